This design comes from an exercise in tuning for small area on the open sky130 flow, not from production work. RTL that was checked went through simulation tests only; none was proved equivalent to the original. The runs stand in the order in which they began. Some may have run side by side, so a run need not build on the results above it, and the first need not be the original design. The series may have gaps, and a smaller design here may also do less where the tests do not look. No functional check of the RTL was part of run 6.

**config.mk**
```make
export PLATFORM = sky130hd
export DESIGN_NAME = z_1_rtc_top
export DESIGN_NICKNAME = z_1_rtc_top
export VERILOG_FILES = /design/flow/design.v
export SDC_FILE = /design/flow/constraint.sdc
export NUM_CORES = 4
export LEC_CHECK = 0
export CAP_MARGIN = 20
export CORE_MARGIN = 2
export CORE_UTILIZATION = 40
export SLEW_MARGIN = 20
```
**constraint.sdc**
```tcl
create_clock -name core_clock -period 10.0 [get_ports {clk}]
set_input_delay 2.0000 -clock core_clock [delete_from_list [all_inputs] [get_ports {clk}]]
set_output_delay 2.0000 -clock core_clock [all_outputs]
set_load 0.01 [all_outputs]
```
**design.v**
```verilog
module divider #(
	parameter INTERNAL_COUNT = 78125,
	parameter ROLLOVER_WIDTH = 7
)(
	input clk,
	input rst,
	input trig,
	output reg one_hz,
	output reg half_hz_50
);
reg s_trig;
reg last_s_trig;
wire trig_edge_pulse;
reg [(ROLLOVER_WIDTH-1):0] rollover;
integer counter;
reg last_rollover;
assign trig_edge_pulse = s_trig && (~last_s_trig);
always @(posedge clk) begin
	last_s_trig <= s_trig;
	s_trig <= trig;
	if (rst) begin
		s_trig <= 0;
		last_s_trig <= 0;
	end
end
always @(posedge clk) begin
	counter <= counter;
	rollover <= rollover;
	one_hz <= 0;
	half_hz_50 <= half_hz_50;
	last_rollover <= rollover[ROLLOVER_WIDTH-1];
	if (rst) begin
		one_hz <= 0;
		half_hz_50 <= 0;
		counter <= 0;
		rollover <= 0;
		last_rollover <= 0;
	end
	if (rollover[ROLLOVER_WIDTH-1] && ~(last_rollover)) begin
		counter <= counter + 1;
	end
	if (counter == INTERNAL_COUNT) begin
		one_hz <= 1;
		half_hz_50 <= ~half_hz_50;
		counter <= 0;
	end
	if (trig_edge_pulse) begin
		rollover <= rollover + 1;
	end
end
endmodule
module register #(
	parameter WIDTH = 8
)(
	input clk,
	input rst,
	input we,
	input [WIDTH-1:0] d,
	output reg [WIDTH-1:0] q
);
always @(posedge clk) begin
	if (rst) begin
		q <= 0;
	end else if (we) begin
		q <= d;
	end else begin
		q <= q;
	end
end
endmodule
module spi_slave #(
	parameter TXWIDTH = 8,
	parameter RXWIDTH = 8
)(
	input clk,
	input rst,
	input sclk,
	input mosi,
	output reg miso,
	input [TXWIDTH-1:0] tx_buffer,
	input wr,
	output reg tx_halt,
	output reg [RXWIDTH-1:0] rx_buffer,
	output reg rx_dv
);
reg [TXWIDTH-1:0] txb;
integer bits_in, bits_out;
reg s_sclk, ds_sclk;  
wire ppulse_s_sclk, npulse_s_sclk;  
always @(posedge clk) begin
	s_sclk <= sclk;
	ds_sclk <= s_sclk;
end
assign ppulse_s_sclk = s_sclk & (~ds_sclk);
assign npulse_s_sclk = (~s_sclk) & ds_sclk;
always @(posedge clk) begin
	if(rst) begin
		miso <= 0;
		rx_buffer <= 0;
		rx_dv <= 0;
		bits_in <= 0;
		bits_out <= 0;
	end else if (ppulse_s_sclk) begin
		rx_buffer <= {rx_buffer[RXWIDTH-2:0], mosi};
		bits_in <= bits_in + 1;
	end else if (npulse_s_sclk) begin
		if (bits_out != 0) begin
			miso <= txb[TXWIDTH-1];
			txb <= {txb[TXWIDTH-2:0], 1'b0};
			bits_out <= bits_out - 1;
			tx_halt <= 1;
		end
	end
	if (bits_in == RXWIDTH) begin
		rx_dv <= 1;
		bits_in <= 0;
	end else begin
		rx_dv <= 0;
	end
	if (bits_out == 0) begin
		tx_halt <= 0;
	end
	if (wr & ~tx_halt) begin
		txb <= tx_buffer;
		bits_out <= TXWIDTH;
		tx_halt <= 1;
	end
end
endmodule
module spi_fsm #(
	parameter DEPTH = 8,  
	parameter WIDTH = 8,  
	parameter WRCMD = 8'h01,
	parameter RDCMD = 8'h02
)(
	input clk,
	input rst,
	output reg spi_we,  
	input spi_dv,  
	input spi_halt,
	input [WIDTH-1:0] i_data,  
	output reg [WIDTH-1:0] o_data,  
	output reg buf_dv,  
	input [(DEPTH*WIDTH)-1:0] i_buffer,
	output reg [(DEPTH*WIDTH)-1:0] o_buffer
);
parameter [2:0] S0 = 3'b000,
		S1 = 3'b001,
		S2 = 3'b010,
		S3 = 3'b011,
		S4 = 3'b100,
		S5 = 3'b101;
integer count;
reg [2:0] current_state, next_state;
always @(posedge clk) begin
	if (rst) begin
		current_state <= S0;
	end else begin
		current_state <= next_state;
	end
end
always @(*) begin
	case(current_state)
		S0: begin
			if (spi_dv && (i_data == WRCMD)) begin
				next_state =  S1;
			end else if (spi_dv && (i_data == RDCMD)) begin
				next_state = S3;
			end else begin
				next_state = S0;
			end
		end
		S1: begin
			if(count != 0) begin
				next_state = S1;
			end else begin
				next_state = S2;
			end
		end
		S2: begin
			next_state = S0;
		end
		S3: begin
			next_state = S4;
		end
		S4: begin
			if(count != 0) begin
				next_state = S5;
			end else begin
				next_state = S0;
			end
		end
		S5: begin
			next_state = S4;
		end
		default: begin
			next_state = S0;
		end
	endcase
end
always @(posedge clk) begin
	spi_we <= spi_we;
	o_data <= o_data;
	buf_dv <= buf_dv;
	o_buffer <= o_buffer;
	count <= count;
	if(rst) begin
		spi_we <= 0;
		o_data <= 0;
		buf_dv <= 0;
		o_buffer <= 0;
		count <= DEPTH;
	end else begin
		case(current_state)
			S0: begin
				spi_we <= 0;
				buf_dv <= 0;
				count <= DEPTH;
			end
			S1: begin
				if(spi_dv) begin
					o_buffer <= {o_buffer[(WIDTH*(DEPTH-1))-1:0], i_data};
					count <= count - 1;
				end
			end
			S2: begin
				buf_dv <= 1;
			end
			S3: begin
				o_buffer <= i_buffer;
			end
			S4: begin
				if(~spi_halt) begin 
					spi_we <= 1;
					o_data <= o_buffer[(WIDTH*DEPTH)-1:(WIDTH*(DEPTH-1))];
					o_buffer <= {o_buffer[(WIDTH*(DEPTH-1))-1:0], {WIDTH{1'b0}}};
					count <= count - 1;
				end else begin
					spi_we <= 0;
				end
			end
			S5: begin
				count <= count;  
			end
		endcase
	end
end
endmodule
module timer #(
	parameter WIDTH = 64
)(
	input clk,
	input rst,
	input count_enable,
	input load_enable,
	input one_hz,
	input [WIDTH-1:0] i_time,
	output [WIDTH-1:0] o_time
);
reg [WIDTH-1:0] d;
reg we;
always @(posedge clk) begin
	we <= 0;
	d <= d;
	if (load_enable) begin
		d <= i_time;
		we <= 1;
	end else if(count_enable && one_hz) begin
		d <= o_time + 1;
		we <= 1;
	end
end
register #(
	.WIDTH(WIDTH)
) r (
	.clk(clk),
	.rst(rst),
	.we(we),
	.d(d),
	.q(o_time)
);
endmodule
module z_1_rtc_top (
	input  clk,       
	input  rst,       
	output spi_miso,  
	input  spi_sck,   
	input  spi_ss_n,  
	input  spi_mosi,  
	output half_hz,   
	input  freq_in    
);
wire sclk, mosi, miso, ss;
assign ss = ~spi_ss_n;
assign mosi = spi_mosi & ss;
assign spi_miso = miso;  
assign sclk = spi_sck & ss;
wire frequency_source;
assign frequency_source = freq_in;
wire [7:0] o_spi_data, i_spi_data;
wire spi_we, spi_halt, spi_dv;
wire [63:0] i_epoch_data, o_epoch_data;
wire epoch_le, epoch_ce;
assign epoch_ce = 1'b1;
wire one_hz;
wire half_hz_50;
assign half_hz = half_hz_50;
divider #(
	.INTERNAL_COUNT(78125),
	.ROLLOVER_WIDTH(1)
) main_divider (
	.clk(clk),
	.rst(rst),
	.trig(frequency_source),
	.one_hz(one_hz),
	.half_hz_50(half_hz_50)
);
spi_slave spi (
	.clk(clk),
	.rst(rst),
	.sclk(sclk),
	.mosi(mosi),
	.miso(miso),
	.tx_buffer(i_spi_data),
	.wr(spi_we),
	.tx_halt(spi_halt),
	.rx_buffer(o_spi_data),
	.rx_dv(spi_dv)
);
spi_fsm #(
	.WRCMD(8'h01),
	.RDCMD(8'h02)
) epoch_controller (
	.clk(clk),
	.rst(rst),
	.spi_we(spi_we),
	.spi_dv(spi_dv),
	.spi_halt(spi_halt),
	.i_data(o_spi_data),
	.o_data(i_spi_data),
	.buf_dv(epoch_le),
	.i_buffer(o_epoch_data),
	.o_buffer(i_epoch_data)
);
timer epoch (
	.clk(clk),
	.rst(rst),
	.count_enable(epoch_ce),
	.load_enable(epoch_le),
	.one_hz(one_hz),
	.i_time(i_epoch_data),
	.o_time(o_epoch_data)
);
endmodule
```
**run.sh**
```bash
#!/bin/bash
# synth_recipe.tcl (not shown) runs the flow's synth.tcl, then flattens the netlist and writes it again
# the make line also repeats each setting of config.mk as NAME=value (left out here)
make -C /OpenROAD-flow-scripts/flow DESIGN_CONFIG=/design/flow/config.mk WORK_HOME=/design/flow/orfs CLKGATE_MAP_FILE= SYNTH_SCRIPT=/design/flow/synth_recipe.tcl finish
```
==> results of run 1 <==
## how the worst min path moves through the flow
stage	startpoint	to	slack, ps
after global routing	spi.s_sclk$_DFF_P_	spi.ds_sclk$_DFF_P_	460
after floorplan	spi.s_sclk$_DFF_P_	spi.ds_sclk$_DFF_P_	380
final	main_divider.one_hz$_DFF_P_	epoch.we$_SDFF_PP1_	440
after detailed placement	main_divider.one_hz$_DFF_P_	epoch.we$_SDFF_PP1_	430
after global placement	main_divider.one_hz$_DFF_P_	epoch.we$_SDFF_PP1_	440
after CTS	main_divider.one_hz$_DFF_P_	epoch.we$_SDFF_PP1_	450
## layer usage
| metal | share of wire [%] | wire, um | vias up |
|---|---|---|---|
| met1 | 50 | 18700 | 6128 |
| met2 | 45 | 16600 | 184 |
| li1 | - | - | 6596 |
| met3 | 3.4 | 1270 | 50 |
| met4 | 1.9 | 726 | 0 |
| met5 | 0 | 0 | - |
## kinds of logic after synthesis
group	count (synthesis)	share of synthesized area [%]
AND/OR/NAND/NOR	798	23.6
adder cells (fa/ha/maj)	9	0.672
buffers and inverters	150	3.39
AO/OA/AOI/OAI	306	11.5
XOR/XNOR	100	5.23
flip-flops	361	47.5
multiplexers	135	8.14
## critical path, stage by stage
cell and delay, ps:
buf_6 580, inv_1 250, nand2_1 730, or4_1 200
o21ai_0 60
## synthesized netlist by cell type, types with 24 or more instances
cell | count | share of area, %
dfxtp_1 | 288 | 34
nor2_1 | 271 | 6.1
nand2_1 | 154 | 3.4
mux2i_1 | 124 | 7.4
clkbuf_1 | 110 | 2.5
o21ai_0 | 82 | 2.4
xnor2_1 | 75 | 3.9
edfxtp_1 | 73 | 13
a21oi_1 | 72 | 2.1
nor4_1 | 64 | 2.4
nand3_1 | 58 | 1.7
a211oi_1 | 52 | 2.3
nand4_1 | 44 | 1.6
or3_1 | 42 | 1.6
nor3_1 | 34 | 1.0
a31oi_1 | 26 | 0.97
or4_1 | 25 | 1.1
xor2_1 | 25 | 1.3
inv_1 | 24 | 0.54
o31ai_1 | 24 | 1.1
## layout make-up
| type | instances | area [sq um] | share of cell area [%] |
|---|---|---|---|
| inverter | 25 | 93.8 | 0.507 |
| multi-input combinational | 1348 | 8270 | 44.7 |
| timing repair buffer | 17 | 150 | 0.810 |
| sequential | 361 | 7960 | 43.0 |
| clock buffer | 59 | 1210 | 6.56 |
| clock inverter | 15 | 165 | 0.892 |
| tap | 532 | 666 | 3.59 |
## metrics by stage
step | instance area [sq um] | worst slack [ps] | std cells
5_1_grt | 18500 | 6350 | 2357
2_1_floorplan | 16800 | 6410 | 1859
4_1_cts | 18500 | 6470 | 2357
3_3_place_gp | 17100 | 5940 | 2283
3_5_place_dp | 17100 | 5920 | 2283
6_report | 18500 | 6510 | 2357
## state kept, by name, indices dropped and copies added (netlist names), 3 cells and up
name	flops
epoch.d	64
epoch.r.q	64
epoch_controller.count	32
epoch_controller.current_state	3
epoch_controller.o_buffer	64
epoch_controller.o_data	8
main_divider.counter	32
spi.bits_in	32
spi.bits_out	32
spi.rx_buffer	8
spi.txb	8
==> results by group, run 1 <==
Status
  • Outcome: finished clean

Worst setup path
  • Startpoint class of the critical path: input pin
  • Crit Path Category: input pin to flop
  • Reg2reg end: epoch.d[61]$_DFFE_PP_
  • Critical Path Fanout Max: between 100 and 150
  • Type of destination of the critical path: flop
  • Required arrival time at the worst endpoint: 10,400 ps
  • CP Data Arrival Time: 3890 ps
  • Setup slack of the worst register-to-register path: 6530 ps
  • Critical path capture point: spi.bits_out[2]$_SDFFE_PP0P_
  • Startpoint of the most critical register-to-register path: epoch.r.q[19]$_SDFFE_PP0P_
  • Critical path startpoint: rst
  • Depth of the worst register-to-register path: 5

GRT
  • Largest net degree at the start of global routing: roughly 110
  • Met3 GRT Util: 2.36%
  • Vias in the first global route: 12,112
  • Peak-usage layer in the global routing report: met2
  • Global-route track usage on met1: 23.9%
  • GR Util All Layers: 16.9%
  • Grt total ovfl: 0
  • Wire length of the first global-routing pass: 62,100 um
  • Initial antenna violation count: 0
  • GR Layer Usage met2: 27.0%

Final layout
  • Growth of design area from synthesis to finish: 10.5%
  • Diode count: 0
  • Proportion of layout cells with a drive suffix above 1: 7.12%
  • Fill cell instance count of the final layout: 3,978
  • Most common cell after layout, fill and taps aside: dfxtp_1
  • Final design utilization: 45.1%
  • Commonest cells after routing, fill and taps aside: 286 x dfxtp_1, 271 x nor2_1, 152 x nand2_1
  • Post-layout net count: between 1,500 and 2,000

Timing
  • Max-slew violations: 0
  • Sum of negative setup slack: 0 ps
  • Unrepaired setup endpoints after global routing: false
  • Final cycle utilization of the critical path: around a third
  • Final number of setup-violating endpoints: 0
  • Clock period minus worst slack: 3490 ps
  • Fmax: 286 MHz
  • Headroom to the max-slew limit: 27.0%
  • Final hold slack: 443 ps
  • Slew @ Worst Pin: 1090 ps
  • Hold violation count in the final report: 0
  • Clock skew: 28.8 ps

Placement
  • Port Buffers: 7
  • Total half-perimeter wirelength after legalization and detailed placement: 22,700 um
  • GPL Wtd Cong: slightly below 0.8

Routing
  • Remaining routing DRC violations: 0
  • Total vias in the final route: 12,958
  • First-pass iteration count of the detailed router: 5
  • Average routed wire per standard cell: ~16 um
  • Detailed Route Iter0 Violations: 810
  • Final Routed Wirelength: 37,300 um
  • Via density per instance: 5.50
  • Final antenna-violating net count: 0

Clocking
  • Number of buffers added for setup after CTS: 0
  • Maximum buffer depth of the clock tree: 3
  • Clock root buffer master: clkbuf_16
  • Insertion delay of the later-clocked pin in the worst-skew pair: 550 ps
  • Post-cts hold buffer count: 0
  • CTS tree: yes
  • Clock slew at reported path FFs: roughly 60 ps
  • Number of cells upsized or downsized after cts: 0
  • Inserted Clock Buffers: 40
  • CTS Sinks: 361
  • CTS H-tree lvls: 2

Run
  • # Max-Cap Violations: 0

Synth
  • Synth unique cells: 60
  • Share of synthesized area occupied by flip-flops and latches: between 40% and 50%
  • Net count after synthesis: between 1,500 and 2,000
  • Ys Warns: 5
  • Synth Area per Inst: between 9 and 10 sq um
  • Post-synth EDFFs: 73
  • Number of register bits inferred by synthesis: 361
  • Cells after Synth: 1,859
  • Prevailing post-synth register cell: dfxtp_1
  • Post-synthesis instance area: 0.0168 sq mm
  • Ys async rst share: 0%

Floorplanning
  • Row Count: 74
  • Initial core utilization: 40.8%
  • Number of top-level design ports: 8
  • Horiz. Die Dim: 209 um
  • Height of the die: 209 um
  • Core Footprint: slightly above 0.04 sq mm
  • Die Area: 0.0436 sq mm

Worst hold path
  • Depth of the worst hold-timing path: 1
  • Worst min-delay path category: flop to flop
Power of run 1 is not shown: the default activity estimate is doubtful for this run.
==> run 2, diff against run 1 <==
==> design.v (replaced) <==
module z_1_rtc_top #(
	parameter [16:0] INTERNAL_COUNT = 17'd78125
)(
	input  clk,
	input  rst,
	output spi_miso,
	input  spi_sck,
	input  spi_ss_n,
	input  spi_mosi,
	output half_hz,
	input  freq_in
);
reg s_trig, l_trig, roll, l_roll, one_hz, half;
reg [16:0] dcnt;
wire trig_pulse = s_trig & ~l_trig;
wire dinc = roll & ~l_roll;
wire hit = (dcnt == INTERNAL_COUNT);
always @(posedge clk) begin
	s_trig <= freq_in & ~rst;
	l_trig <= s_trig;
	l_roll <= roll;
	if (rst) begin
		roll <= 1'b0;
		dcnt <= 17'd0;
		one_hz <= 1'b0;
		half <= 1'b0;
	end else begin
		roll <= roll ^ trig_pulse;
		one_hz <= hit;
		half <= half ^ hit;
		dcnt <= hit ? 17'd0 : dcnt + {16'd0, dinc};
	end
end
assign half_hz = half;
wire sclk_in = spi_sck & ~spi_ss_n;
wire mosi_in = spi_mosi & ~spi_ss_n;
reg s_sclk, ds_sclk;
always @(posedge clk) begin
	s_sclk <= sclk_in;
	ds_sclk <= s_sclk;
end
wire pp = s_sclk & ~ds_sclk;
wire np = ~s_sclk & ds_sclk;
reg [7:0] rxb;
reg [3:0] bi;
wire rx_dv = (bi == 4'd9);
always @(posedge clk) begin
	if (pp) rxb <= {rxb[6:0], mosi_in};
	if (rst)
		bi <= 4'd0;
	else if (bi == 4'd8)
		bi <= 4'd9;
	else if (rx_dv)
		bi <= {3'd0, pp};
	else if (pp)
		bi <= bi + 4'd1;
end
localparam [1:0] M_IDLE = 2'd0, M_WR = 2'd1, M_RD = 2'd2;
reg [1:0] mode;
reg [3:0] cnt;
reg ph;
reg sendd;
reg [63:0] ob;
reg [63:0] q;
reg inc1;
reg [7:0] txb;
reg [3:0] bo;
reg miso_r;
wire halt = (bo != 4'd0);
wire busy = (bo[3] | bo[2] | bo[1]);
wire is_w = (mode == M_WR);
wire is_r = (mode == M_RD);
wire s3 = is_r & ph & (cnt == 4'd15);
wire s4 = is_r & ~ph;
wire ld = is_w & (cnt == 4'd11);
wire send = s4 & ~halt;
always @(posedge clk) begin
	ph <= ~ph;
	sendd <= send;
	if (rst) begin
		mode <= M_IDLE;
	end else begin
		case (mode)
			M_IDLE: begin
				if (rx_dv && rxb == 8'h01) begin
					mode <= M_WR;
					cnt <= 4'd0;
				end else if (rx_dv && rxb == 8'h02) begin
					mode <= M_RD;
					cnt <= 4'd15;
					ph <= 1'b1;
				end
			end
			M_WR: begin
				if (rx_dv | cnt[3]) cnt <= cnt + 4'd1;
				if (ld) mode <= M_IDLE;
			end
			default: begin
				if (s3 | send) cnt <= cnt + 4'd1;
				if (s4 && cnt == 4'd8) mode <= M_IDLE;
			end
		endcase
	end
end
always @(posedge clk) begin
	if (s3)
		ob <= q;
	else if ((is_w & rx_dv) | sendd)
		ob <= {ob[55:0], rxb};
end
always @(posedge clk) begin
	inc1 <= one_hz;
	if (rst)
		q <= 64'd0;
	else if (ld & ~one_hz)
		q <= ob;
	else if (inc1)
		q <= q + 64'd1;
end
always @(posedge clk) begin
	if (rst) begin
		bo <= 4'd0;
		miso_r <= 1'b0;
	end else if (sendd) begin
		txb <= ob[63:56];
		bo <= 4'd9;
	end else if (np & busy) begin
		miso_r <= txb[7];
		txb <= {txb[6:0], 1'b0};
		bo <= bo - 4'd1;
	end else if (bo == 4'd1) begin
		bo <= 4'd0;
	end
end
assign spi_miso = miso_r;
endmodule
==> run 2 against run 1 <==
Non-clock buffer count down 2. Sequential share of layout area up 2.4 points. Maximum frequency down 14%. Synthesized area down 45%. Register-to-register slack better by 480 ps. Largest cell class is now registers.
==> results by group, run 2 <==
Status
  • Outcome: finished clean (unchanged)

Timing
  • Final number of setup-violating endpoints: 0 (unchanged)
  • Max-slew violations: 0 (unchanged)
  • Headroom to the max-slew limit: 30.4% (was 27.0%)
  • Clock period minus worst slack: 4050 ps (was 3490 ps)
  • Unrepaired setup endpoints after global routing: false (unchanged)
  • Clock skew: 9.64 ps (was 28.8 ps)
  • Slew @ Worst Pin: 1040 ps (was 1090 ps)
  • Sum of negative setup slack: 0 ps (unchanged)
  • Fmax: 247 MHz (was 286 MHz)
  • Hold violation count in the final report: 0 (unchanged)
  • Final cycle utilization of the critical path: 40.5% (was 34.9%)

Final layout
  • Post-layout net count: 894 (was 1,808)
  • Regs by FF count: ob: 64 flops, q: 64 flops, dcnt: 17 flops (was epoch.d: 64 flops, epoch.r.q: 64 flops, epoch_controller.o_buffer: 64 flops)
  • Sequential cell area: 0.00458 sq mm (was 0.00796 sq mm)
  • Proportion of layout cells with a drive suffix above 1: 14.0% (was 7.12%)
  • Footprint of the multi-input gates: 0.00438 sq mm (was 0.00827 sq mm)
  • Fill cell instance count of the final layout: 2,151 (was 3,978)
  • Finished Layout Cells: 1,176 (was 2,357)
  • Most common cell after layout, fill and taps aside: dfxtp_1 (unchanged)
  • Diode count: 0 (unchanged)
  • Commonest cells after routing, fill and taps aside: 103 x dfxtp_1, 87 x nor2_1, 84 x edfxtp_1 (was 286 x dfxtp_1, 271 x nor2_1, 152 x nand2_1)
  • Growth of design area from synthesis to finish: 9.47% (was 10.5%)

Run
  • # Max-Cap Violations: 0 (unchanged)

Synth
  • Ranking of synthesized cells by area: edfxtp_1 27%, dfxtp_1 22%, mux2_2 8.8%, nor2_1 3.5%, nand3_1 3.5% (was dfxtp_1 34%, edfxtp_1 13%, mux2i_1 7.4%, nor2_1 6.1%, xnor2_1 3.9%)
  • Synth Area per Inst: 10.3 sq um (was 9.02 sq um)
  • Most frequent cell after synthesis: dfxtp_1 (unchanged)
  • Cell type with the largest total area after synthesis: edfxtp_1 (was dfxtp_1)
  • Post-synth EDFFs: 84 (was 73)
  • Ys Warns: 1 (was 5)
  • Synth Area in Adders: 1.36% (was 0.672%)
  • Post-synthesis instance area: 0.00922 sq mm (was 0.0168 sq mm)
  • Area share of and/or/nand/nor cells after synthesis: 22.0% (was 23.6%)
  • Share of synthesized area occupied by flip-flops and latches: 49.7% (was 47.5%)
  • Synth unique cells: 60 (unchanged)
  • Top cells by instance count after synthesis: 103 x dfxtp_1, 87 x nor2_1, 84 x edfxtp_1 (was 288 x dfxtp_1, 271 x nor2_1, 154 x nand2_1)
  • Combinational family with the most area after synthesis: simple AND/OR/NAND/NOR gates (unchanged)
  • Ys async rst share: 0% (unchanged)
  • Net count after synthesis: 912 (was 1,874)
  • Compound-gate portion of the synthesized area: 9.55% (was 11.5%)
  • Mux cell area share after synthesis: 8.90% (was 8.14%)
  • Synthesized-area fraction occupied by xor and xnor cells: 5.41% (was 5.23%)
  • Number of register bits inferred by synthesis: 187 (was 361)
  • Cells after Synth: 896 (was 1,859)
  • Prevailing post-synth register cell: dfxtp_1 (unchanged)
  • Share of the synthesized area in the top cell type: 27.4% (was 34.4%)

GRT
  • Wire length of the first global-routing pass: 35,600 um (was 62,100 um)
  • Largest net degree at the start of global routing: 72 (was 113)
  • Grt total ovfl: 0 (unchanged)
  • GR Util All Layers: 18.5% (was 16.9%)
  • Initial antenna violation count: 0 (unchanged)
  • Vias in the first global route: 6,553 (was 12,112)

Worst setup path
  • Critical path startpoint: rst (unchanged)
  • Startpoint class of the critical path: input pin (unchanged)
  • Crit Path Category: input pin to flop (unchanged)
  • Critical Path Fanout Max: 53 (was 103)
  • Required arrival time at the worst endpoint: 10,310 ps (was 10,400 ps)
  • Startpoint of the most critical register-to-register path: cnt[0]$_DFFE_PP_ (was epoch.r.q[19]$_SDFFE_PP0P_)
  • Type of destination of the critical path: flop (unchanged)
  • CP Data Arrival Time: 4360 ps (was 3890 ps)

Floorplanning
  • Core Footprint: 0.0226 sq mm (was 0.0411 sq mm)
  • Number of top-level design ports: 8 (unchanged)
  • Row Count: 55 (was 74)
  • Horiz. Die Dim: 156 um (was 209 um)
  • Die Area: 0.0243 sq mm (was 0.0436 sq mm)
  • Height of the die: 156 um (was 209 um)
  • Initial core utilization: 40.7% (was 40.8%)

Routing
  • Via density per instance: 5.84 (was 5.50)
  • Remaining routing DRC violations: 0 (unchanged)
  • First-pass iteration count of the detailed router: 5 (unchanged)
  • Final Routed Wirelength: 21,700 um (was 37,300 um)
  • Final antenna-violating net count: 0 (unchanged)
  • Average routed wire per standard cell: 18.4 um (was 15.8 um)
  • Detailed Route Iter0 Violations: 621 (was 810)
  • Total vias in the final route: 6,866 (was 12,958)

Clocking
  • Maximum buffer depth of the clock tree: 2 (was 3)
  • Insertion delay of the later-clocked pin in the worst-skew pair: 440 ps (was 550 ps)
  • Number of cells upsized or downsized after cts: 0 (unchanged)
  • Number of buffers added for setup after CTS: 0 (unchanged)
  • CTS tree: yes (unchanged)
  • Clock slew at reported path FFs: 70 ps (was 60 ps)
  • Post-cts hold buffer count: 0 (unchanged)
  • CTS Sinks: 187 (was 361)
  • Clock root buffer master: clkbuf_16 (unchanged)
  • Inserted Clock Buffers: 17 (was 40)
  • CTS H-tree lvls: 4 (was 2)

Placement
  • Total half-perimeter wirelength after legalization and detailed placement: 14,200 um (was 22,700 um)
  • Number of placed instances, taps included: 1,144 (was 2,283)
  • GPL Wtd Cong: 0.889 (was 0.783)
  • Port Buffers: 7 (unchanged)

Worst hold path
  • Hold_sp: s_trig$_DFF_P_ (was main_divider.one_hz$_DFF_P_)
  • Worst min-delay path category: flop to flop (unchanged)
run 2: cell type report:
class / count / share of cell area (%)
clock buffers: 22 / 4.92
clock inverters: 10 / 0.744
inverters: 21 / 0.781
multi-input cells: 636 / 43.4
flip-flops and latches: 187 / 45.4
well taps: 285 / 3.53
repair buffers: 15 / 1.24
run 2: final timing paths:
kind | end | slack, ps | depth (start not counted)
setup reg to reg | ob[29]$_DFFE_PP_ | 7010 | 5
hold reg to reg | l_trig$_DFF_P_ | 350 | 0
hold / removal | l_trig$_DFF_P_ | 350 | 0
setup / recovery | q[57]$_SDFFE_PP0P_ | 5950 | 8
run 2: critical path, cell delays in order:
cell and delay [ps]:
buf_2 450, buf_4 630, nor2b_1 120, a21boi_0 150
buf_4 240, nand2_1 110, o221a_2 180, or3b_2 430
run 2: kinds of logic after synthesis:
logic type | count (synthesis)
AOI/OAI and AO/OA | 120
xor gates and xnor gates | 57
and+or+nand+nor | 376
adders and majority gates | 10
buffers and inverters | 73
muxes | 73
DFF | 187
run 2: per-layer routing:
layer  vias to the layer above  part of all wire, %  track usage, %
met1                      3348                   49            26.4
met2                       143                   46            29.4
met3                        22                  3.9            2.64
met5                         -                    0               0
met4                         0                  1.2            5.37
li1                       3353                    -               -
run 2: through the flow:
stage	hold WS [ps]	setup slack, ps	utilization (%)	instance area, sq um
floorplan	324	6430	-	9220
global placement	329	5430	42.0	9520
detailed placement	331	5380	42.0	9520
CTS	348	5850	44.6	10100
global route	359	5780	44.6	10100
finish	345	5950	44.6	10100
Power of run 2 is not shown: the default activity estimate is doubtful for this run.
==> run 3, diff against run 2 <==
--- a/design.v
+++ b/design.v
@@ -104,16 +104,17 @@
 end
+wire ob_sh = (is_w & rx_dv) | sendd;
+wire ob_hold = ~s3 & ~ob_sh;
 always @(posedge clk) begin
-	if (s3)
-		ob <= q;
-	else if ((is_w & rx_dv) | sendd)
-		ob <= {ob[55:0], rxb};
+	ob <= ({64{s3}} & q) | ({64{ob_sh}} & {ob[55:0], rxb}) | ({64{ob_hold}} & ob);
 end
+wire ldx = ld & ~one_hz;
+wire [64:0] qc;
+assign qc[0] = inc1;
+genvar gi;
+generate for (gi = 0; gi < 64; gi = gi + 1) begin : g_qc
+	assign qc[gi+1] = qc[gi] & q[gi];
+end endgenerate
 always @(posedge clk) begin
 	inc1 <= one_hz;
-	if (rst)
-		q <= 64'd0;
-	else if (ld & ~one_hz)
-		q <= ob;
-	else if (inc1)
-		q <= q + 64'd1;
+	q <= {64{~rst}} & (({64{ldx}} & ob) | ({64{~ldx}} & (q ^ qc[63:0])));
 end
@@ -124,3 +125,2 @@
 	end else if (sendd) begin
-		txb <= ob[63:56];
 		bo <= 4'd9;
@@ -128,3 +128,2 @@
 		miso_r <= txb[7];
-		txb <= {txb[6:0], 1'b0};
 		bo <= bo - 4'd1;
@@ -134,2 +133,6 @@
 end
+wire tx_sh = np & busy;
+wire tx_hold = ~sendd & ~tx_sh;
+always @(posedge clk)
+	txb <= ({8{sendd}} & ob[63:56]) | ({8{tx_sh}} & {txb[6:0], 1'b0}) | ({8{tx_hold}} & txb);
 assign spi_miso = miso_r;
==> run 3 against run 2 <==
The layout now fails its checks (setup timing). Clock skew rose by 7.3 ps. Global-route usage shrank 2.0 points. Critical path type is now flop to flop. Highest routed layer unchanged. Utilization rose by 4.6 points. Largest cell class is now multi-input combinational cells. Synthesized cell count decreased by 9.7%. Non-clock buffer count is 1 lower. Count of clock-buffer cells in the layout is 3 lower.
==> results by group, run 3 <==
Final layout
  • Footprint of the multi-input gates: 0.00470 sq mm (was 0.00438 sq mm)
  • Commonest cells after routing, fill and taps aside: 173 x dfxtp_1, 135 x nand2_1, 70 x a21oi_1 (was 103 x dfxtp_1, 87 x nor2_1, 84 x edfxtp_1)
  • Final design utilization: 49.1% (was 44.6%)
  • Fin area: 0.00963 sq mm (was 0.0101 sq mm)
  • Most common cell after layout, fill and taps aside: dfxtp_1 (unchanged)
  • Diode count: 0 (unchanged)
  • Regs by FF count: ob: 64 flops, q: 64 flops, dcnt: 17 flops (unchanged)
  • Sequential cell area: 0.00387 sq mm (was 0.00458 sq mm)
  • Growth of design area from synthesis to finish: 19.5% (was 9.47%)
  • Post-layout net count: 872 (was 894)
  • Fill cell instance count of the final layout: 1,777 (was 2,151)
  • Proportion of layout cells with a drive suffix above 1: 14.6% (was 14.0%)

Synth
  • Share of synthesized area occupied by flip-flops and latches: 48.0% (was 49.7%)
  • Post-synthesis instance area: 0.00806 sq mm (was 0.00922 sq mm)
  • Post-synth EDFFs: 12 (was 84)
  • Synth Area per Inst: 9.96 sq um (was 10.3 sq um)
  • Top cells by instance count after synthesis: 175 x dfxtp_1, 136 x nand2_1, 73 x ha_1 (was 103 x dfxtp_1, 87 x nor2_1, 84 x edfxtp_1)
  • Synth unique cells: 51 (was 60)
  • Ys async rst share: 0% (unchanged)
  • Net count after synthesis: 888 (was 912)
  • Ranking of synthesized cells by area: dfxtp_1 43%, ha_1 11%, a221o_1 8.0%, nand2_1 6.3%, nor2b_1 5.4% (was edfxtp_1 27%, dfxtp_1 22%, mux2_2 8.8%, nor2_1 3.5%, nand3_1 3.5%)
  • Ys Warns: 1 (unchanged)
  • Prevailing post-synth register cell: dfxtp_1 (unchanged)
  • Cells after Synth: 809 (was 896)
  • Cell type with the largest total area after synthesis: dfxtp_1 (was edfxtp_1)
  • Number of register bits inferred by synthesis: 187 (unchanged)
  • Share of the synthesized area in the top cell type: 43.5% (was 27.4%)
  • Most frequent cell after synthesis: dfxtp_1 (unchanged)

Routing
  • Average routed wire per standard cell: 15.9 um (was 18.4 um)
  • First-pass iteration count of the detailed router: 5 (unchanged)
  • Via density per instance: 5.34 (was 5.84)
  • Final Routed Wirelength: 17,000 um (was 21,700 um)
  • Remaining routing DRC violations: 0 (unchanged)
  • Total vias in the final route: 5,717 (was 6,866)
  • Final antenna-violating net count: 0 (unchanged)
  • Detailed Route Iter0 Violations: 295 (was 621)

Clocking
  • CTS H-tree lvls: 4 (unchanged)
  • CTS tree: yes (unchanged)
  • Clock root buffer master: clkbuf_16 (unchanged)
  • Maximum buffer depth of the clock tree: 2 (unchanged)
  • Number of buffers added for setup after CTS: 0 (unchanged)
  • Inserted Clock Buffers: 17 (unchanged)
  • Insertion delay of the later-clocked pin in the worst-skew pair: 430 ps (was 440 ps)
  • Clock slew at reported path FFs: 70 ps (about the same)
  • CTS Sinks: 187 (unchanged)

Worst setup path
  • Required arrival time at the worst endpoint: 10,340 ps (was 10,310 ps)
  • Startpoint class of the critical path: flop (was input pin)
  • Setup slack of the worst register-to-register path: -420 ps (was 7010 ps)
  • Crit Path Category: flop to flop (was input pin to flop)
  • Type of destination of the critical path: flop (unchanged)
  • CP Data Arrival Time: 10,760 ps (was 4360 ps)
  • Critical Path Fanout Max: 2 (was 53)
  • Slowest stage cell on the critical path: dfxtp_2 (was buf_4)
  • CP peak stage delay: 340 ps (was 630 ps)
  • Cell seen most often among critical-path stages: ha_4 (was buf_4)

GRT
  • Vias in the first global route: 5,717 (was 6,553)
  • GR Util All Layers: 16.5% (was 18.5%)
  • Grt total ovfl: 0 (unchanged)
  • Initial antenna violation count: 0 (unchanged)
  • Largest net degree at the start of global routing: 81 (was 72)
  • Wire length of the first global-routing pass: 28,800 um (was 35,600 um)

Timing
  • Final cycle utilization of the critical path: 104% (was 40.5%)
  • Final number of setup-violating endpoints: 4 (was 0)
  • Fmax: 96.0 MHz (was 247 MHz)
  • Headroom to the max-slew limit: 38.3% (was 30.4%)
  • Clock period minus worst slack: 10,420 ps (was 4050 ps)
  • Clock skew: 16.9 ps (was 9.64 ps)
  • Slew @ Worst Pin: 925 ps (was 1040 ps)
  • Final setup slack of the worst path: -417 ps (was 5950 ps)
  • Final hold slack: 357 ps (was 345 ps)
  • Max-slew violations: 0 (unchanged)
  • Hold violation count in the final report: 0 (unchanged)
  • Unrepaired setup endpoints after global routing: true (was false)

Floorplanning
  • Row Count: 51 (was 55)
  • Die Area: 0.0213 sq mm (was 0.0243 sq mm)
  • Core Footprint: 0.0196 sq mm (was 0.0226 sq mm)
  • Initial core utilization: 41.1% (was 40.7%)
  • Number of top-level design ports: 8 (unchanged)
  • Height of the die: 146 um (was 156 um)
  • Horiz. Die Dim: 146 um (was 156 um)

Run
  • # Max-Cap Violations: 0 (unchanged)

Placement
  • Port Buffers: 7 (unchanged)
  • DP Area: 0.00903 sq mm (was 0.00952 sq mm)
  • GPL Wtd Cong: 0.781 (was 0.889)
  • Total half-perimeter wirelength after legalization and detailed placement: 10,900 um (was 14,200 um)

Status
  • Outcome: complete, but fails checks (was finished clean)
  • Failed Checks: setup timing

Worst hold path
  • Worst min-delay path category: flop to flop (unchanged)
==> run 3: cell types whose count changed in the layout (fill, tap and decap cells not counted), moves of 63 or more <==
cell,before,now
ha_4,0,63
dfxtp_1,103,173
mux2_2,72,0
a221o_1,0,64
nand2_1,42,135
edfxtp_1,84,12
==> run 3: through the flow <==
stage	setup WS [ps]	cells	setup TNS [ps]
3_5_place_dp	-436	1039	-1200
6_report	-417	1071	-1060
2_1_floorplan	-166	809	-285
3_3_place_gp	-324	1039	-738
5_1_grt	-624	1071	-2140
4_1_cts	-446	1071	-1230
==> run 3: path summary, 6_finish.rpt <==
check                       from             end  cells after the start
hold / removal    s_trig$_DFF_P_  l_trig$_DFF_P_                      0
setup / recovery    q[0]$_DFF_P_   q[63]$_DFF_P_                     65
hold reg to reg   s_trig$_DFF_P_  l_trig$_DFF_P_                      0
setup reg to reg    q[0]$_DFF_P_   q[63]$_DFF_P_                     65
==> run 3: layout make-up <==
class	instances	share of cell area [%]
multi-input cells	562	48.8
clock buffers	19	4.50
inverters	11	0.429
flip-flops and latches	187	40.2
well taps	265	3.44
repair buffers	14	1.22
clock inverters	13	1.47
==> run 3: per-layer routing <==
layer  wire (um)  GRT usage, %
met5           0             0
met1        8160          21.7
met3         455          3.51
met2        8220          27.6
met4         164          4.31
==> run 3: cells by family after synthesis <==
kind of cell / count (synthesis) / share of synthesized area [%]
simple gates: 298 / 18.7
xor+xnor: 24 / 2.61
buf+inv: 60 / 3.96
flops: 187 / 48.0
compound gates: 167 / 15.4
fa+ha+maj: 73 / 11.3
==> run 3: critical path: cells and delay by family, from the launching register on <==
family | cells | cell delay [ps]
AO/OA/AOI/OAI | 1 | 180
flip-flops | 1 | 340
adder cells (fa/ha/maj) | 63 | 9540
XOR/XNOR | 1 | 120
==> run 3: repair_timing <==
item / in CTS / in global routing
endpoints found under the hold margin: 0 / 0
setup endpoints to repair: 4 / 5
pin swaps: 3 / 1
gates resized for setup: 4 / 1
hold buffers: 0 / 0
Power of run 3 is not shown: the default activity estimate is doubtful for this run.
==> run 4, diff against run 3 <==
--- a/design.v
+++ b/design.v
@@ -111,6 +111,11 @@
 wire [64:0] qc;
-assign qc[0] = inc1;
-genvar gi;
-generate for (gi = 0; gi < 64; gi = gi + 1) begin : g_qc
-	assign qc[gi+1] = qc[gi] & q[gi];
+wire [8:0] bc;
+assign bc[0] = inc1;
+genvar gi, gb;
+generate for (gb = 0; gb < 8; gb = gb + 1) begin : g_blk
+	assign bc[gb+1] = bc[gb] & (&q[gb*8 +: 8]);
+	assign qc[gb*8] = bc[gb];
+	for (gi = gb*8; gi < gb*8 + 7; gi = gi + 1) begin : g_qc
+		assign qc[gi+1] = qc[gi] & q[gi];
+	end
 end endgenerate
==> run 4 against run 3 <==
Now clean on timing, DRC and antenna. Synthesized area is 1.3% higher. Cell count is 2.6% higher. Highest routed layer unchanged. Synthesized cell count increased by 3.0%. Worst setup slack improved by 7100 ps.
==> results by group, run 4 <==
Floorplanning
  • Row Count: 52 (was 51)
  • Core Footprint: 0.0201 sq mm (was 0.0196 sq mm)
  • Die Area: 0.0216 sq mm (was 0.0213 sq mm)
  • Initial core utilization: 40.6% (was 41.1%)
  • Height of the die: 147 um (was 146 um)
  • Number of top-level design ports: 8 (unchanged)
  • Horiz. Die Dim: 147 um (was 146 um)

Timing
  • Clock skew: 8.67 ps (was 16.9 ps)
  • Final number of setup-violating endpoints: 0 (was 4)
  • Hold violation count in the final report: 0 (unchanged)
  • Headroom to the max-slew limit: 36.9% (was 38.3%)
  • Slew @ Worst Pin: 947 ps (was 925 ps)
  • Clock period minus worst slack: 3350 ps (was 10,420 ps)
  • Fmax: 298 MHz (was 96.0 MHz)
  • Unrepaired setup endpoints after global routing: false (was true)
  • Final cycle utilization of the critical path: 33.5% (was 104%)
  • Max-slew violations: 0 (unchanged)
  • Sum of negative setup slack: 0 ps (was -1060 ps)

Final layout
  • Proportion of layout cells with a drive suffix above 1: 6.27% (was 14.6%)
  • Final design utilization: 44.8% (was 49.1%)
  • Fill cell instance count of the final layout: 1,950 (was 1,777)
  • Footprint of the multi-input gates: 0.00401 sq mm (was 0.00470 sq mm)
  • Finished Layout Cells: 1,099 (was 1,071)
  • Sequential cell area: 0.00386 sq mm (was 0.00387 sq mm)
  • Commonest cells after routing, fill and taps aside: 175 x dfxtp_1, 124 x nand2_1, 73 x nor2b_1 (was 173 x dfxtp_1, 135 x nand2_1, 70 x a21oi_1)
  • Fin area: 0.00901 sq mm (was 0.00963 sq mm)
  • Growth of design area from synthesis to finish: 10.5% (was 19.5%)
  • Post-layout net count: 888 (was 872)
  • Regs by FF count: ob: 64 flops, q: 64 flops, dcnt: 17 flops (unchanged)
  • Diode count: 0 (unchanged)
  • Most common cell after layout, fill and taps aside: dfxtp_1 (unchanged)

Synth
  • Ys async rst share: 0% (unchanged)
  • Number of register bits inferred by synthesis: 187 (unchanged)
  • Top cells by instance count after synthesis: 175 x dfxtp_1, 124 x nand2_1, 75 x nor2b_1 (was 175 x dfxtp_1, 136 x nand2_1, 73 x ha_1)
  • Net count after synthesis: 905 (was 888)
  • Ys Warns: 1 (unchanged)
  • Prevailing post-synth register cell: dfxtp_1 (unchanged)
  • Most frequent cell after synthesis: dfxtp_1 (unchanged)
  • Synth unique cells: 50 (was 51)
  • Ranking of synthesized cells by area: dfxtp_1 43%, ha_1 10%, a221o_1 7.9%, nor2b_1 5.8%, nand2_1 5.7% (was dfxtp_1 43%, ha_1 11%, a221o_1 8.0%, nand2_1 6.3%, nor2b_1 5.4%)
  • Post-synth EDFFs: 12 (unchanged)
  • Share of the synthesized area in the top cell type: 42.9% (was 43.5%)
  • Share of synthesized area occupied by flip-flops and latches: 47.4% (was 48.0%)
  • Cell type with the largest total area after synthesis: dfxtp_1 (unchanged)
  • Post-synthesis instance area: 0.00816 sq mm (was 0.00806 sq mm)
  • Cells after Synth: 833 (was 809)
  • Synth Area per Inst: 9.79 sq um (was 9.96 sq um)

Clocking
  • Maximum buffer depth of the clock tree: 2 (unchanged)
  • CTS Sinks: 187 (unchanged)
  • Insertion delay of the later-clocked pin in the worst-skew pair: 440 ps (was 430 ps)
  • CTS tree: yes (unchanged)
  • Inserted Clock Buffers: 17 (unchanged)
  • Clock root buffer master: clkbuf_16 (unchanged)
  • Number of buffers added for setup after CTS: 0 (unchanged)
  • Clock slew at reported path FFs: 70 ps (about the same)
  • Number of cells upsized or downsized after cts: 0 (was 4)
  • Post-cts hold buffer count: 0 (unchanged)
  • CTS H-tree lvls: 4 (unchanged)

Worst setup path
  • Critical Path Fanout Max: 80 (was 2)
  • Required arrival time at the worst endpoint: 10,070 ps (was 10,340 ps)
  • Startpoint class of the critical path: input pin (was flop)
  • Worst Path Buf+Inv: 3 (was 0)
  • Crit Path Category: input pin to flop (was flop to flop)
  • Cell Chain, Critical Path: buf_2 > buf_4 > inv_1 > o31ai_1 > a221oi_1
  • CP peak stage delay: 560 ps (was 340 ps)
  • Slowest stage cell on the critical path: a221oi_1 (was dfxtp_2)
  • CP Data Arrival Time: 3420 ps (was 10,760 ps)
  • Setup slack of the worst register-to-register path: 7030 ps (was -420 ps)
  • Crit-path leading delay family: buffers and inverters (was adder cells)
  • Type of destination of the critical path: flop (unchanged)

Status
  • Outcome: finished clean (was complete, but fails checks)

GRT
  • Grt total ovfl: 0 (unchanged)
  • GR Util All Layers: 15.9% (was 16.5%)
  • Largest net degree at the start of global routing: 81 (unchanged)
  • Initial antenna violation count: 0 (unchanged)
  • Vias in the first global route: 5,783 (was 5,717)
  • Wire length of the first global-routing pass: 28,400 um (was 28,800 um)

Routing
  • Via density per instance: 5.31 (was 5.34)
  • First-pass iteration count of the detailed router: 4 (was 5)
  • Detailed Route Iter0 Violations: 376 (was 295)
  • Remaining routing DRC violations: 0 (unchanged)
  • Average routed wire per standard cell: 15.1 um (was 15.9 um)
  • Final Routed Wirelength: 16,500 um (was 17,000 um)
  • Final antenna-violating net count: 0 (unchanged)
  • Total vias in the final route: 5,834 (was 5,717)

Placement
  • GPL Wtd Cong: 0.780 (was 0.781)
  • DP Area: 0.00837 sq mm (was 0.00903 sq mm)
  • Total half-perimeter wirelength after legalization and detailed placement: 9790 um (was 10,900 um)
  • Number of placed instances, taps included: 1,067 (was 1,039)
  • Port Buffers: 7 (unchanged)

Run
  • # Max-Cap Violations: 0 (unchanged)

Worst hold path
  • Worst min-delay path category: flop to flop (unchanged)
==> run 4: routing by layer <==
layer	part of all wire, %	global-route usage (%)	vias up
met5	0	0	-
met4	1.6	4.95	0
met3	3.0	3.51	16
met2	45	25.4	85
met1	50	21.6	2786
li1	-	-	2947
==> run 4: kinds of logic (layout without fill, tap and decap cells) <==
| family | Yosys count | after routing | synth area share (%) |
|---|---|---|---|
| adder cells (fa/ha/maj) | 66 | 66 | 10.1 |
| multiplexers | 1 | 1 | 0.123 |
| flip-flops | 187 | 187 | 47.4 |
| XOR/XNOR | 29 | 29 | 3.11 |
| AO/OA/AOI/OAI | 169 | 169 | 15.5 |
| buffers and inverters | 62 | 58 | 3.76 |
| AND/OR/NAND/NOR | 319 | 319 | 20.1 |
==> run 4: worst paths after layout <==
| kind | from | end | depth (start not counted) |
|---|---|---|---|
| min | s_trig$_DFF_P_ | l_trig$_DFF_P_ | 0 |
| min reg2reg | s_trig$_DFF_P_ | l_trig$_DFF_P_ | 0 |
| max reg2reg | q[7]$_DFF_P_ | q[39]$_DFF_P_ | 13 |
| max | rst | cnt[2]$_DFFE_PP_ | 5 |
==> run 4: through the flow <==
stage	hold slack (ps)	worst slack, ps
after floorplan	324	6840
after global placement	327	6240
after detailed placement	329	6210
after CTS	345	6620
after global routing	355	6500
final	345	6650
==> run 4: area by class of cell <==
| class | count | area share [%] |
|---|---|---|
| clock buffers | 21 | 5.47 |
| clock inverters | 11 | 1.68 |
| inverters | 13 | 0.541 |
| multi-input cells | 584 | 44.5 |
| flip-flops and latches | 187 | 42.9 |
| well taps | 270 | 3.75 |
| repair buffers | 13 | 1.22 |
==> run 4: worst register-to-register path, cell delays in order, from the launching register on <==
cell	delay, ps
dfxtp_1	390
nand4_1	120
nor3_1	420
nand3_1	320
nor3_1	270
ha_1	190
ha_1	150
ha_1	140
ha_1	140
ha_1	140
ha_1	130
ha_1	150
xnor2_1	70
a211oi_1	250
Power of run 4 is not shown: the default activity estimate is doubtful for this run.
==> run 5, diff against run 4 <==
--- a/config.mk
+++ b/config.mk
@@ -9,3 +9,5 @@
 export CORE_MARGIN = 2
-export CORE_UTILIZATION = 40
+export CORE_UTILIZATION = 60
+export CTS_BUF_LIST = sky130_fd_sc_hd__clkbuf_8
+export PLACE_DENSITY = 0.7
 export SLEW_MARGIN = 20
==> run 5 against run 4 <==
Worst hold slack better by 7.5 ps. Cell count shrank 8.4%. Sequential share of layout area up 1.6 points. Critical endpoint is now half_hz.
==> results by group, run 5 <==
Synth
  • Synth Area per Inst: 9.79 sq um (unchanged)
  • Cell type with the largest total area after synthesis: dfxtp_1 (unchanged)
  • Area share of and/or/nand/nor cells after synthesis: 20.1% (unchanged)
  • Ranking of synthesized cells by area: dfxtp_1 43%, ha_1 10%, a221o_1 7.9%, nor2b_1 5.8%, nand2_1 5.7% (unchanged)
  • Synth Area in Adders: 10.1% (unchanged)
  • Share of the synthesized area in the top cell type: 42.9% (unchanged)
  • Cells after Synth: 833 (unchanged)
  • Combinational family with the most area after synthesis: simple AND/OR/NAND/NOR gates (unchanged)
  • Number of register bits inferred by synthesis: 187 (unchanged)
  • Synth unique cells: 50 (unchanged)
  • Share of synthesized area occupied by flip-flops and latches: 47.4% (unchanged)
  • Compound-gate portion of the synthesized area: 15.5% (unchanged)
  • Synthesized-area fraction occupied by xor and xnor cells: 3.11% (unchanged)
  • Prevailing post-synth register cell: dfxtp_1 (unchanged)
  • Post-synthesis instance area: 0.00816 sq mm (unchanged)
  • Net count after synthesis: 905 (unchanged)
  • Top cells by instance count after synthesis: 175 x dfxtp_1, 124 x nand2_1, 75 x nor2b_1 (unchanged)
  • Post-synth EDFFs: 12 (unchanged)
  • Ys async rst share: 0% (unchanged)
  • Mux cell area share after synthesis: 0.123% (unchanged)
  • Most frequent cell after synthesis: dfxtp_1 (unchanged)
  • Ys Warns: 1 (unchanged)

Floorplanning
  • Row Count: 42 (was 52)
  • Number of top-level design ports: 8 (unchanged)
  • Horiz. Die Dim: 121 um (was 147 um)
  • Core Footprint: 0.0132 sq mm (was 0.0201 sq mm)
  • Height of the die: 121 um (was 147 um)
  • Initial core utilization: 61.6% (was 40.6%)
  • Die Area: 0.0145 sq mm (was 0.0216 sq mm)

Placement
  • Total half-perimeter wirelength after legalization and detailed placement: 10,500 um (was 9790 um)
  • GPL Wtd Cong: 0.792 (was 0.780)
  • Port Buffers: 7 (unchanged)

Clocking
  • Maximum buffer depth of the clock tree: 2 (unchanged)
  • Insertion delay of the later-clocked pin in the worst-skew pair: 460 ps (was 440 ps)
  • CTS tree: yes (unchanged)
  • Clock root buffer master: clkbuf_8 (was clkbuf_16)
  • Post-cts hold buffer count: 0 (unchanged)
  • CTS H-tree lvls: 4 (unchanged)
  • Number of cells upsized or downsized after cts: 0 (unchanged)
  • Number of buffers added for setup after CTS: 0 (unchanged)
  • Inserted Clock Buffers: 17 (unchanged)
  • Clock slew at reported path FFs: 90 ps (was 70 ps)
  • CTS Sinks: 187 (unchanged)

Worst setup path
  • CP Data Arrival Time: 1370 ps (was 3420 ps)
  • Crit Path Category: flop to output port (was input pin to flop)
  • Cell Chain, Critical Path: clkdlybuf4s50_1 (was buf_2 > buf_4 > inv_1 > o31ai_1 > a221oi_1)
  • Startpoint class of the critical path: flop (was input pin)
  • CP peak stage delay: 540 ps (was 560 ps)
  • Critical Path Fanout Max: 3 (was 80)
  • Crit-path leading delay family: buffers and inverters (unchanged)
  • Worst Path Buf+Inv: 1 (was 3)
  • Type of destination of the critical path: output port (was flop)
  • Slowest stage cell on the critical path: clkdlybuf4s50_1 (was a221oi_1)
  • Required arrival time at the worst endpoint: 8000 ps (was 10,070 ps)

Timing
  • Headroom to the max-slew limit: 38.9% (was 36.9%)
  • Final hold slack: 352 ps (was 345 ps)
  • Hold violation count in the final report: 0 (unchanged)
  • Final number of setup-violating endpoints: 0 (unchanged)
  • Final cycle utilization of the critical path: 33.7% (was 33.5%)
  • Max-slew violations: 0 (unchanged)
  • Clock skew: 10.2 ps (was 8.67 ps)
  • Sum of negative setup slack: 0 ps (unchanged)
  • Unrepaired setup endpoints after global routing: false (unchanged)
  • Fmax: 297 MHz (was 298 MHz)
  • Clock period minus worst slack: 3370 ps (was 3350 ps)
  • Slew @ Worst Pin: 916 ps (was 947 ps)

Final layout
  • Commonest cells after routing, fill and taps aside: 175 x dfxtp_1, 124 x nand2_1, 73 x nor2b_1 (unchanged)
  • Regs by FF count: ob: 64 flops, q: 64 flops, dcnt: 17 flops (unchanged)
  • Growth of design area from synthesis to finish: 6.41% (was 10.5%)
  • Proportion of layout cells with a drive suffix above 1: 6.26% (was 6.27%)
  • Most common cell after layout, fill and taps aside: dfxtp_1 (unchanged)
  • Diode count: 0 (unchanged)
  • Post-layout net count: 890 (was 888)
  • Fill cell instance count of the final layout: 1,110 (was 1,950)

Routing
  • Via density per instance: 5.91 (was 5.31)
  • Detailed Route Iter0 Violations: 417 (was 376)
  • Total vias in the final route: 5,954 (was 5,834)
  • Final antenna-violating net count: 0 (unchanged)
  • Average routed wire per standard cell: 16.5 um (was 15.1 um)
  • Final Routed Wirelength: 16,700 um (was 16,500 um)
  • First-pass iteration count of the detailed router: 6 (was 4)
  • Remaining routing DRC violations: 0 (unchanged)

Worst hold path
  • Worst min-delay path category: flop to flop (unchanged)

Run
  • # Max-Cap Violations: 0 (unchanged)

GRT
  • Grt total ovfl: 0 (unchanged)
  • GR Util All Layers: 24.0% (was 15.9%)
  • Vias in the first global route: 5,969 (was 5,783)
  • Initial antenna violation count: 0 (unchanged)
  • Wire length of the first global-routing pass: 28,300 um (was 28,400 um)
  • Largest net degree at the start of global routing: 81 (unchanged)

Status
  • Outcome: finished clean (unchanged)
## run 5: area by class of cell
type,instances,area (sq um),area share (%)
Clock inverter,15,180,2.08
Sequential cell,187,3860,44.5
Timing Repair Buffer,15,125,1.44
Multi-Input combinational cell,584,4010,46.2
Inverter,13,48.8,0.562
Clock buffer,17,234,2.70
Tap cell,176,220,2.54
## run 5: through the flow
stage	instance area, sq um	util (%)	setup WS (ps)	instances
after floorplan	8160	-	6840	833
after global placement	8260	62.4	6290	975
after detailed placement	8260	62.4	6250	975
after CTS	8680	65.5	6600	1007
after global routing	8680	65.6	6580	1007
final	8680	65.6	6630	1007
## run 5: path summary, 6_finish.rpt
path / endpoint / cells after the start / startpoint / slack [ps]
min: l_trig$_DFF_P_ / 0 / s_trig$_DFF_P_ / 350
max reg2reg: q[39]$_DFF_P_ / 13 / q[7]$_DFF_P_ / 7120
max: half_hz / 1 / half$_SDFF_PP0_ / 6630
min reg2reg: l_trig$_DFF_P_ / 0 / s_trig$_DFF_P_ / 350
## run 5: kinds of logic (layout without fill, tap and decap cells)
kind of cell | count (synthesis) | in the layout
DFF | 187 | 187
buffers and inverters | 62 | 60
xor gates and xnor gates | 29 | 29
AOI/OAI and AO/OA | 169 | 169
adders and majority gates | 66 | 66
and+or+nand+nor | 319 | 319
muxes | 1 | 1
## run 5: metal layers
layer | GRT usage, % | routed length, um | up-vias
met5 | 0 | 0 | -
met4 | 6.32 | 182 | 0
met3 | 5.05 | 539 | 15
met2 | 40.9 | 8250 | 98
met1 | 30.9 | 7690 | 2901
li1 | - | - | 2940
Power of run 5 is not shown: the default activity estimate is doubtful for this run.
==> run 6, diff against run 5 <==
--- a/design.v
+++ b/design.v
@@ -43,15 +43,12 @@
 wire np = ~s_sclk & ds_sclk;
-reg [7:0] rxb;
-reg [3:0] bi;
-wire rx_dv = (bi == 4'd9);
+reg [8:0] R;
+reg rx_dv;
+wire [7:0] rxb = R[7:0];
+wire rx_restart = rst | rx_dv;
 always @(posedge clk) begin
-	if (pp) rxb <= {rxb[6:0], mosi_in};
-	if (rst)
-		bi <= 4'd0;
-	else if (bi == 4'd8)
-		bi <= 4'd9;
-	else if (rx_dv)
-		bi <= {3'd0, pp};
+	rx_dv <= ~rst & R[8] & ~rx_dv;
+	if (rx_restart)
+		R <= {7'd0, pp & ~rst, (pp & ~rst) ? mosi_in : 1'b1};
 	else if (pp)
-		bi <= bi + 4'd1;
+		R <= {R[7:0], mosi_in};
 end
@@ -65,7 +62,6 @@
 reg inc1;
-reg [7:0] txb;
-reg [3:0] bo;
+reg [8:0] T;
+reg halt;
 reg miso_r;
-wire halt = (bo != 4'd0);
-wire busy = (bo[3] | bo[2] | bo[1]);
+wire busy = |T[7:0];
 wire is_w = (mode == M_WR);
@@ -125,19 +121,13 @@
 end
+wire tx_ld = ~rst & sendd;
+wire tx_sh = ~rst & np & busy;
+wire tx_hold = ~rst & ~sendd & ~(np & busy);
 always @(posedge clk) begin
-	if (rst) begin
-		bo <= 4'd0;
+	halt <= ~rst & (sendd | busy);
+	T <= ({9{tx_ld}} & {ob[63:56], 1'b1}) | ({9{tx_sh}} & {T[7:0], 1'b0}) | ({9{tx_hold}} & T);
+	if (rst)
 		miso_r <= 1'b0;
-	end else if (sendd) begin
-		bo <= 4'd9;
-	end else if (np & busy) begin
-		miso_r <= txb[7];
-		bo <= bo - 4'd1;
-	end else if (bo == 4'd1) begin
-		bo <= 4'd0;
-	end
+	else if (np & busy)
+		miso_r <= T[8];
 end
-wire tx_sh = np & busy;
-wire tx_hold = ~sendd & ~tx_sh;
-always @(posedge clk)
-	txb <= ({8{sendd}} & ob[63:56]) | ({8{tx_sh}} & {txb[6:0], 1'b0}) | ({8{tx_hold}} & txb);
 assign spi_miso = miso_r;
--- a/config.mk
+++ b/config.mk
@@ -7,3 +7,3 @@
 export LEC_CHECK = 0
-export CAP_MARGIN = 20
+export CAP_MARGIN = 0
 export CORE_MARGIN = 2
@@ -12,2 +12,2 @@
 export PLACE_DENSITY = 0.7
-export SLEW_MARGIN = 20
+export SLEW_MARGIN = 0
==> run 6 against run 5 <==
Utilization grew 0.74 points. Non-clock buffer count shrank 3. Worst hold slack gained 4.0 ps. Die area shrank 3.9%. Critical endpoint unchanged. First-iteration DRC count grew 23%. Worst setup slack gained 12 ps. Sequential share of layout area shrank 0.18 points. Flip-flop and latch count shrank 4. Clock skew grew 0.52 ps.
==> results by group, run 6 <==
GRT
  • Vias in the first global route: 5,762 (was 5,969)
  • Largest net degree at the start of global routing: 88 (was 81)
  • Initial antenna violation count: 0 (unchanged)
  • Grt total ovfl: 0 (unchanged)
  • GR Util All Layers: 24.0% (about the same)
  • Wire length of the first global-routing pass: 27,300 um (was 28,300 um)

Routing
  • First-pass iteration count of the detailed router: 5 (was 6)
  • Detailed Route Iter0 Violations: 511 (was 417)
  • Via density per instance: 5.88 (was 5.91)
  • Final antenna-violating net count: 0 (unchanged)
  • Average routed wire per standard cell: 16.2 um (was 16.5 um)
  • Remaining routing DRC violations: 0 (unchanged)
  • Total vias in the final route: 5,854 (was 5,954)
  • Final Routed Wirelength: 16,200 um (was 16,700 um)

Final layout
  • Proportion of layout cells with a drive suffix above 1: 5.10% (was 6.26%)
  • Fin area: 0.00840 sq mm (was 0.00868 sq mm)
  • Fill cell instance count of the final layout: 1,050 (was 1,110)
  • Footprint of the multi-input gates: 0.00386 sq mm (was 0.00401 sq mm)
  • Growth of design area from synthesis to finish: 7.29% (was 6.41%)
  • Sequential cell area: 0.00372 sq mm (was 0.00386 sq mm)
  • Regs by FF count: ob: 64 flops, q: 64 flops, dcnt: 17 flops (unchanged)
  • Commonest cells after routing, fill and taps aside: 177 x dfxtp_1, 132 x nand2_1, 71 x a21oi_1 (was 175 x dfxtp_1, 124 x nand2_1, 73 x nor2b_1)
  • Diode count: 0 (unchanged)
  • Post-layout net count: 877 (was 890)
  • Most common cell after layout, fill and taps aside: dfxtp_1 (unchanged)

Floorplanning
  • Initial core utilization: 61.8% (was 61.6%)
  • Horiz. Die Dim: 118 um (was 121 um)
  • Row Count: 41 (was 42)
  • Core Footprint: 0.0127 sq mm (was 0.0132 sq mm)
  • Number of top-level design ports: 8 (unchanged)
  • Height of the die: 118 um (was 121 um)
  • Die Area: 0.0140 sq mm (was 0.0145 sq mm)

Worst setup path
  • CP peak stage delay: 530 ps (was 540 ps)
  • Crit-path leading delay family: buffers and inverters (unchanged)
  • Startpoint class of the critical path: flop (unchanged)
  • Worst Path Buf+Inv: 1 (unchanged)
  • Critical Path Fanout Max: 3 (unchanged)
  • Slowest stage cell on the critical path: clkdlybuf4s50_1 (unchanged)
  • Depth of the worst register-to-register path: 13 (unchanged)
  • Startpoint of the most critical register-to-register path: q[7]$_DFF_P_ (unchanged)
  • Cell Chain, Critical Path: clkdlybuf4s50_1 (unchanged)
  • Critical path startpoint: half$_SDFF_PP0_ (unchanged)
  • Reg2reg end: q[63]$_DFF_P_ (was q[39]$_DFF_P_)
  • Crit Path Category: flop to output port (unchanged)
  • Required arrival time at the worst endpoint: 8000 ps (about the same)
  • Type of destination of the critical path: output port (unchanged)
  • CP Data Arrival Time: 1350 ps (was 1370 ps)
  • Setup slack of the worst register-to-register path: 7040 ps (was 7120 ps)

Synth
  • Mux cell area share after synthesis: 0.256% (was 0.123%)
  • Cells after Synth: 833 (unchanged)
  • Prevailing post-synth register cell: dfxtp_1 (unchanged)
  • Number of register bits inferred by synthesis: 183 (was 187)
  • Net count after synthesis: 899 (was 905)
  • Compound-gate portion of the synthesized area: 20.4% (was 15.5%)
  • Area share of and/or/nand/nor cells after synthesis: 16.0% (was 20.1%)
  • Synth Area in Adders: 9.59% (was 10.1%)
  • Ys Warns: 1 (unchanged)
  • Share of synthesized area occupied by flip-flops and latches: 47.6% (was 47.4%)
  • Post-synthesis instance area: 0.00783 sq mm (was 0.00816 sq mm)
  • Share of the synthesized area in the top cell type: 45.3% (was 42.9%)
  • Combinational family with the most area after synthesis: compound AO/OA/AOI/OAI gates (was simple AND/OR/NAND/NOR gates)
  • Post-synth EDFFs: 6 (was 12)
  • Most frequent cell after synthesis: dfxtp_1 (unchanged)
  • Synthesized-area fraction occupied by xor and xnor cells: 2.91% (was 3.11%)
  • Synth Area per Inst: 9.40 sq um (was 9.79 sq um)
  • Top cells by instance count after synthesis: 177 x dfxtp_1, 132 x nand2_1, 71 x a21oi_1 (was 175 x dfxtp_1, 124 x nand2_1, 75 x nor2b_1)
  • Ranking of synthesized cells by area: dfxtp_1 45%, ha_1 9.6%, a22o_1 7.2%, nand2_1 6.3%, a21o_1 6.1% (was dfxtp_1 43%, ha_1 10%, a221o_1 7.9%, nor2b_1 5.8%, nand2_1 5.7%)
  • Ys async rst share: 0% (unchanged)
  • Cell type with the largest total area after synthesis: dfxtp_1 (unchanged)
  • Synth unique cells: 41 (was 50)

Timing
  • Unrepaired setup endpoints after global routing: false (unchanged)
  • Final cycle utilization of the critical path: 33.5% (was 33.7%)
  • Hold violation count in the final report: 0 (unchanged)
  • Clock period minus worst slack: 3350 ps (was 3370 ps)
  • Max-slew violations: 0 (unchanged)
  • Sum of negative setup slack: 0 ps (unchanged)
  • Final number of setup-violating endpoints: 0 (unchanged)
  • Final hold slack: 356 ps (was 352 ps)
  • Slew @ Worst Pin: 1190 ps (was 916 ps)
  • Clock skew: 10.7 ps (was 10.2 ps)
  • Fmax: 298 MHz (was 297 MHz)
  • Headroom to the max-slew limit: 20.6% (was 38.9%)

Clocking
  • CTS Sinks: 183 (was 187)
  • Insertion delay of the later-clocked pin in the worst-skew pair: 480 ps (was 460 ps)
  • Number of buffers added for setup after CTS: 0 (unchanged)
  • Post-cts hold buffer count: 0 (unchanged)
  • Number of cells upsized or downsized after cts: 0 (unchanged)
  • Inserted Clock Buffers: 17 (unchanged)
  • CTS tree: yes (unchanged)
  • Clock root buffer master: clkbuf_8 (unchanged)
  • CTS H-tree lvls: 4 (unchanged)
  • Clock slew at reported path FFs: 80 ps (was 90 ps)
  • Maximum buffer depth of the clock tree: 2 (unchanged)

Worst hold path
  • Worst min-delay path category: flop to flop (unchanged)
  • Depth of the worst hold-timing path: 0 (unchanged)
  • Hold Path Sink: l_trig$_DFF_P_ (unchanged)
  • Hold_sp: s_trig$_DFF_P_ (unchanged)

Run
  • # Max-Cap Violations: 0 (unchanged)

Placement
  • DP Area: 0.00795 sq mm (was 0.00826 sq mm)
  • Total half-perimeter wirelength after legalization and detailed placement: 9920 um (was 10,500 um)
  • GPL Wtd Cong: 0.840 (was 0.792)
  • Port Buffers: 7 (unchanged)

Status
  • Outcome: finished clean (unchanged)
==> run 6: changes by cell type after synthesis, moves of 9 or more <==
cell | before | now
a221o_1 | 64 | 1
nor2_1 | 43 | 53
nor2b_1 | 75 | 8
a21o_1 | 7 | 64
buf_1 | 0 | 10
buf_2 | 14 | 5
clkbuf_1 | 26 | 37
a22o_1 | 8 | 64
==> run 6: layout make-up <==
type | instances | share of cell area, %
Clock buffer | 19 | 3.11
Clock inverter | 12 | 2.19
Inverter | 13 | 0.581
Multi-Input combinational cell | 584 | 46.0
Sequential cell | 183 | 44.3
Tap cell | 172 | 2.56
Timing Repair Buffer | 12 | 1.22
==> run 6: worst max-delay path by stage <==
| stage | end | slack [ps] | cells after the start |
|---|---|---|---|
| 2_1_floorplan | cnt[0]$_DFFE_PP_ | 6930 | 3 |
| 3_3_place_gp | R[0]$_DFFE_PP_ | 6370 | 4 |
| 3_5_place_dp | R[0]$_DFFE_PP_ | 6350 | 4 |
| 4_1_cts | half_hz | 6610 | 1 |
| 5_1_grt | half_hz | 6570 | 1 |
| 6_report | half_hz | 6650 | 1 |
==> run 6: cell families after synthesis <==
group,Yosys count
XOR/XNOR,26
AO/OA/AOI/OAI,224
multiplexers,2
flip-flops,183
buffers and inverters,66
AND/OR/NAND/NOR,272
adder cells (fa/ha/maj),60
==> run 6: layer usage <==
layer | up-vias | track usage [%] | wire (um)
li1 | 2910 | - | -
met1 | 2824 | 31.0 | 7570
met2 | 104 | 39.6 | 7740
met3 | 16 | 5.98 | 712
met4 | 0 | 7.45 | 146
met5 | - | 0 | 0
==> run 6: per-stage QoR <==
step / setup slack [ps] / utilization, % / instances
floorplan: 6930 / - / 833
global placement: 6370 / 62.8 / 964
detailed placement: 6350 / 62.8 / 964
CTS: 6610 / 66.3 / 995
global route: 6570 / 66.3 / 995
finish: 6650 / 66.3 / 995
Power of run 6 is not shown: the default activity estimate is doubtful for this run.
==> run 7, diff against run 6 <==
--- a/design.v
+++ b/design.v
@@ -1,3 +1,3 @@
 module z_1_rtc_top #(
-	parameter [16:0] INTERNAL_COUNT = 17'd78125
+	parameter [16:0] INTERNAL_COUNT = 17'd18441
 )(
@@ -30,3 +30,4 @@
 		half <= half ^ hit;
-		dcnt <= hit ? 17'd0 : dcnt + {16'd0, dinc};
+		if (hit) dcnt <= 17'd0;
+		else if (dinc) dcnt <= {dcnt[15:0], ~(dcnt[16] ^ dcnt[13])};
 	end
==> run 7 against run 6 <==
Still clean. Count of clock-buffer cells in the layout increased by 1. Worst setup slack got worse by 7.2 ps. Maximum frequency fell by 0.22%. Register-to-register slack better by 90 ps. Global-route usage decreased by 0.077 points. Synthesized cell count decreased by 1.3%. Critical endpoint unchanged. Largest cell class is now registers.
==> results by group, run 7 <==
Floorplanning
  • Horiz. Die Dim: 117 um (was 118 um)
  • Initial core utilization: 61.2% (was 61.8%)
  • Row Count: 41 (unchanged)
  • Core Footprint: 0.0126 sq mm (was 0.0127 sq mm)
  • Number of top-level design ports: 8 (unchanged)
  • Height of the die: 117 um (was 118 um)
  • Die Area: 0.0137 sq mm (was 0.0140 sq mm)

Synth
  • Most frequent cell after synthesis: dfxtp_1 (unchanged)
  • Ranking of synthesized cells by area: dfxtp_1 46%, ha_1 9.4%, nand2_1 8.2%, a22o_1 7.3%, a21o_1 6.2% (was dfxtp_1 45%, ha_1 9.6%, a22o_1 7.2%, nand2_1 6.3%, a21o_1 6.1%)
  • Share of the synthesized area in the top cell type: 46.1% (was 45.3%)
  • Ys Warns: 1 (unchanged)
  • Top cells by instance count after synthesis: 177 x dfxtp_1, 169 x nand2_1, 92 x a21oi_1 (was 177 x dfxtp_1, 132 x nand2_1, 71 x a21oi_1)
  • Synth unique cells: 46 (was 41)
  • Share of synthesized area occupied by flip-flops and latches: 48.4% (was 47.6%)
  • Cells after Synth: 822 (was 833)
  • Ys async rst share: 0% (unchanged)
  • Post-synthesis instance area: 0.00769 sq mm (was 0.00783 sq mm)
  • Cell type with the largest total area after synthesis: dfxtp_1 (unchanged)
  • Synth Area per Inst: 9.36 sq um (was 9.40 sq um)
  • Net count after synthesis: 886 (was 899)
  • Prevailing post-synth register cell: dfxtp_1 (unchanged)
  • Number of register bits inferred by synthesis: 183 (unchanged)
  • Post-synth EDFFs: 6 (unchanged)

Timing
  • Fmax: 298 MHz (about the same)
  • Final hold slack: 356 ps (about the same)
  • Max-slew violations: 0 (unchanged)
  • Unrepaired setup endpoints after global routing: false (unchanged)
  • Sum of negative setup slack: 0 ps (unchanged)
  • Final number of setup-violating endpoints: 0 (unchanged)
  • Clock period minus worst slack: 3360 ps (was 3350 ps)
  • Slew @ Worst Pin: 1210 ps (was 1190 ps)
  • Hold violation count in the final report: 0 (unchanged)
  • Clock skew: 7.40 ps (was 10.7 ps)
  • Headroom to the max-slew limit: 19.4% (was 20.6%)
  • Final cycle utilization of the critical path: 33.6% (was 33.5%)

Worst setup path
  • Slowest stage cell on the critical path: clkdlybuf4s50_1 (unchanged)
  • Critical Path Fanout Max: 3 (unchanged)
  • Crit-path leading delay family: buffers and inverters (unchanged)
  • Critical path startpoint: half$_SDFF_PP0_ (unchanged)
  • Cell Chain, Critical Path: clkdlybuf4s50_1 (unchanged)
  • Required arrival time at the worst endpoint: 8000 ps (about the same)
  • Type of destination of the critical path: output port (unchanged)
  • Worst Path Buf+Inv: 1 (unchanged)
  • CP Data Arrival Time: 1360 ps (was 1350 ps)
  • Startpoint class of the critical path: flop (unchanged)
  • Crit Path Category: flop to output port (unchanged)
  • CP peak stage delay: 540 ps (was 530 ps)
  • Startpoint of the most critical register-to-register path: q[31]$_DFF_P_ (was q[7]$_DFF_P_)

Routing
  • Via density per instance: 5.83 (was 5.88)
  • First-pass iteration count of the detailed router: 5 (unchanged)
  • Final antenna-violating net count: 0 (unchanged)
  • Detailed Route Iter0 Violations: 362 (was 511)
  • Total vias in the final route: 5,732 (was 5,854)
  • Average routed wire per standard cell: 15.7 um (was 16.2 um)
  • Final Routed Wirelength: 15,500 um (was 16,200 um)
  • Remaining routing DRC violations: 0 (unchanged)

Placement
  • GPL Wtd Cong: 0.782 (was 0.840)
  • Total half-perimeter wirelength after legalization and detailed placement: 9740 um (was 9920 um)
  • Port Buffers: 7 (unchanged)

Final layout
  • Diode count: 0 (unchanged)
  • Growth of design area from synthesis to finish: 6.00% (was 7.29%)
  • Final design utilization: 64.9% (was 66.3%)
  • Proportion of layout cells with a drive suffix above 1: 5.55% (was 5.10%)
  • Commonest cells after routing, fill and taps aside: 177 x dfxtp_1, 169 x nand2_1, 92 x a21oi_1 (was 177 x dfxtp_1, 132 x nand2_1, 71 x a21oi_1)
  • Post-layout net count: 862 (was 877)
  • Most common cell after layout, fill and taps aside: dfxtp_1 (unchanged)
  • Regs by FF count: ob: 64 flops, q: 64 flops, dcnt: 17 flops (unchanged)

GRT
  • Largest net degree at the start of global routing: 88 (unchanged)
  • Vias in the first global route: 5,506 (was 5,762)
  • Grt total ovfl: 0 (unchanged)
  • Wire length of the first global-routing pass: 25,800 um (was 27,300 um)
  • Initial antenna violation count: 0 (unchanged)
  • GR Util All Layers: 23.9% (was 24.0%)

Status
  • Outcome: finished clean (unchanged)

Clocking
  • CTS H-tree lvls: 4 (unchanged)
  • Number of cells upsized or downsized after cts: 0 (unchanged)
  • Clock slew at reported path FFs: 90 ps (was 80 ps)
  • CTS Sinks: 183 (unchanged)
  • Post-cts hold buffer count: 0 (unchanged)
  • Clock root buffer master: clkbuf_8 (unchanged)
  • Insertion delay of the later-clocked pin in the worst-skew pair: 470 ps (was 480 ps)
  • Inserted Clock Buffers: 17 (unchanged)
  • Number of buffers added for setup after CTS: 0 (unchanged)
  • CTS tree: yes (unchanged)
  • Maximum buffer depth of the clock tree: 2 (unchanged)

Worst hold path
  • Hold_sp: s_trig$_DFF_P_ (unchanged)
  • Worst min-delay path category: flop to flop (unchanged)

Run
  • # Max-Cap Violations: 0 (unchanged)
## run 7: cell types whose count changed after synthesis, sizes merged, moves of 6 or more
cell and change:
a21oi +21, a221oi -7, a22oi +7, buf +6
nand2 +37, nor2 -25, nor3b -7, xnor2 -14
## run 7: logic make-up after synthesis
group / share of synthesized area (%)
muxes: 0.260
DFF: 48.4
and+or+nand+nor: 14.7
AOI/OAI and AO/OA: 22.3
xor gates and xnor gates: 1.48
adders and majority gates: 9.44
buffers and inverters: 3.40
## run 7: worst paths after layout
| kind | endpoint | slack (ps) | depth (start not counted) |
|---|---|---|---|
| worst min-delay path | l_trig$_DFF_P_ | 360 | 0 |
| worst max-delay path | half_hz | 6640 | 1 |
| worst max register to register | q[63]$_DFF_P_ | 7130 | 13 |
| worst min register to register | l_trig$_DFF_P_ | 360 | 0 |
## run 7: metrics by stage
stage	std cells	setup slack (ps)	area, sq um
3_3_place_gp	951	6380	7790
5_1_grt	983	6580	8150
2_1_floorplan	822	6920	7690
3_5_place_dp	951	6350	7790
4_1_cts	983	6610	8150
6_report	983	6640	8150
## run 7: area by class of cell
| cell class | instances | area [sq um] |
|---|---|---|
| fill | 1035 | 4420 |
| sequential | 183 | 3720 |
| multi-input combinational | 576 | 3720 |
| clock buffer | 20 | 275 |
| tap | 172 | 215 |
| timing repair buffer | 12 | 103 |
| clock inverter | 12 | 86.3 |
| inverter | 8 | 30.0 |
## run 7: layer usage
metal  routed length (um)  track usage (%)  share of wire (%)
met1                 7330             31.0                 47
met2                 7300             39.4                 47
met3                  571             6.13                3.7
met4                  267             7.53                1.7
met5                    0                0                  0
Power of run 7 is not shown: the default activity estimate is doubtful for this run.
==> run 8, diff against run 7 <==
--- a/config.mk
+++ b/config.mk
@@ -9,5 +9,5 @@
 export CORE_MARGIN = 2
-export CORE_UTILIZATION = 60
-export CTS_BUF_LIST = sky130_fd_sc_hd__clkbuf_8
-export PLACE_DENSITY = 0.7
+export CORE_UTILIZATION = 70
+export CTS_BUF_LIST = sky130_fd_sc_hd__clkbuf_4 sky130_fd_sc_hd__clkbuf_8
+export PLACE_DENSITY = 0.8
 export SLEW_MARGIN = 0
==> run 8 against run 7 <==
Non-clock buffer count is 1 higher. Critical endpoint unchanged. Still clean. Count of clock-buffer cells in the layout is 4 higher. Synthesized cell count stayed put. Critical path depth stayed put. Highest routed layer unchanged.
==> results by group, run 8 <==
Status
  • Outcome: finished clean (unchanged)

Final layout
  • Diode count: 0 (unchanged)
  • Fill cell instance count of the final layout: 784 (was 1,035)
  • Footprint of the multi-input gates: 0.00372 sq mm (unchanged)
  • Sequential cell area: 0.00372 sq mm (unchanged)
  • Post-layout net count: 863 (was 862)
  • Proportion of layout cells with a drive suffix above 1: 5.92% (was 5.55%)
  • Most common cell after layout, fill and taps aside: dfxtp_1 (unchanged)
  • Commonest cells after routing, fill and taps aside: 177 x dfxtp_1, 169 x nand2_1, 92 x a21oi_1 (unchanged)
  • Growth of design area from synthesis to finish: 6.15% (was 6.00%)
  • Regs by FF count: ob: 64 flops, q: 64 flops, dcnt: 17 flops (unchanged)

GRT
  • GR Util All Layers: 27.7% (was 23.9%)
  • Largest net degree at the start of global routing: 88 (unchanged)
  • Wire length of the first global-routing pass: 25,900 um (was 25,800 um)
  • Grt total ovfl: 0 (unchanged)
  • Initial antenna violation count: 0 (unchanged)
  • Vias in the first global route: 5,645 (was 5,506)

Worst setup path
  • Cell Chain, Critical Path: clkdlybuf4s50_1 (unchanged)
  • Type of destination of the critical path: output port (unchanged)
  • Startpoint class of the critical path: flop (unchanged)
  • CP Data Arrival Time: 1350 ps (was 1360 ps)
  • Required arrival time at the worst endpoint: 8000 ps (about the same)
  • Worst Path Buf+Inv: 1 (unchanged)
  • Crit-path leading delay family: buffers and inverters (unchanged)
  • CP peak stage delay: 540 ps (about the same)
  • Critical Path Fanout Max: 3 (unchanged)
  • Slowest stage cell on the critical path: clkdlybuf4s50_1 (unchanged)
  • Crit Path Category: flop to output port (unchanged)

Clocking
  • Inserted Clock Buffers: 17 (unchanged)
  • CTS tree: yes (unchanged)
  • Number of buffers added for setup after CTS: 0 (unchanged)
  • Post-cts hold buffer count: 0 (unchanged)
  • Maximum buffer depth of the clock tree: 2 (unchanged)
  • CTS Sinks: 183 (unchanged)
  • CTS H-tree lvls: 4 (unchanged)
  • Clock slew at reported path FFs: 80 ps (was 90 ps)
  • Insertion delay of the later-clocked pin in the worst-skew pair: 470 ps (about the same)
  • Clock root buffer master: clkbuf_8 (unchanged)
  • Number of cells upsized or downsized after cts: 0 (unchanged)

Timing
  • Sum of negative setup slack: 0 ps (unchanged)
  • Fmax: 299 MHz (was 298 MHz)
  • Final number of setup-violating endpoints: 0 (unchanged)
  • Slew @ Worst Pin: 1170 ps (was 1210 ps)
  • Headroom to the max-slew limit: 21.9% (was 19.4%)
  • Max-slew violations: 0 (unchanged)
  • Hold violation count in the final report: 0 (unchanged)
  • Final cycle utilization of the critical path: 33.5% (was 33.6%)
  • Clock period minus worst slack: 3350 ps (was 3360 ps)
  • Unrepaired setup endpoints after global routing: false (unchanged)
  • Clock skew: 11.4 ps (was 7.40 ps)

Placement
  • Port Buffers: 7 (unchanged)
  • Total half-perimeter wirelength after legalization and detailed placement: 9540 um (was 9740 um)
  • GPL Wtd Cong: 0.765 (was 0.782)

Synth
  • Ranking of synthesized cells by area: dfxtp_1 46%, ha_1 9.4%, nand2_1 8.2%, a22o_1 7.3%, a21o_1 6.2% (unchanged)
  • Ys Warns: 1 (unchanged)
  • Net count after synthesis: 886 (unchanged)
  • Prevailing post-synth register cell: dfxtp_1 (unchanged)
  • Share of the synthesized area in the top cell type: 46.1% (unchanged)
  • Post-synth EDFFs: 6 (unchanged)
  • Ys async rst share: 0% (unchanged)
  • Cells after Synth: 822 (unchanged)
  • Most frequent cell after synthesis: dfxtp_1 (unchanged)
  • Synth Area per Inst: 9.36 sq um (unchanged)
  • Post-synthesis instance area: 0.00769 sq mm (unchanged)
  • Synth unique cells: 46 (unchanged)
  • Cell type with the largest total area after synthesis: dfxtp_1 (unchanged)
  • Share of synthesized area occupied by flip-flops and latches: 48.4% (unchanged)
  • Number of register bits inferred by synthesis: 183 (unchanged)
  • Top cells by instance count after synthesis: 177 x dfxtp_1, 169 x nand2_1, 92 x a21oi_1 (unchanged)

Routing
  • Detailed Route Iter0 Violations: 397 (was 362)
  • Remaining routing DRC violations: 0 (unchanged)
  • Via density per instance: 6.10 (was 5.83)
  • Total vias in the final route: 5,799 (was 5,732)
  • Final Routed Wirelength: 15,300 um (was 15,500 um)
  • Final antenna-violating net count: 0 (unchanged)
  • First-pass iteration count of the detailed router: 5 (unchanged)
  • Average routed wire per standard cell: 16.1 um (was 15.7 um)

Floorplanning
  • Core Footprint: 0.0108 sq mm (was 0.0126 sq mm)
  • Initial core utilization: 71.3% (was 61.2%)
  • Number of top-level design ports: 8 (unchanged)
  • Row Count: 38 (was 41)
  • Horiz. Die Dim: 109 um (was 117 um)
  • Die Area: 0.0118 sq mm (was 0.0137 sq mm)
  • Height of the die: 109 um (was 117 um)

Worst hold path
  • Worst min-delay path category: flop to flop (unchanged)

Run
  • # Max-Cap Violations: 0 (unchanged)
==> run 8: area by class of cell <==
cell class	instances	area share [%]
clock buffers	24	3.82
inverters	8	0.368
flip-flops and latches	183	45.6
multi-input cells	576	45.6
repair buffers	13	1.35
clock inverters	7	1.15
well taps	140	2.15
==> run 8: per-layer routing <==
| layer | routed length [um] | global-route usage [%] | vias to the layer above |
|---|---|---|---|
| met2 | 7470 | 46.3 | 115 |
| met3 | 555 | 7.05 | 18 |
| met5 | 0 | 0 | - |
| met1 | 7120 | 35.4 | 2799 |
| met4 | 188 | 8.52 | 0 |
| li1 | - | - | 2867 |
==> run 8: worst paths after layout <==
check / start / endpoint / slack, ps / cells after the start
min reg2reg: s_trig$_DFF_P_ / l_trig$_DFF_P_ / 360 / 0
min: s_trig$_DFF_P_ / l_trig$_DFF_P_ / 360 / 0
max reg2reg: q[7]$_DFF_P_ / q[39]$_DFF_P_ / 7070 / 13
max: half$_SDFF_PP0_ / half_hz / 6650 / 1
==> run 8: through the flow <==
step | instance area [sq um] | hold slack (ps) | util (%) | cells | setup WS [ps]
5_1_grt | 8160 | 366 | 75.6 | 951 | 6580
6_report | 8160 | 359 | 75.6 | 951 | 6650
4_1_cts | 8160 | 361 | 75.6 | 951 | 6630
3_3_place_gp | 7760 | 331 | 71.9 | 920 | 6390
3_5_place_dp | 7760 | 339 | 71.9 | 920 | 6390
2_1_floorplan | 7690 | 324 | - | 822 | 6920
==> run 8: worst reg2reg max path: cells and delay by family (launching register included) <==
family / cells / cell delay, ps
compound gates: 1 / 230
flops: 1 / 390
simple gates: 4 / 1130
xor+xnor: 1 / 70
fa+ha+maj: 7 / 1010
==> run 8: cells by family after synthesis <==
kind of cell | Yosys count | synth area share [%]
fa+ha+maj | 58 | 9.44
mux | 2 | 0.260
simple gates | 253 | 14.7
buf+inv | 63 | 3.40
compound gates | 250 | 22.3
xor+xnor | 13 | 1.48
flops | 183 | 48.4
Power of run 8 is not shown: the default activity estimate is doubtful for this run.
==> run 9, diff against run 8 <==
--- a/design.v
+++ b/design.v
@@ -108,9 +108,9 @@
 wire [64:0] qc;
-wire [8:0] bc;
+wire [64/32:0] bc;
 assign bc[0] = inc1;
 genvar gi, gb;
-generate for (gb = 0; gb < 8; gb = gb + 1) begin : g_blk
-	assign bc[gb+1] = bc[gb] & (&q[gb*8 +: 8]);
-	assign qc[gb*8] = bc[gb];
-	for (gi = gb*8; gi < gb*8 + 7; gi = gi + 1) begin : g_qc
+generate for (gb = 0; gb < 64/32; gb = gb + 1) begin : g_blk
+	assign bc[gb+1] = bc[gb] & (&q[gb*32 +: 32]);
+	assign qc[gb*32] = bc[gb];
+	for (gi = gb*32; gi < gb*32 + 32 - 1; gi = gi + 1) begin : g_qc
 		assign qc[gi+1] = qc[gi] & q[gi];
==> flow/run.sh (new file) <==
#!/bin/bash
set -e
export CTS_ARGS="-sink_clustering_enable -repair_clock_nets -dont_use_dummy_load -buf_list sky130_fd_sc_hd__clkbuf_8"
bash standard.sh > standard_flow.log 2>&1
==> standard.sh (new file) <==
#!/bin/bash
# synth_recipe.tcl (not shown) runs the flow's synth.tcl, then flattens the netlist and writes it again
# the make line also repeats each setting of config.mk as NAME=value (left out here)
make -C /OpenROAD-flow-scripts/flow DESIGN_CONFIG=/design/flow/config.mk WORK_HOME=/design/flow/orfs CLKGATE_MAP_FILE= SYNTH_SCRIPT=/design/flow/synth_recipe.tcl "${@:-finish}"
--- a/config.mk
+++ b/config.mk
@@ -10,3 +10,3 @@
 export CORE_UTILIZATION = 70
-export CTS_BUF_LIST = sky130_fd_sc_hd__clkbuf_4 sky130_fd_sc_hd__clkbuf_8
+export CTS_BUF_LIST = sky130_fd_sc_hd__clkbuf_8
 export PLACE_DENSITY = 0.8
removed: run.sh
==> run 9 against run 8 <==
Register-to-register slack got worse by 3900 ps. Maximum frequency fell by 51%. Cell count rose by 3.8%. Critical path depth rose by 35. Critical path type is now flop to flop. Largest cell class unchanged.
==> results by group, run 9 <==
Status
  • Outcome: finished clean (unchanged)

Worst setup path
  • Type of destination of the critical path: flop (was output port)
  • CP peak stage delay: 340 ps (was 540 ps)
  • Cell seen most often among critical-path stages: ha_1
  • CP Data Arrival Time: 7180 ps (was 1350 ps)
  • Required arrival time at the worst endpoint: 10,360 ps (was 8000 ps)
  • Startpoint class of the critical path: flop (unchanged)
  • Worst Path Buf+Inv: 0 (was 1)
  • Slowest stage cell on the critical path: dfxtp_1 (was clkdlybuf4s50_1)
  • Crit Path Category: flop to flop (was flop to output port)
  • Critical Path Fanout Max: 3 (unchanged)
  • Crit-path leading delay family: adder cells (was buffers and inverters)

Placement
  • DP Area: 0.00763 sq mm (was 0.00776 sq mm)
  • Post-Place Worst Slack: 3220 ps (was 6390 ps)
  • GPL Wtd Cong: 0.824 (was 0.765)
  • Number of placed instances, taps included: 970 (was 920)
  • Port Buffers: 7 (unchanged)
  • Total half-perimeter wirelength after legalization and detailed placement: 10,100 um (was 9540 um)

Floorplanning
  • Number of top-level design ports: 8 (unchanged)
  • Initial core utilization: 72.6% (was 71.3%)
  • Die Area: 0.0117 sq mm (was 0.0118 sq mm)
  • Height of the die: 108 um (was 109 um)
  • Row Count: 37 (was 38)
  • Core Footprint: 0.0104 sq mm (was 0.0108 sq mm)
  • Horiz. Die Dim: 108 um (was 109 um)

Synth
  • Synth Area per Inst: 8.64 sq um (was 9.36 sq um)
  • Net count after synthesis: 946 (was 886)
  • Share of synthesized area occupied by flip-flops and latches: 49.2% (was 48.4%)
  • Post-synth EDFFs: 6 (unchanged)
  • Most frequent cell after synthesis: nand2_1 (was dfxtp_1)
  • Share of the synthesized area in the top cell type: 46.8% (was 46.1%)
  • Cells after Synth: 876 (was 822)
  • Post-synthesis instance area: 0.00757 sq mm (was 0.00769 sq mm)
  • Cell type with the largest total area after synthesis: dfxtp_1 (unchanged)
  • Ys async rst share: 0% (unchanged)
  • Ranking of synthesized cells by area: dfxtp_1 47%, nand2_1 15%, ha_1 11%, a22oi_1 7.1%, a21oi_1 6.5% (was dfxtp_1 46%, ha_1 9.4%, nand2_1 8.2%, a22o_1 7.3%, a21o_1 6.2%)
  • Ys Warns: 1 (unchanged)
  • Number of register bits inferred by synthesis: 183 (unchanged)
  • Top cells by instance count after synthesis: 311 x nand2_1, 177 x dfxtp_1, 98 x a21oi_1 (was 177 x dfxtp_1, 169 x nand2_1, 92 x a21oi_1)
  • Synth unique cells: 41 (was 46)
  • Prevailing post-synth register cell: dfxtp_1 (unchanged)

Timing
  • Final number of setup-violating endpoints: 0 (unchanged)
  • Slew @ Worst Pin: 969 ps (was 1170 ps)
  • Clock period minus worst slack: 6830 ps (was 3350 ps)
  • Max-slew violations: 0 (unchanged)
  • Fmax: 147 MHz (was 299 MHz)
  • Unrepaired setup endpoints after global routing: false (unchanged)
  • Final cycle utilization of the critical path: 68.3% (was 33.5%)
  • Headroom to the max-slew limit: 35.2% (was 21.9%)
  • Clock skew: 15.3 ps (was 11.4 ps)
  • Hold violation count in the final report: 0 (unchanged)
  • Sum of negative setup slack: 0 ps (unchanged)
  • Final setup slack of the worst path: 3170 ps (was 6650 ps)

Routing
  • Via density per instance: 6.03 (was 6.10)
  • Detailed Route Iter0 Violations: 514 (was 397)
  • Final Routed Wirelength: 15,700 um (was 15,300 um)
  • Average routed wire per standard cell: 15.9 um (was 16.1 um)
  • Remaining routing DRC violations: 0 (unchanged)
  • First-pass iteration count of the detailed router: 5 (unchanged)
  • Final antenna-violating net count: 0 (unchanged)
  • Total vias in the final route: 5,956 (was 5,799)

GRT
  • Vias in the first global route: 5,894 (was 5,645)
  • Largest net degree at the start of global routing: 88 (unchanged)
  • Grt total ovfl: 0 (unchanged)
  • GR Util All Layers: 28.9% (was 27.7%)
  • Wire length of the first global-routing pass: 26,500 um (was 25,900 um)
  • Initial antenna violation count: 0 (unchanged)

Clocking
  • Insertion delay of the later-clocked pin in the worst-skew pair: 450 ps (was 470 ps)
  • Maximum buffer depth of the clock tree: 2 (unchanged)
  • CTS Sinks: 183 (unchanged)
  • Clock slew at reported path FFs: 90 ps (was 80 ps)
  • Number of buffers added for setup after CTS: 0 (unchanged)
  • Inserted Clock Buffers: 17 (unchanged)
  • Number of cells upsized or downsized after cts: 0 (unchanged)
  • Clock root buffer master: clkbuf_8 (unchanged)
  • CTS H-tree lvls: 4 (unchanged)
  • Post-cts hold buffer count: 0 (unchanged)
  • CTS tree: yes (unchanged)

Final layout
  • Growth of design area from synthesis to finish: 3.95% (was 6.15%)
  • Post-layout net count: 923 (was 863)
  • Proportion of layout cells with a drive suffix above 1: 4.11% (was 5.92%)
  • Regs by FF count: ob: 64 flops, q: 64 flops, dcnt: 17 flops (unchanged)
  • Finished Layout Cells: 987 (was 951)
  • Fin area: 0.00787 sq mm (was 0.00816 sq mm)
  • Diode count: 0 (unchanged)
  • Commonest cells after routing, fill and taps aside: 310 x nand2_1, 177 x dfxtp_1, 98 x a21oi_1 (was 177 x dfxtp_1, 169 x nand2_1, 92 x a21oi_1)
  • Most common cell after layout, fill and taps aside: nand2_1 (was dfxtp_1)

Run
  • # Max-Cap Violations: 0 (unchanged)

Worst hold path
  • Worst min-delay path category: flop to flop (unchanged)
==> run 9: cell count changes in the layout (fill, tap and decap cells not counted), sizes merged, moves of 3 or more <==
cell and change:
nand2 +142, a21o -64, a22o -64, a22oi +64, nor2 -14, clkbuf -7
a211oi -6, a21oi +6, ha +6, nand4 -6, xnor2 -6, clkinv -3
==> run 9: kinds of logic after synthesis <==
group | count (synthesis) | share of synthesized area (%)
AOI/OAI and AO/OA | 185 | 15.1
xor gates and xnor gates | 7 | 0.810
adders and majority gates | 64 | 10.6
DFF | 183 | 49.2
buffers and inverters | 62 | 3.34
and+or+nand+nor | 373 | 20.7
muxes | 2 | 0.265
==> run 9: worst paths after layout <==
check,start,to,slack (ps),cells after the start
worst max-delay path,q[4]$_DFF_P_,q[63]$_DFF_P_,3170,36
worst min-delay path,s_trig$_DFF_P_,l_trig$_DFF_P_,340,0
worst max register to register,q[4]$_DFF_P_,q[63]$_DFF_P_,3170,36
worst min register to register,s_trig$_DFF_P_,l_trig$_DFF_P_,340,0
==> run 9: routing by layer <==
metal / share of wire [%] / vias to the layer above / global-route usage, % / routed length, um
met5: 0 / - / 0 / 0
met4: 1.9 / 0 / 9.52 / 301
met3: 3.9 / 30 / 7.35 / 618
li1: - / 2936 / - / -
met1: 45 / 2873 / 35.5 / 7030
met2: 49 / 117 / 49.7 / 7740
==> run 9: layout make-up <==
class	instances	area (sq um)
multi-input cells	631	3600
fillers	768	2550
flip-flops and latches	183	3720
well taps	136	170
clock buffers	17	234
repair buffers	13	110
inverters	7	26.3
==> run 9: through the flow <==
stage               hold WS [ps]  utilization (%)
global placement             328             73.3
global route                 356             75.5
CTS                          350             75.5
detailed placement           335             73.3
floorplan                    324                -
finish                       344             75.5
Power of run 9 is not shown: the default activity estimate is doubtful for this run.
==> run 10, diff against run 9 <==
==> flow/run.sh (replaced) <==
#!/bin/bash
# The standard layout, with two changes:
#  - synthesis maps the logic with ABC's area-oriented mapper (area.abc,
#    via area_synth.tcl); everything else in synthesis is the standard
#    script, so the registers are the standard synthesis's;
#  - clock tree synthesis adds no dummy loads for balancing.
set -e
here=$(pwd)
export CTS_ARGS="-sink_clustering_enable -repair_clock_nets -dont_use_dummy_load -buf_list sky130_fd_sc_hd__clkbuf_8"
bash standard.sh SYNTH_SCRIPT="$here/flow/area_synth.tcl" finish > standard_flow.log 2>&1
==> flow/area.abc (new file) <==
strash
dc2
dch -f
amap
topo
==> flow/area_synth.tcl (new file) <==
proc synth {args} { yosys synth -nofsm -noshare {*}$args }
# Map the logic with ABC's area-oriented mapper instead of the default
# delay-oriented script (the design has ample timing slack).
set area_abc_script [file join [file dirname [file normalize [info script]]] area.abc]
proc abc {args} {
  global area_abc_script
  set out {}
  set i 0
  while {$i < [llength $args]} {
    set a [lindex $args $i]
    if {$a eq "-script"} {
      lappend out -script $area_abc_script
      incr i 2
      continue
    }
    lappend out $a
    incr i
  }
  yosys abc {*}$out
}
source $::env(SCRIPTS_DIR)/synth.tcl
# left out here: clear keep_hierarchy, flatten, clean up, hide names made inside functions, write 1_2_yosys.v
==> run 10 against run 9 <==
Sequential share of layout area is 1.6 points higher. Wire length decreased by 4.1%. Synthesized cell count shrank 31%. Global-route usage is 0.12 points higher. Worst hold slack better by 17 ps. First-iteration DRC count is 22% higher. Count of clock-buffer cells in the layout is the same. Still clean. Clock skew increased by 4.5 ps. Highest routed layer unchanged.
==> results by group, run 10 <==
Routing
  • Remaining routing DRC violations: 0 (unchanged)
  • First-pass iteration count of the detailed router: 9 (was 5)
  • Total vias in the final route: 5,318 (was 5,956)
  • Detailed Route Iter0 Violations: 626 (was 514)
  • Final Routed Wirelength: 15,100 um (was 15,700 um)
  • Final antenna-violating net count: 0 (unchanged)
  • Average routed wire per standard cell: 19.7 um (was 15.9 um)
  • Via density per instance: 6.94 (was 6.03)

Timing
  • Clock period minus worst slack: 6920 ps (was 6830 ps)
  • Headroom to the max-slew limit: 23.3% (was 35.2%)
  • Unrepaired setup endpoints after global routing: false (unchanged)
  • Slew @ Worst Pin: 1150 ps (was 969 ps)
  • Fmax: 145 MHz (was 147 MHz)
  • Clock skew: 19.8 ps (was 15.3 ps)
  • Final number of setup-violating endpoints: 0 (unchanged)
  • Final cycle utilization of the critical path: 69.2% (was 68.3%)
  • Sum of negative setup slack: 0 ps (unchanged)
  • Hold violation count in the final report: 0 (unchanged)
  • Max-slew violations: 0 (unchanged)

GRT
  • GR Layer Usage met2: 45.8% (was 49.7%)
  • Wire length of the first global-routing pass: 25,500 um (was 26,500 um)
  • Initial antenna violation count: 0 (unchanged)
  • Global-route track usage on met1: 39.2% (was 35.5%)
  • Peak-usage layer in the global routing report: met2 (unchanged)
  • Grt total ovfl: 0 (unchanged)
  • Met3 GRT Util: 7.83% (was 7.35%)
  • Largest net degree at the start of global routing: 67 (was 88)
  • Vias in the first global route: 5,091 (was 5,894)
  • GR Util All Layers: 29.0% (was 28.9%)

Clocking
  • CTS H-tree lvls: 4 (unchanged)
  • Inserted Clock Buffers: 17 (unchanged)
  • Post-cts hold buffer count: 0 (unchanged)
  • Maximum buffer depth of the clock tree: 2 (unchanged)
  • Clock slew at reported path FFs: 90 ps (about the same)
  • Clock root buffer master: clkbuf_8 (unchanged)
  • Number of buffers added for setup after CTS: 0 (unchanged)
  • CTS tree: yes (unchanged)
  • Number of cells upsized or downsized after cts: 0 (unchanged)
  • CTS Sinks: 183 (unchanged)
  • Insertion delay of the later-clocked pin in the worst-skew pair: 450 ps (about the same)

Synth
  • Share of synthesized area occupied by flip-flops and latches: 52.7% (was 49.2%)
  • Ys Warns: 1 (unchanged)
  • Post-synth EDFFs: 6 (unchanged)
  • Ys async rst share: 0% (unchanged)
  • Post-synthesis instance area: 0.00706 sq mm (was 0.00757 sq mm)
  • Synth unique cells: 29 (was 41)
  • Net count after synthesis: 673 (was 946)
  • Cells after Synth: 603 (was 876)
  • Prevailing post-synth register cell: dfxtp_1 (unchanged)
  • Synth Area per Inst: 11.7 sq um (was 8.64 sq um)
  • Number of register bits inferred by synthesis: 183 (unchanged)
  • Most frequent cell after synthesis: dfxtp_1 (was nand2_1)
  • Share of the synthesized area in the top cell type: 50.2% (was 46.8%)
  • Ranking of synthesized cells by area: dfxtp_1 50%, ha_1 11%, o221a_1 11%, a222oi_1 10%, clkinv_1 4.8% (was dfxtp_1 47%, nand2_1 15%, ha_1 11%, a22oi_1 7.1%, a21oi_1 6.5%)
  • Cell type with the largest total area after synthesis: dfxtp_1 (unchanged)
  • Top cells by instance count after synthesis: 177 x dfxtp_1, 90 x clkinv_1, 72 x a222oi_1 (was 311 x nand2_1, 177 x dfxtp_1, 98 x a21oi_1)

Final layout
  • Commonest cells after routing, fill and taps aside: 177 x dfxtp_1, 89 x clkinv_1, 72 x a222oi_1 (was 310 x nand2_1, 177 x dfxtp_1, 98 x a21oi_1)
  • Most common cell after layout, fill and taps aside: dfxtp_1 (was nand2_1)
  • Diode count: 0 (unchanged)
  • Footprint of the multi-input gates: 0.00303 sq mm (was 0.00360 sq mm)
  • Post-layout net count: 705 (was 923)
  • Fill cell instance count of the final layout: 674 (was 768)
  • Regs by FF count: ob: 64 flops, q: 64 flops, dcnt: 17 flops (unchanged)
  • Proportion of layout cells with a drive suffix above 1: 4.42% (was 4.11%)
  • Growth of design area from synthesis to finish: 7.74% (was 3.95%)
  • Sequential cell area: 0.00372 sq mm (unchanged)

Worst setup path
  • CP peak stage delay: 330 ps (was 340 ps)
  • Type of destination of the critical path: flop (unchanged)
  • CP Data Arrival Time: 7240 ps (was 7180 ps)
  • Cell seen most often among critical-path stages: ha_1 (unchanged)
  • Startpoint class of the critical path: flop (unchanged)
  • Required arrival time at the worst endpoint: 10,320 ps (was 10,360 ps)
  • Crit Path Category: flop to flop (unchanged)
  • Critical Path Fanout Max: 3 (unchanged)
  • Slowest stage cell on the critical path: dfxtp_1 (unchanged)

Floorplanning
  • Number of top-level design ports: 8 (unchanged)
  • Die Area: 0.0109 sq mm (was 0.0117 sq mm)
  • Horiz. Die Dim: 104 um (was 108 um)
  • Initial core utilization: 72.3% (was 72.6%)
  • Row Count: 36 (was 37)
  • Height of the die: 104 um (was 108 um)
  • Core Footprint: 0.00977 sq mm (was 0.0104 sq mm)

Placement
  • GPL Wtd Cong: 0.851 (was 0.824)
  • Port Buffers: 7 (unchanged)
  • Total half-perimeter wirelength after legalization and detailed placement: 9750 um (was 10,100 um)

Worst hold path
  • Worst min-delay path category: flop to flop (unchanged)

Run
  • # Max-Cap Violations: 0 (unchanged)

Status
  • Outcome: finished clean (unchanged)
[run 10: cell count changes in the layout (fill, tap and decap cells not counted), sizes merged, moves of 4 or more]
cell	change
a21oi	-92
a222oi	+72
a22oi	-56
clkinv	+89
inv	-6
nand2	-303
nand2b	-6
nor2	+22
o221a	+71
xnor2	-4
[run 10: area by class of cell]
| class | count | share of cell area (%) |
|---|---|---|
| clock buffers | 17 | 3.07 |
| inverters | 90 | 4.44 |
| multi-input cells | 330 | 39.9 |
| flip-flops and latches | 183 | 48.9 |
| well taps | 133 | 2.19 |
| repair buffers | 13 | 1.51 |
[run 10: metrics by stage]
| stage | utilization, % | instance area, sq um | setup slack, ps | hold slack, ps | std cells |
|---|---|---|---|---|---|
| floorplan | - | 7060 | 2550 | 324 | 603 |
| global placement | 75.5 | 7380 | 3320 | 326 | 749 |
| detailed placement | 75.5 | 7380 | 3110 | 345 | 749 |
| CTS | 77.9 | 7610 | 3050 | 360 | 766 |
| global route | 77.9 | 7610 | 2660 | 372 | 766 |
| finish | 77.9 | 7610 | 3080 | 361 | 766 |
[run 10: path summary, 6_finish.rpt]
path | startpoint | end | slack, ps | depth (start not counted)
worst min register to register | s_trig$_DFF_P_ | l_trig$_DFF_P_ | 360 | 0
worst max register to register | q[21]$_DFF_P_ | q[63]$_DFF_P_ | 3080 | 38
worst max-delay path | q[21]$_DFF_P_ | q[63]$_DFF_P_ | 3080 | 38
worst min-delay path | s_trig$_DFF_P_ | l_trig$_DFF_P_ | 360 | 0
[run 10: kinds of logic (layout without fill, tap and decap cells)]
family | after synthesis | in the layout | share of synthesized area (%)
adder cells (fa/ha/maj) | 64 | 64 | 11.3
flip-flops | 183 | 183 | 52.7
AO/OA/AOI/OAI | 181 | 181 | 25.2
AND/OR/NAND/NOR | 85 | 85 | 6.00
buffers and inverters | 90 | 120 | 4.78
[run 10: worst max-delay path: cells and delay by family (launching register included)]
kind / cells / cell delay, ps
fa+ha+maj: 31 / 5690
simple gates: 5 / 500
flops: 1 / 330
compound gates: 2 / 260
[run 10: routing by layer]
metal | vias up | share of wire [%]
li1 | 2500 | -
met1 | 2588 | 44
met2 | 205 | 48
met3 | 25 | 6.6
met4 | 0 | 1.7
met5 | - | 0
Power of run 10 is not shown: the default activity estimate is doubtful for this run.
==> run 11, diff against run 10 <==
--- a/design.v
+++ b/design.v
@@ -64,5 +64,5 @@
 reg [8:0] T;
-reg halt;
 reg miso_r;
 wire busy = |T[7:0];
+wire halt = busy | T[8];
 wire is_w = (mode == M_WR);
@@ -126,4 +126,3 @@
 always @(posedge clk) begin
-	halt <= ~rst & (sendd | busy);
-	T <= ({9{tx_ld}} & {ob[63:56], 1'b1}) | ({9{tx_sh}} & {T[7:0], 1'b0}) | ({9{tx_hold}} & T);
+	T <= ({9{tx_ld}} & {ob[63:56], 1'b1}) | ({9{tx_sh}} & {T[7:0], 1'b0}) | ({9{tx_hold}} & {T[8] & busy, T[7:0]});
 	if (rst)
--- a/flow/run.sh
+++ b/flow/run.sh
@@ -5,3 +5,4 @@
 #    script, so the registers are the standard synthesis's;
-#  - clock tree synthesis adds no dummy loads for balancing.
+#  - clock tree synthesis adds no dummy loads for balancing;
+#  - the port buffers are buf_1 cells.
 set -e
@@ -9,2 +10,3 @@
 export CTS_ARGS="-sink_clustering_enable -repair_clock_nets -dont_use_dummy_load -buf_list sky130_fd_sc_hd__clkbuf_8"
+export BUFFER_PORTS_ARGS="-buffer_cell sky130_fd_sc_hd__buf_1"
 bash standard.sh SYNTH_SCRIPT="$here/flow/area_synth.tcl" finish > standard_flow.log 2>&1
==> run 11 against run 10 <==
Still clean. Non-clock buffer count is the same. Worst hold slack worse by 1.3 ps. Clock skew shrank 1.3 ps. Flip-flop and latch count fell by 1. Synthesized area decreased by 0.34%. Final area shrank 0.89%. First-iteration DRC count is 3.4% higher. Count of clock-buffer cells in the layout is the same. Largest cell class unchanged.
==> results by group, run 11 <==
Status
  • Outcome: finished clean (unchanged)

Synth
  • Cells after Synth: 602 (was 603)
  • Ys async rst share: 0% (unchanged)
  • Cell type with the largest total area after synthesis: dfxtp_1 (unchanged)
  • Post-synth EDFFs: 6 (unchanged)
  • Net count after synthesis: 672 (was 673)
  • Ranking of synthesized cells by area: dfxtp_1 50%, ha_1 11%, o221a_1 11%, a222oi_1 10%, clkinv_1 4.7% (was dfxtp_1 50%, ha_1 11%, o221a_1 11%, a222oi_1 10%, clkinv_1 4.8%)
  • Synth unique cells: 29 (unchanged)
  • Ys Warns: 1 (unchanged)
  • Most frequent cell after synthesis: dfxtp_1 (unchanged)
  • Post-synthesis instance area: 0.00704 sq mm (was 0.00706 sq mm)
  • Prevailing post-synth register cell: dfxtp_1 (unchanged)
  • Top cells by instance count after synthesis: 176 x dfxtp_1, 89 x clkinv_1, 72 x a222oi_1 (was 177 x dfxtp_1, 90 x clkinv_1, 72 x a222oi_1)
  • Number of register bits inferred by synthesis: 182 (was 183)
  • Share of the synthesized area in the top cell type: 50.0% (was 50.2%)
  • Synth Area per Inst: 11.7 sq um (about the same)
  • Share of synthesized area occupied by flip-flops and latches: 52.6% (was 52.7%)

Worst hold path
  • Worst min-delay path category: flop to flop (unchanged)

Run
  • # Max-Cap Violations: 0 (unchanged)

Timing
  • Unrepaired setup endpoints after global routing: false (unchanged)
  • Clock skew: 18.5 ps (was 19.8 ps)
  • Slew @ Worst Pin: 1190 ps (was 1150 ps)
  • Max-slew violations: 0 (unchanged)
  • Clock period minus worst slack: 6850 ps (was 6920 ps)
  • Final cycle utilization of the critical path: 68.5% (was 69.2%)
  • Hold violation count in the final report: 0 (unchanged)
  • Headroom to the max-slew limit: 20.6% (was 23.3%)
  • Fmax: 146 MHz (was 145 MHz)
  • Final number of setup-violating endpoints: 0 (unchanged)
  • Sum of negative setup slack: 0 ps (unchanged)

Clocking
  • CTS tree: yes (unchanged)
  • Clock root buffer master: clkbuf_8 (unchanged)
  • Clock slew at reported path FFs: 80 ps (was 90 ps)
  • Post-cts hold buffer count: 0 (unchanged)
  • CTS Sinks: 182 (was 183)
  • Number of buffers added for setup after CTS: 0 (unchanged)
  • Number of cells upsized or downsized after cts: 0 (unchanged)
  • Maximum buffer depth of the clock tree: 2 (unchanged)
  • Insertion delay of the later-clocked pin in the worst-skew pair: 460 ps (was 450 ps)
  • CTS H-tree lvls: 4 (unchanged)
  • Inserted Clock Buffers: 17 (unchanged)

Final layout
  • Commonest cells after routing, fill and taps aside: 176 x dfxtp_1, 87 x clkinv_1, 72 x a222oi_1 (was 177 x dfxtp_1, 89 x clkinv_1, 72 x a222oi_1)
  • Diode count: 0 (unchanged)
  • Growth of design area from synthesis to finish: 7.14% (was 7.74%)
  • Fin area: 0.00754 sq mm (was 0.00761 sq mm)
  • Regs by FF count: ob: 64 flops, q: 64 flops, dcnt: 17 flops (unchanged)
  • Fill cell instance count of the final layout: 662 (was 674)
  • Most common cell after layout, fill and taps aside: dfxtp_1 (unchanged)
  • Post-layout net count: 704 (was 705)
  • Finished Layout Cells: 765 (was 766)
  • Proportion of layout cells with a drive suffix above 1: 4.59% (was 4.42%)

Worst setup path
  • Required arrival time at the worst endpoint: 10,350 ps (was 10,320 ps)
  • CP Data Arrival Time: 7200 ps (was 7240 ps)
  • Crit Path Category: flop to flop (unchanged)
  • Critical Path Fanout Max: 3 (unchanged)
  • Slowest stage cell on the critical path: dfxtp_1 (unchanged)
  • CP peak stage delay: 340 ps (was 330 ps)
  • Type of destination of the critical path: flop (unchanged)
  • Startpoint class of the critical path: flop (unchanged)
  • Cell seen most often among critical-path stages: ha_1 (unchanged)

Routing
  • Average routed wire per standard cell: 19.3 um (was 19.7 um)
  • Detailed Route Iter0 Violations: 647 (was 626)
  • Final antenna-violating net count: 0 (unchanged)
  • Remaining routing DRC violations: 0 (unchanged)
  • Via density per instance: 6.91 (was 6.94)
  • Final Routed Wirelength: 14,800 um (was 15,100 um)
  • Total vias in the final route: 5,284 (was 5,318)
  • First-pass iteration count of the detailed router: 7 (was 9)

Floorplanning
  • Initial core utilization: 72.0% (was 72.3%)
  • Core Footprint: 0.00977 sq mm (unchanged)
  • Horiz. Die Dim: 104 um (about the same)
  • Row Count: 36 (unchanged)
  • Number of top-level design ports: 8 (unchanged)
  • Height of the die: 104 um (about the same)
  • Die Area: 0.0109 sq mm (about the same)

GRT
  • Wire length of the first global-routing pass: 25,300 um (was 25,500 um)
  • Largest net degree at the start of global routing: 71 (was 67)
  • GR Util All Layers: 28.7% (was 29.0%)
  • Initial antenna violation count: 0 (unchanged)
  • Grt total ovfl: 0 (unchanged)
  • Vias in the first global route: 5,104 (was 5,091)

Placement
  • Port Buffers: 7 (unchanged)
  • Number of placed instances, taps included: 748 (was 749)
  • Total half-perimeter wirelength after legalization and detailed placement: 9240 um (was 9750 um)
  • DP Area: 0.00731 sq mm (was 0.00738 sq mm)
  • GPL Wtd Cong: 0.799 (was 0.851)
==> run 11: layout make-up <==
cell class,count,area (sq um),share of cell area (%)
multi-input combinational,331,3030,40.2
clock buffer,17,234,3.10
inverter,89,334,4.43
tap,133,166,2.21
sequential,182,3700,49.1
timing repair buffer,13,71.3,0.945
==> run 11: logic make-up after synthesis <==
group | after synthesis | synth area share [%]
simple gates | 87 | 6.13
fa+ha+maj | 64 | 11.4
compound gates | 180 | 25.1
flops | 182 | 52.6
buf+inv | 89 | 4.74
==> run 11: metrics by stage <==
step / utilization, % / setup slack [ps] / hold WS [ps]
global route: 77.2 / 2770 / 369
CTS: 77.2 / 3130 / 362
global placement: 74.8 / 3340 / 327
detailed placement: 74.8 / 3200 / 349
finish: 77.2 / 3150 / 360
floorplan: - / 2550 / 324
==> run 11: worst paths after layout <==
kind | start | to | slack, ps | depth (start not counted)
setup / recovery | q[9]$_DFF_P_ | q[63]$_DFF_P_ | 3150 | 38
hold / removal | s_sclk$_DFF_P_ | ds_sclk$_DFF_P_ | 360 | 0
setup reg to reg | q[9]$_DFF_P_ | q[63]$_DFF_P_ | 3150 | 38
hold reg to reg | s_sclk$_DFF_P_ | ds_sclk$_DFF_P_ | 360 | 0
==> run 11: worst max-delay path, delay by kind of cell, from the launching register on <==
kind,cells,cell delay (ps)
DFF,1,340
AOI/OAI and AO/OA,2,250
and+or+nand+nor,5,540
adders and majority gates,31,5620
==> run 11: per-layer routing <==
layer / share of wire [%] / GRT usage [%] / up-vias
met5: 0 / 0 / -
met4: 1.5 / 10.4 / 0
met3: 5.6 / 6.52 / 24
met2: 49 / 45.1 / 154
met1: 44 / 39.0 / 2612
li1: - / - / 2494
Power of run 11 is not shown: the default activity estimate is doubtful for this run.

[port drivers added, routing unchanged]
The results above use ideal ports. As a check the final layouts listed here were re-extracted and re-timed, cells and wires unchanged.
Step 1: set_driving_cell puts a clkbuf_16 on clk and a buf_2 on each other input, an assumption about the parent block.
Step 2 moves the port delays by t, midway between the first and last clock arrival at a register: inputs arrive t later, outputs are due t later. That takes back most of the time a late clock gives input paths.
Slacks: ideal / step 1 / step 2; pairs: ideal / step 1.
run | t, ns | setup slack, ns | worst setup path at the end | clock arrival spread, ns
run 1 | 0.584 | 6.509 / 6.470 / 5.921 | input to register | 0.030 / 0.030
run 2 | 0.475 | 5.952 / 5.974 / 5.499 | input to register | 0.010 / 0.010
run 3 | 0.470 | -0.417 / -0.417 / -0.417 | register to register | 0.017 / 0.016
run 4 | 0.483 | 6.646 / 6.620 / 6.188 | input to register | 0.015 / 0.015
run 5 | 0.496 | 6.634 / 6.594 / 6.237 | input to register | 0.010 / 0.010
run 6 | 0.508 | 6.646 / 6.610 / 6.355 | input to register | 0.011 / 0.012
run 7 | 0.503 | 6.639 / 6.602 / 6.341 | input to register | 0.008 / 0.008
run 8 | 0.499 | 6.653 / 6.616 / 6.375 | input to register | 0.011 / 0.011
run 9 | 0.480 | 3.174 / 3.174 / 3.174 | register to register | 0.015 / 0.016
run 10 | 0.477 | 3.080 / 3.080 / 3.080 | register to register | 0.020 / 0.020
run 11 | 0.488 | 3.152 / 3.152 / 3.152 | register to register | 0.019 / 0.019
The setup slack of run 1, which loses most, moves by -0.039 ns with the drivers and by -0.588 ns with both steps.
